This is an optimization exercise on Yosys and OpenROAD, whose aim is small area, not a production implementation. The RTL was checked by simulation tests, not by an equivalence proof against the original design. Order is by start time. A run may have started before the one above it ended, and the first run may already hold edits. The series may have gaps, and a smaller design here may also do less where the tests do not look. In runs 6 to 8 the design's own scripts or RTL, not TritonCTS, make the clock network. No driver is modelled on the clock port, so clock power and skew are understated where the tree is cut down; a real chip needs a root buffer or a tree. Power and IR drop assume default switching activity.

<file path="flow/design.v">
`timescale 1ns / 1ps
module serial(
    output reg tx,
    output reg [7:0] dat_r,
    output ready,
    input clk,
    input rst,
    input rx,
    input [7:0] dat_t,
    input txe,
    input ready_rst
    );
parameter CLK_FREQ = 50_000_000;
parameter BAUD = 9600;
parameter CLK_MUL = CLK_FREQ / (BAUD * 16);
parameter CLK_MUL_WIDTH = 15;  
reg [(CLK_MUL_WIDTH-1):0] baudcounter;
wire baudtick16 = (baudcounter == (CLK_MUL-1));
always @(posedge clk)
    if(rst | baudtick16)
        baudcounter <= 0;
    else
        baudcounter <= baudcounter + 1;
reg [3:0] baudcounter2;
wire baudtick = baudtick16 & (baudcounter2 == 4'h0);
always @(posedge clk)
    if(rst)
        baudcounter2 <= 0;
    else if(baudtick16)
        baudcounter2 <= baudcounter2 + 1;
reg [7:0] dat_t_ff;
reg [3:0] tx_state;
always @(posedge clk)
    if(rst)
        tx_state <= 4'h0;
    else if(txe) begin
        tx_state <= 4'h1;
        dat_t_ff <= dat_t;
    end else if(baudtick)
        if(tx_state == 11)
            tx_state <= 4'h0;
        else if(tx_state != 0)
            tx_state <= tx_state + 1;
always @(tx_state[3:0] or dat_t_ff[7:0])
    casex(tx_state[3:0])
        0: tx <= 1'b1;  
        1: tx <= 1'b1;  
        2: tx <= 1'b0;  
        3: tx <= dat_t_ff[0];
        4: tx <= dat_t_ff[1];
        5: tx <= dat_t_ff[2];
        6: tx <= dat_t_ff[3];
        7: tx <= dat_t_ff[4];
        8: tx <= dat_t_ff[5];
        9: tx <= dat_t_ff[6];
        10: tx <= dat_t_ff[7];
        11: tx <= 1'b1;  
        default: tx <= 1'b1;
    endcase
reg rx_active;
reg [7:0] rx_counter;
reg ready_ff;
assign ready = ready_ff & ~ready_rst;
always @(posedge clk) begin
    if(ready_rst)
        ready_ff <= 0;
    if(rst) begin
        rx_active <= 0;
        rx_counter <= 8'h00;
        dat_r <= 8'h0;
        ready_ff <= 0;
    end else if(!rx_active) begin
        if(rx == 1'b0) begin
            rx_active <= 1;
            rx_counter <= 8'h00;
            ready_ff <= 0;
        end
    end else if(baudtick16) begin
        rx_counter <= rx_counter + 1;
        if(rx_counter[3:0] == 4'h8) begin
            case(rx_counter[7:4])
                0: begin
                    if(rx == 1'b1)
                        rx_active <= 0;
                end
                9: begin
                    rx_active <= 0;
                end
                default: begin
                    dat_r <= {rx, dat_r[7:1]};
                    if(rx_counter[7:4] == 8)
                        ready_ff <= 1;
                end 
            endcase
        end
    end
end
endmodule
`timescale 1ns / 1ps
module serial_wb_if(
    input clk,
    input rst,
    output serial_tx,
    input serial_rx,
    output [6:0] wb_adr_o,
    input [7:0] wb_dat_i,
    output [7:0] wb_dat_o,
    output wb_we_o,
    output wb_stb_o,
    input wb_ack_i,
    output wb_cyc_o
    );
reg [7:0] dat_t_ff;
reg txe_ff;
reg ready_rst_ff;
wire [7:0] dat_r;
wire ready;
serial serial(
    .tx(serial_tx),
    .dat_r(dat_r),
    .ready(ready),
    .clk(clk),
    .rst(rst),
    .rx(serial_rx),
    .dat_t(dat_t_ff),
    .txe(txe_ff),
    .ready_rst(ready_rst_ff)
);
reg [6:0] addr_ff;
assign wb_adr_o = addr_ff;
reg [7:0] data_ff;
assign wb_dat_o = data_ff;
reg wb_we_ff;
assign wb_we_o = wb_we_ff;
reg wb_stb_ff;
assign wb_stb_o = wb_stb_ff;
reg wb_cyc_ff;
assign wb_cyc_o = wb_cyc_ff;
parameter ST_IDLE = 2'h0;
parameter ST_READ_WAIT = 2'h1;
parameter ST_GET_DATA = 2'h2;
parameter ST_WRITE_WAIT = 2'h3;
wire write_cmd = dat_r[7];
reg [1:0] state;
always @(posedge clk) begin
    dat_t_ff <= 8'h00;
    txe_ff <= 0;
    ready_rst_ff <= 0; 
    wb_we_ff <= 0;
    wb_stb_ff <= 0;
    if(rst) begin
        state <= ST_IDLE;
        wb_cyc_ff <= 0;
    end else begin
        case(state)
            ST_IDLE: begin
                if(ready) begin
                    ready_rst_ff <= 1;
                    addr_ff <= dat_r[6:0];
                    if(write_cmd) begin
                        state <= ST_GET_DATA;
                    end else begin
                        state <= ST_READ_WAIT;
                        wb_stb_ff <= 1;
                        wb_cyc_ff <= 1;
                    end
                end
            end
            ST_READ_WAIT: begin
                if(wb_ack_i) begin
                    dat_t_ff <= wb_dat_i;
                    txe_ff <= 1;
                    wb_cyc_ff <= 0;
                    state <= ST_IDLE;
                end
            end
            ST_GET_DATA: begin
                if(ready) begin
                    ready_rst_ff <= 1;
                    data_ff <= dat_r;
                    wb_we_ff <= 1;
                    wb_stb_ff <= 1;
                    wb_cyc_ff <= 1;
                    state <= ST_WRITE_WAIT;
                end
            end
            ST_WRITE_WAIT: begin
                if(wb_ack_i) begin
                    dat_t_ff <= data_ff;
                    txe_ff <= 1;
                    wb_cyc_ff <= 0;
                    state <= ST_IDLE;
                end
            end
        endcase
    end
end
endmodule
module csr #(
    parameter NUM_CH = 4,
    parameter VOL_WIDTH = (8*2*NUM_CH),
    parameter ADDR_OFFSET_VOLS = 8'h00
)(
    input clk,
    input rst,
    output [(VOL_WIDTH-1):0] vol,
    input [6:0] wb_adr_i,
    input [7:0] wb_dat_i,
    output [7:0] wb_dat_o,
    input wb_we_i,
    input wb_stb_i,
    output wb_ack_o,
    input wb_cyc_i);
reg [(VOL_WIDTH-1):0] vol_ff;
assign vol = vol_ff;
reg wb_ack_ff;
assign wb_ack_o = wb_ack_ff;
reg [7:0] wb_dat_ff;
assign wb_dat_o = wb_dat_ff;
integer i;
always @(posedge clk) begin
    wb_ack_ff <= 0;
    wb_dat_ff <= 8'h00;
    if(rst) begin
        vol_ff <= {(VOL_WIDTH){1'b0}};
    end else if(wb_stb_i & wb_cyc_i) begin
        wb_ack_ff <= 1;
        for(i = 0; i < (VOL_WIDTH/8); i = i + 1) begin
            if(wb_we_i) begin
                if(wb_adr_i == ADDR_OFFSET_VOLS + i)
                    vol_ff[i*8 +:8] <= wb_dat_i;
            end else begin
                if(wb_adr_i == ADDR_OFFSET_VOLS + i)
                    wb_dat_ff <= vol_ff[i*8 +:8];
            end
        end
    end
end
endmodule
`timescale 1ns / 1ps
module top(
    input clk,
    input rst,
    output tx,
    input rx,
    output led,
    output led2
    );
assign led = ~tx;
assign led2 = ~rx;
wire [6:0] wb_adr;
wire [7:0] wb_dat_ms;
wire [7:0] wb_dat_sm;
wire wb_we;
wire wb_stb;
wire wb_ack;
wire wb_cyc;
serial_wb_if uut(
    .clk(clk), 
    .rst(rst),
    .serial_rx(rx),
    .serial_tx(tx),
    .wb_adr_o(wb_adr),
    .wb_dat_i(wb_dat_sm),
    .wb_dat_o(wb_dat_ms),
    .wb_we_o(wb_we),
    .wb_stb_o(wb_stb),
    .wb_ack_i(wb_ack),
    .wb_cyc_o(wb_cyc));
csr csr(
    .clk(clk),
    .rst(rst),
    .wb_adr_i(wb_adr),
    .wb_dat_i(wb_dat_ms),
    .wb_dat_o(wb_dat_sm),
    .wb_we_i(wb_we),
    .wb_stb_i(wb_stb),
    .wb_ack_o(wb_ack),
    .wb_cyc_i(wb_cyc));
endmodule
</file>
<file path="flow/constraint.sdc">
create_clock -name core_clock -period 20.0 [get_ports {clk}]
set_input_delay 4.0000 -clock core_clock [delete_from_list [all_inputs] [get_ports {clk}]]
set_output_delay 4.0000 -clock core_clock [all_outputs]
set_load 0.01 [all_outputs]
</file>
<file path="flow/config.mk">
export PLATFORM = sky130hd
export DESIGN_NAME = top
export DESIGN_NICKNAME = top
export VERILOG_FILES = /design/flow/design.v
export SDC_FILE = /design/flow/constraint.sdc
export NUM_CORES = 4
export LEC_CHECK = 0
export CAP_MARGIN = 20
export CORE_MARGIN = 2
export CORE_UTILIZATION = 40
export SLEW_MARGIN = 20
</file>
<file path="flow/run.sh">
#!/bin/bash
# synth_recipe.tcl (not shown) runs the flow's synth.tcl, then flattens the netlist and writes it again
# the make line also repeats each setting of config.mk as NAME=value (left out here)
make -C /OpenROAD-flow-scripts/flow DESIGN_CONFIG=/design/flow/config.mk WORK_HOME=/design/flow/orfs CLKGATE_MAP_FILE= SYNTH_SCRIPT=/design/flow/synth_recipe.tcl finish
</file>
==> run notes, run 1 <==
FP Rows=47; CTS tree=yes; clock sink count=152; Worst Skew=0.0102 ns; Final ANT Viol Nets=0; final WL=14400 um; reg-to-reg endpoint=csr.vol_ff[24]; cell area after synthesis=6860 sq um; die area=18200 sq um; RSZ-0062 raised after global routing=no; DRT iter0 DRCs=313; Post-Synthesis Cells=699; fraction of registers with async set/reset=0%; hold crit path type=reg2reg; post-synthesis average cell area=9.81 sq um; Register Area=3270 sq um; Worst Path Arrival=5.12 ns; CTS Root Cell=clkbuf_16; Post-Syn Nets=712; WL per Instance=15.8 um; leakage=3.04 nW; Die X=135 um; endpoints failing hold=0; antenna cells=0; # H-tree levels=4; VDD IR max=0.0553 mV; largest net degree at the start of global routing=74; post-synthesis cell type count=70; final setup fails=0; crit-path max FO=5; Hold EP=uut.serial.dat_t_ff[2]; nets=694; clock latency on the worst-skew pair=0.42 ns; CP cell instances=clkdlybuf4s50_1, inv_1, clkdlybuf4s50_1; HPWL Detailed=9610 um; WP data required=16.00 ns; fill count=1576; DR vias/cell=5.41; DRC errors left=0; via count=4945; WS Path Type=in2out; setup ws final=10.88 ns; Hold Buf Count CTS=0; GRT Total Usage=16.9%; Setup crit start kind=input port; Post-synth EDFFs=23; Critical Path End Type=primary output; pwr/cell area=84.0 nW/um^2; vias in the first global route=4809; CTS buffer count=17; layout cells sized above 1=10.2%; Final Slew Violations=0; detailed-router iteration count before antenna repair=5; Initial Util=41.1%; Hold Path Depth=0; Tcrit/Tclk final=45.6%; initial antenna violation count=0; CTS resizes=0; Final Critical Period=9.12 ns; Routability Congestion=0.841; Final TNS setup=0 ns; CTS Buffer Depth=2; relative slew slack=51.4%; post-CTS setup buffers=0; IO Port Bufs=5; sequential share of the synthesized area=47.7%; crit-path most repeated cell=clkdlybuf4s50_1; Highest Clock Rate=110 MHz; remaining global-route overflow=0; Synth warnings=3; ys flop type=dfxtp_1; status=complete, no violations; Crit-path slowest cell=clkdlybuf4s50_1; reg2reg setup slack=17.79 ns; core area=16700 sq um; worst slack at placement=10.88 ns; Clock Pin Slew Worst Setup and Hold Paths=0.06 ns; area occupied by multi-input gates=3280 sq um; global-route wire length before repair=24300 um; worst r2r path cells=4; io pins=6; Worst path max stage delay=0.53 ns; worst reg2reg startpoint=uut.addr_ff[5]; synthesized flop and latch total=152; min-delay src=uut.dat_t_ff[2]; max-capacitance violation count=0; worst slew pin tran=0.729 ns; Die H=135 um; Area growth, synth to finish=10.7%
-- how the worst max path moves through the flow --
stage / start / endpoint / slack [ns] / cells past startpoint
detailed placement: rx / led2 / 10.88 / 3
global route: rx / led2 / 10.83 / 3
global placement: rx / led2 / 10.90 / 3
floorplan: rx / led2 / 11.91 / 1
CTS: rx / led2 / 10.88 / 3
finish: rx / led2 / 10.88 / 3
-- final cells by class --
type	count	area share, %
inverter	25	1.24
timing repair buffer	10	1.14
sequential	152	43.1
clock buffer	23	6.29
multi-input combinational	475	43.2
clock inverter	9	1.47
tap	220	3.62
-- synth_stat cells, drive strengths merged, types with 3 or more instances --
cell,n,area [sq um]
nor3,6,35.0
xnor2,7,61.3
inv,24,90.1
ha,10,125
buf,17,98.8
a221oi,3,26.3
mux2i,78,781
mux2,15,169
and3,5,31.3
a31oi,18,113
a21oi,28,140
nand2,32,120
o211ai,3,22.5
o21ai,27,135
nand3,17,85.1
dfxtp,129,2580
and2,6,37.5
edfxtp,23,691
nor2b,7,43.8
a22o,6,52.6
nand4,18,156
or4,5,41.3
or3,4,25.0
clkbuf,30,116
nand4b,6,52.6
nand2b,5,31.3
nand4bb,6,67.6
nor4,4,40.0
xor2,5,43.8
and4,5,43.8
nor2,110,413
-- per-stage QoR --
step           utilization, %  total power, mW  cells  instance area (sq um)  hold slack, ns
2_1_floorplan               -            0.326    699                   6860           0.386
3_3_place_gp             41.9            0.327    881                   7000           0.392
3_5_place_dp             41.9            0.328    881                   7000           0.389
4_1_cts                  45.4            0.644    913                   7580           0.402
5_1_grt                  45.5            0.659    914                   7600           0.406
6_report                 45.5            0.638    914                   7600           0.402
-- sequential cells by signal, indices dropped and copies added, names as in the netlist --
name and flops:
csr.vol_ff 64, uut.serial.baudcounter 15, csr.wb_dat_ff 8, uut.dat_t_ff 8
uut.data_ff 8, uut.serial.dat_r 8, uut.serial.dat_t_ff 8, uut.serial.rx_counter 8
uut.addr_ff 7, uut.serial.baudcounter2 4, uut.serial.tx_state 4, uut.state 2
csr.wb_ack_ff 1, uut.ready_rst_ff 1, uut.serial.ready_ff 1, uut.serial.rx_active 1
uut.txe_ff 1, uut.wb_cyc_ff 1, uut.wb_stb_ff 1, uut.wb_we_ff 1
-- layer usage --
| layer | up-vias | wire length (um) | global-route usage (%) |
|---|---|---|---|
| met4 | 0 | 257 | 6.66 |
| met3 | 21 | 406 | 3.19 |
| li1 | 2461 | - | - |
| met2 | 63 | 6860 | 27.2 |
| met1 | 2400 | 6900 | 22.5 |
| met5 | - | 0 | 0 |
-- cell families (layout without fill, tap and decap cells) --
kind of cell	Yosys count	in the layout	synth area share [%]
fa+ha+maj	10	10	1.82
simple gates	251	251	20.0
buf+inv	72	67	4.50
compound gates	107	107	9.98
xor+xnor	12	12	1.53
flops	152	152	47.7
mux	95	95	14.5
-- power by group --
part	leakage [nW]	switching (mW)	total, mW	internal (mW)
Sequential	1.27	0.00182	0.312	0.310
Combinational	1.48	0.00591	0.00919	0.00328
Clock	0.289	0.123	0.317	0.195
-- worst max-delay path, delay by kind of cell --
family	cells	cell delay, ns
buffers and inverters	3	1.12
-- cell usage in the layout, fill, tap and decap left out, types with 5 or more instances in the layout --
cell type,instances
nand4_2,7
and4_1,5
xor2_1,5
nand4_1,11
nand4bb_1,6
ha_1,10
nor2_1,110
nand4b_1,6
mux2_2,15
dfxtp_1,129
and2_1,6
nand2_1,32
nor2b_1,7
xnor2_1,7
and3_1,5
inv_1,24
mux2i_1,78
a31oi_1,18
a21oi_1,28
clkbuf_16,17
nand3_1,17
a22o_1,6
nor3_1,5
nand2b_1,5
edfxtp_1,23
o21ai_0,25
==> inputs of run 2 (changes only) <==
==> flow/design.v (replaced) <==
`timescale 1ns / 1ps
module top(
    input clk,
    input rst,
    output tx,
    input rx,
    output led,
    output led2
    );
reg [3:0] c16;   
reg [2:0] c5a;   
reg [2:0] c5b;   
reg [3:0] c13;   
wire c5a_w = c5a[2];            
always @(posedge clk) begin
    if (rst) begin
        c16 <= 4'd0;
        c5a <= 3'd0;
        c5b <= 3'd0;
        c13 <= 4'd0;
    end else begin
        c16 <= c16 + 4'd1;
        c5a <= c5a_w ? 3'd0 : c5a + 3'd1;
        if (c5a_w)
            c5b <= c5b[2] ? 3'd0 : c5b + 3'd1;
        c13 <= (c13[3] & c13[2]) ? 4'd0 : c13 + 4'd1;
    end
end
wire t16  = c5a[2] & c5b[2] & c13[3] & c13[2];
wire tick = t16 & (c16 == 4'd4);
wire t16_3 = (c5a == 3'd3) & (c5b == 3'd0) & (c13 == 4'd3);
reg act;
reg [7:0] cnt;
reg [7:0] dat;
always @(posedge clk) begin
    if (rst) begin
        act <= 1'b0;
    end else if (!act) begin
        if (!rx) begin
            act <= 1'b1;
            cnt <= 8'h00;
        end
    end else if (t16) begin
        cnt <= cnt + 8'h01;
        if (cnt[3:0] == 4'h8) begin
            dat <= {rx, dat[7:1]};
            if (cnt[7:4] == 4'h0) begin
                if (rx) act <= 1'b0;
            end else if (cnt[7:4] == 4'h9) begin
                act <= 1'b0;
            end
        end
    end
end
reg gd;              
reg [3:0] rsel;      
wire proc  = act & (cnt == 8'h89) & t16_3;
wire fend  = act & t16 & (cnt == 8'h98);   
wire hi    = |dat[6:3];
wire reply = proc & (gd | ~dat[7]);
always @(posedge clk) begin
    if (rst)
        gd <= 1'b0;
    else if (fend)
        gd <= ~gd & dat[7];
    if (proc & ~gd)
        rsel <= hi ? {~dat[7], 3'b100} : {dat[2], 1'b0, dat[1:0]};
end
reg [79:0] ring;
reg clr;
wire tap   = ring[0];
wire rmat  = (rsel[3] == c16[3]) & (rsel[2:0] == c5a);
wire wr    = gd & ~(cnt[7] & cnt[4]) & rmat & (cnt[6:4] == c16[2:0]);
wire rin   = wr ? dat[7] : (clr ? 1'b0 : tap);
always @(posedge clk) begin
    ring <= {rin, ring[79:1]};
    clr <= rst | (clr & ~t16);
end
reg [3:0] ts;        
reg nxt;
reg txo;
always @(posedge clk) begin
    if (rmat & (ts[2:0] == c16[2:0]))
        nxt <= tap;
    if (rst) begin
        ts <= 4'hf;
        txo <= 1'b1;
    end else if (reply) begin
        ts <= 4'h0;
        txo <= 1'b1;
    end else if (tick) begin
        if (ts == 4'ha)
            ts <= 4'hf;
        else if (ts != 4'hf)
            ts <= ts + 4'h1;
        if (ts == 4'h0)
            txo <= 1'b0;
        else if (ts <= 4'h8)
            txo <= nxt;
        else
            txo <= 1'b1;
    end
end
assign tx = txo;
assign led = ~txo;
assign led2 = ~rx;
endmodule
==> run notes, run 2 <==
status=complete, no violations; GRT Total Usage=12.2% (-4.7 points); io pins=6 (unchanged); VDD IR max=0.0531 mV (-3.9%); count leader, synth=dfxtp_1; Critical Path End Type=primary output; clock latency on the worst-skew pair=0.51 ns (+0.09 ns); FP Rows=35 (-26%); endpoints failing hold=0 (unchanged); most used routing layer in global routing=met1; Synth warnings=1 (-2); min-delay src=ring[33]; vias in the first global route=1882 (-61%); remaining global-route overflow=0 (unchanged); detailed-router iteration count before antenna repair=4 (-1); worst reg2reg startpoint=c5a[0]; CTS Root Cell=clkbuf_8; fraction of registers with async set/reset=0% (unchanged); Die X=100 um (-26%); IO Port Bufs=5 (unchanged); commonest non-fill, non-tap cell in the layout=dfxtp_1; Highest Clock Rate=110 MHz (about the same); crit-path most repeated cell=clkdlybuf4s50_1; post-synthesis average cell area=13.5 sq um (+38%); most frequent cells in the layout=dfxtp_1, edfxtp_1, clkbuf_16; CP cell instances=clkdlybuf4s50_1, inv_1, clkdlybuf4s50_1; HPWL Detailed=3170 um (-67%); max-capacitance violation count=0 (unchanged); pwr/cell area=127 nW/um^2 (+51%); via count=1900 (-62%); die area=10000 sq um (-45%); Clock Pin Slew Worst Setup and Hold Paths=0.06 ns (about the same); final WL=5210 um (-64%); Setup crit start kind=input port; largest net degree at the start of global routing=19 (-74%); Die H=100 um (-26%); crit-path max FO=3 (-2); Area growth, synth to finish=20.4%; relative slew slack=49.1% (-2.3 points); Hold Path Depth=0 (unchanged); Post-synth top cells=dfxtp_1, edfxtp_1, inv_1; post-CTS setup buffers=0 (unchanged); final setup fails=0 (unchanged); worst r2r path cells=5 (+1); WS Path Type=in2out; antenna cells=0 (unchanged); Top Registers=ring: 80 flops, cnt: 8 flops, dat: 8 flops; Post-Route Utilization=48.8% (+3.3 points); worst slew pin tran=0.761 ns (+0.0315 ns); global-route wire length before repair=9060 um (-63%); Final Slew Violations=0 (unchanged); Final TNS setup=0 ns (unchanged); met2 GRT Util=15.6% (-12 points); met3 usage=6.06% (+2.9 points); DRT iter0 DRCs=105 (-66%); Post-synth EDFFs=21 (-8.7%); Largest Register=ring; reg-to-reg endpoint=rsel[1]; cell area after synthesis=3690 sq um (-46%); nets=308 (-56%); CTS buffer count=17 (unchanged); Final Critical Period=9.11 ns (-0.00890 ns); synthesized flop and latch total=123 (-19%); Routability Congestion=0.757 (-10%); CP Launch Point=rx; RSZ-0062 raised after global routing=no; Worst path max stage delay=0.54 ns (about the same); clock sink count=123 (-19%); layout cells sized above 1=12.8% (+2.6 points); Worst Path Arrival=5.11 ns (about the same); sequential share of the synthesized area=72.4% (+25 points); CTS tree=yes; hold_ws=0.323 ns (-0.0784 ns); Initial Util=40.5% (-0.54 points); Synth top area share=55.3% (+18 points); post-synthesis cell type count=45 (-36%); max reg flops=80 (+25%); hold crit path type=reg2reg; leakage=1.79 nW (-41%); CTS resizes=0 (unchanged); Hold EP=ring[32]; Post-Synthesis Cells=273 (-61%); Area contributors post-synth=dfxtp_1, edfxtp_1, ha_1; met1 usage=16.6% (-5.8 points); WP data required=16.00 ns (about the same); DRC errors left=0 (unchanged); Post-Syn Nets=289 (-59%); core area=9110 sq um (-45%); DR vias/cell=4.57 (-16%); WL per Instance=12.5 um (-21%); CTS Buffer Depth=2 (unchanged); Yosys top cell by area=dfxtp_1; Tcrit/Tclk final=45.6% (about the same); ys flop type=dfxtp_1; Final ANT Viol Nets=0 (unchanged); Worst Skew=0.00895 ns (-0.00125 ns); # H-tree levels=4 (unchanged); Crit-path slowest cell=clkdlybuf4s50_1; initial antenna violation count=0 (unchanged); reg2reg setup slack=18.11 ns (+0.32 ns); Hold Buf Count CTS=0 (unchanged)
==> run 2: cell count changes after synthesis, sizes merged, moves of 8 or more <==
cell / before / now
a31oi: 18 / 1
clkbuf: 30 / 2
dfxtp: 129 / 102
a21oi: 28 / 8
nand4: 18 / 4
inv: 24 / 16
mux2: 15 / 0
nand2: 32 / 4
o21ai: 27 / 5
mux2i: 78 / 3
nor2: 110 / 15
buf: 17 / 3
==> run 2: kinds of logic after synthesis <==
family	after synthesis	synth area share (%)
and+or+nand+nor	72	11.6
AOI/OAI and AO/OA	23	4.07
xor gates and xnor gates	17	4.03
DFF	123	72.4
buffers and inverters	21	2.44
muxes	3	0.813
adders and majority gates	14	4.68
==> run 2: worst max-delay path, delay by kind of cell <==
kind,cells,cell delay (ns)
buffers and inverters,3,1.12
==> run 2: layout make-up <==
| cell class | instances | area, sq um |
|---|---|---|
| Clock buffer | 20 | 468 |
| Clock inverter | 12 | 123 |
| Fill cell | 800 | 4660 |
| Inverter | 16 | 60.1 |
| Multi-Input combinational cell | 129 | 935 |
| Sequential cell | 123 | 2670 |
| Tap cell | 111 | 139 |
| Timing Repair Buffer | 5 | 50.0 |
==> run 2: per-stage QoR <==
stage	setup WS, ns	instance area, sq um	cells	power, mW
2_1_floorplan	11.91	3690	273	0.270
3_3_place_gp	10.86	3850	384	0.273
3_5_place_dp	10.86	3850	384	0.274
4_1_cts	10.86	4440	416	0.571
5_1_grt	10.84	4450	416	0.586
6_report	10.89	4450	416	0.564
==> run 2: power by group <==
| group | internal [mW] | switching [mW] |
|---|---|---|
| combinational | 0.00540 | 0.00490 |
| sequential | 0.254 | 0.00366 |
| clock | 0.182 | 0.113 |
==> run 2: metal layers <==
metal / wire length [um] / vias to the layer above / part of all wire [%]
li1: - / 971 / -
met1: 2750 / 897 / 53
met2: 2160 / 25 / 41
met3: 233 / 7 / 4.5
met4: 66 / 0 / 1.3
met5: 0 / - / 0
==> run 2: worst max path at each step <==
stage / endpoint / slack [ns] / depth (start not counted)
2_1_floorplan: led2 / 11.91 / 1
3_3_place_gp: led2 / 10.86 / 3
4_1_cts: led2 / 10.86 / 3
3_5_place_dp: led2 / 10.86 / 3
5_1_grt: led2 / 10.84 / 3
6_report: led2 / 10.89 / 3
==> inputs of run 3 (changes only) <==
==> flow/flow/run.sh (new file) <==
#!/bin/bash
# Own layout flow: the standard flow (standard.sh), with two changes:
# - CTS runs without dummy-load insertion and with small clock buffers only;
# - the port buffers are buf_1 cells instead of clkdlybuf4s50_1.
# make's full output goes to flow.log in the work folder; ORFS keeps each
# step's own log under orfs/logs/.
set -euo pipefail
export CTS_ARGS="-sink_clustering_enable -repair_clock_nets -dont_use_dummy_load -buf_list sky130_fd_sc_hd__clkbuf_4"
export BUFFER_PORTS_ARGS="-buffer_cell sky130_fd_sc_hd__buf_1"
bash standard.sh > flow.log 2>&1
==> flow/standard.sh (new file) <==
#!/bin/bash
# synth_recipe.tcl (not shown) runs the flow's synth.tcl, then flattens the netlist and writes it again
# the make line also repeats each setting of config.mk as NAME=value (left out here)
make -C /OpenROAD-flow-scripts/flow DESIGN_CONFIG=/design/flow/config.mk WORK_HOME=/design/flow/orfs CLKGATE_MAP_FILE= SYNTH_SCRIPT=/design/flow/synth_recipe.tcl "${@:-finish}"
removed: flow/run.sh
==> run notes, run 3 <==
status=complete, no violations; Worst path max stage delay=0.15 ns (-0.39 ns); antenna cells=0 (unchanged); Routability Congestion=0.742 (-2.1%); Clock Pin Slew Worst Setup and Hold Paths=0.09 ns (+0.03 ns); Switching Power=0.0774 mW (-37%); Worst Path Arrival=4.37 ns (-0.74 ns); io pins=6 (unchanged); worst reg2reg startpoint=c5a[0]; DRT iter0 DRCs=30 (-71%); DR vias/cell=4.56 (about the same); Final ANT Viol Nets=0 (unchanged); clock network fraction of design power=28.6% (-24 points); Post-Synthesis Cells=273 (unchanged); Initial Util=40.5% (unchanged); Gate power share=2.7% (+0.9 points); HPWL Detailed=3120 um (-1.6%); fill count=839 (+4.9%); crit-path max FO=3 (unchanged); min-delay src=ring[32]; VDD IR max=0.0480 mV (-9.7%); Flop pwr share=68.7% (+23 points); Top delay family on crit path=buffers and inverters; Crit-path slowest cell=buf_1; sequential share of the synthesized area=72.4% (unchanged); nets=309 (+0.32%); IO Port Bufs=5 (unchanged); commonest non-fill, non-tap cell in the layout=dfxtp_1; fraction of registers with async set/reset=0% (unchanged); CTS tree=yes; hold_ws=0.297 ns (-0.0261 ns); remaining global-route overflow=0 (unchanged); WS Path Type=in2out; DRC errors left=0 (unchanged); worst slack at placement=11.62 ns (+0.759 ns); CP cell instances=buf_1, inv_1, buf_1; worst slew pin tran=0.671 ns (-0.0897 ns); worst r2r path cells=5 (unchanged); CTS resizes=0 (unchanged); Post-synth EDFFs=21 (unchanged); Final TNS setup=0 ns (unchanged); initial antenna violation count=0 (unchanged); via count=1835 (-3.4%); vias in the first global route=1834 (-2.6%); post-synthesis average cell area=13.5 sq um (unchanged); Crit path buffers/inverters=3 (unchanged); WP data required=16.00 ns (about the same); Pint=0.298 mW (-33%); clock sink count=123 (unchanged); max reg flops=80 (unchanged); Top Registers=ring: 80 flops, cnt: 8 flops, dat: 8 flops; detailed-router iteration count before antenna repair=4 (unchanged); Highest Clock Rate=120 MHz (+8.9%); Final Slew Violations=0 (unchanged); RSZ-0062 raised after global routing=no; reg-to-reg endpoint=rsel[3]; Die X=100 um (unchanged); Area contributors post-synth=dfxtp_1, edfxtp_1, ha_1; Synth warnings=1 (unchanged); synthesized flop and latch total=123 (unchanged); reg2reg setup slack=18.05 ns (-0.06 ns); placed inst area=3830 sq um (-0.62%); Worst Skew=0.0463 ns (+0.0374 ns); CTS Buffer Depth=2 (unchanged); max-capacitance violation count=0 (unchanged); layout cells sized above 1=8.93% (-3.9 points); final setup fails=0 (unchanged); post-CTS setup buffers=0 (unchanged); Area growth, synth to finish=7.25%; Switching Fraction=20.6% (-1.0 points); global-route wire length before repair=8780 um (-3.1%); final WL=4980 um (-4.3%); # H-tree levels=4 (unchanged); leakage=1.57 nW (-12%); Setup crit start kind=input port; Synth top area share=55.3% (unchanged); core area=9110 sq um (unchanged); GRT Total Usage=11.7% (-0.47 points); CTS buffer count=17 (unchanged); pwr/cell area=94.8 nW/um^2 (-25%); Hold Path Depth=0 (unchanged); post-synthesis cell type count=45 (unchanged); Tcrit/Tclk final=41.8% (-3.7 points); Yosys top cell by area=dfxtp_1; count leader, synth=dfxtp_1; Final Critical Period=8.37 ns (-0.745 ns); Hold Buf Count CTS=0 (unchanged); Die H=100 um (unchanged); Critical Path End Type=primary output; Post-synth top cells=dfxtp_1, edfxtp_1, inv_1; largest net degree at the start of global routing=19 (unchanged); CTS Root Cell=clkbuf_4; setup ws final=11.63 ns (+0.745 ns); clock latency on the worst-skew pair=0.48 ns (-0.03 ns); most frequent cells in the layout=dfxtp_1, edfxtp_1, clkbuf_4; Hold EP=ring[31]; Finished Cell Area=3960 sq um (-11%); hold crit path type=reg2reg; Largest Register=ring; crit-path most repeated cell=buf_1; ys flop type=dfxtp_1; Post-Syn Nets=289 (unchanged); FP Rows=35 (unchanged); relative slew slack=55.1% (+6.0 points); die area=10000 sq um (unchanged); cell area after synthesis=3690 sq um (unchanged); endpoints failing hold=0 (unchanged); WL per Instance=12.4 um (-0.97%)
run 3: cell counts after synthesis:
No cell type changed its count.
run 3: stage by stage:
step	cells	utilization [%]	total power, mW
final	402	43.5	0.375
after global routing	402	43.5	0.393
after CTS	402	43.4	0.381
after detailed placement	385	42.0	0.274
after global placement	385	42.0	0.273
after floorplan	273	-	0.270
run 3: power groups by stage:
stage / combinational, mW / sequential (mW) / clock [mW]
3_5_place_dp: 0.0102 / 0.264 / 0
3_3_place_gp: 0.00978 / 0.263 / 0
4_1_cts: 0.0104 / 0.258 / 0.113
6_report: 0.0102 / 0.258 / 0.107
5_1_grt: 0.0121 / 0.258 / 0.122
2_1_floorplan: 0.00835 / 0.262 / 0
run 3: worst max-delay path by stage:
stage | endpoint | depth (start not counted) | slack [ns] | from
floorplan | led2 | 1 | 11.91 | rx
global placement | led2 | 3 | 11.64 | rx
detailed placement | led2 | 3 | 11.62 | rx
CTS | led2 | 3 | 11.62 | rx
global route | led2 | 3 | 11.58 | rx
finish | led2 | 3 | 11.63 | rx
run 3: cell type report:
class | instances | area [sq um] | share of cell area, %
flip-flops and latches | 123 | 2670 | 67.5
well taps | 111 | 139 | 3.51
multi-input cells | 129 | 935 | 23.6
clock buffers | 17 | 128 | 3.22
inverters | 16 | 60.1 | 1.52
repair buffers | 6 | 26.3 | 0.664
run 3: metal layers:
layer  track usage, %  vias up  routed length (um)
li1                 -      957                   -
met5                0        -                   0
met2             15.5       22                2030
met1             16.2      850                2690
met3             6.41        6                 202
met4             4.11        0                  51
run 3: kinds of logic after synthesis:
group	Yosys count	synth area share, %
multiplexers	3	0.813
buffers and inverters	21	2.44
adder cells (fa/ha/maj)	14	4.68
AO/OA/AOI/OAI	23	4.07
AND/OR/NAND/NOR	72	11.6
flip-flops	123	72.4
XOR/XNOR	17	4.03
==> inputs of run 4 (changes only) <==
==> flow/design.v (replaced) <==
`timescale 1ns / 1ps
module top(
    input clk,
    input rst,
    output tx,
    input rx,
    output led,
    output led2
    );
reg [3:0] dA;
reg [2:0] dB;
reg [2:0] dC;
reg [3:0] dD;
wire bw = dB[2] & ~dB[1];       
always @(posedge clk) begin
    if (rst) begin
        dA <= 4'b0000;
        dB <= 3'b000;
        dC <= 3'b000;
        dD <= 4'b0011;
    end else begin
        dA <= {dA[2:0], dA[3] ^ ~(dA[0] & ~dA[1] & ~dA[2])};
        dB <= {dB[1:0], ~(dB[1] | dB[2])};
        if (bw)
            dC <= {dC[1:0], ~(dC[1] | dC[2])};
        dD <= {dD[2:0], dD[3] ^ ~(dD[0] & ~dD[1])};
    end
end
wire t16  = bw & dC[2] & ~dC[1] & dD[0] & ~dD[1] & dD[3];
wire tick = t16 & (dA == 4'b1011);
wire t16_3 = ~dB[0] & dB[1] & ~dC[0] & ~dC[2] & ~dD[0] & dD[1] & dD[2];
reg act;
reg [3:0] L;
reg [3:0] H;
reg [2:0] adr;       
reg hacc;            
reg lastbit;         
wire l8  = (L == 4'b0100);
wire l9  = (L == 4'b1001);
wire l15 = (L == 4'b1000);
wire smp = act & t16 & l8;
always @(posedge clk) begin
    if (rst)
        act <= 1'b0;
    else if (!act)
        act <= ~rx;
    else if (smp & (((H == 4'h0) & rx) | (H == 4'h9)))
        act <= 1'b0;
    if (!act) begin
        L <= 4'b0000;
        H <= 4'h0;
    end else if (t16) begin
        L <= {L[2:0], L[3] ^ ~(L[0] & ~L[1] & ~L[2])};
        if (l15)
            H <= H + 4'h1;
    end
    if (smp) begin
        lastbit <= rx;
        if (H <= 4'h3)
            adr <= {rx, adr[2:1]};
        if (H <= 4'h3)
            hacc <= 1'b0;
        else if (H <= 4'h7)
            hacc <= hacc | rx;
    end
end
reg gd;              
reg [3:0] rsel;      
wire proc  = act & (H == 4'h8) & l9 & t16_3;   
wire fend  = smp & (H == 4'h9);                
wire reply = proc & (gd | ~lastbit);
always @(posedge clk) begin
    if (rst)
        gd <= 1'b0;
    else if (fend)
        gd <= ~gd & lastbit;
    if (proc & ~gd)
        rsel <= hacc ? {~lastbit, 3'b100} : {adr[2], adr[1] & ~adr[0], adr[1], adr[0]};
end
reg [79:0] ring;
reg clr;
wire tap   = ring[0];
wire rmat  = (rsel[3] == dA[3]) & (rsel[2:0] == dB);
wire wr    = gd & ~(H == 4'h9) & rmat & (H[2:0] == dA[2:0]);
wire rin   = wr ? lastbit : (clr ? 1'b0 : tap);
always @(posedge clk) begin
    ring <= {rin, ring[79:1]};
    clr <= rst | (clr & ~t16);
end
reg [3:0] ts;        
reg nxt;
reg txo;
always @(posedge clk) begin
    if (rmat & (ts[2:0] == dA[2:0]))
        nxt <= tap;
    if (rst) begin
        ts <= 4'hf;
        txo <= 1'b1;
    end else if (reply) begin
        ts <= 4'h0;
        txo <= 1'b1;
    end else if (tick) begin
        if (ts == 4'ha)
            ts <= 4'hf;
        else if (ts != 4'hf)
            ts <= ts + 4'h1;
        if (ts == 4'h0)
            txo <= 1'b0;
        else if (ts <= 4'h8)
            txo <= nxt;
        else
            txo <= 1'b1;
    end
end
assign tx = txo;
assign led = ~txo;
assign led2 = ~rx;
endmodule
==> run notes, run 4 <==
status=complete, no violations; Hold Buf Count CTS=0 (unchanged); Yosys top cell by area=dfxtp_1; via count=1753 (-4.5%); max reg flops=80 (unchanged); layout cells sized above 1=9.29% (+0.35 points); most frequent cells in the layout=dfxtp_1, clkbuf_4, nor2_1; nets=291 (-5.8%); HPWL Detailed=3000 um (-3.9%); VDD IR max=0.0582 mV (+21%); Final ANT Viol Nets=0 (unchanged); Routability Congestion=0.764 (+3.1%); vias in the first global route=1614 (-12%); Worst Path Arrival=4.37 ns (about the same); commonest non-fill, non-tap cell in the layout=dfxtp_1; Crit-path slowest cell=buf_1; Post-synth EDFFs=10 (-52%); CP cell instances=buf_1, inv_1, buf_1; CTS buffer count=17 (unchanged); Post-Route Utilization=45.0% (+1.5 points); Post-Synthesis Cells=262 (-4.0%); leakage=1.49 nW (-5.5%); Crit path buffers/inverters=3 (unchanged); Highest Clock Rate=120 MHz (unchanged); post-CTS setup buffers=0 (unchanged); core area=8300 sq um (-8.9%); initial antenna violation count=0 (unchanged); die area=9440 sq um (-5.8%); count leader, synth=dfxtp_1; endpoints failing hold=0 (unchanged); Area growth, synth to finish=7.57%; Top delay family on crit path=buffers and inverters; reg2reg setup slack=17.86 ns (-0.19 ns); Final Slew Violations=0 (unchanged); antenna cells=0 (unchanged); Tcrit/Tclk final=41.8% (about the same); Area contributors post-synth=dfxtp_1, edfxtp_1, mux2i_1; post-synthesis cell type count=44 (-2.2%); Synth top area share=63.4% (+8.1 points); final WL=4710 um (-5.5%); Largest Register=ring; post-synthesis average cell area=13.2 sq um (-2.1%); RSZ-0062 raised after global routing=no; largest net degree at the start of global routing=24 (+5); Die H=97.2 um (-2.9%); DR vias/cell=4.55 (-0.25%); crit-path most repeated cell=buf_1; remaining global-route overflow=0 (unchanged); sequential share of the synthesized area=72.1% (-0.28 points); fraction of registers with async set/reset=0% (unchanged); final setup fails=0 (unchanged); Post-synth top cells=dfxtp_1, nor2_1, mux2i_1, nand2_1, inv_1; WL per Instance=12.2 um (-1.3%); worst slew pin tran=1.01 ns (+0.342 ns); DRC errors left=0 (unchanged); Initial Util=41.8% (+1.3 points); Synth warnings=1 (unchanged); Post-Syn Nets=271 (-6.2%); Worst Skew=0.0390 ns (-0.00733 ns); WP data required=16.00 ns (about the same); CTS Buffer Depth=2 (unchanged); relative slew slack=32.5% (-23 points); GRT Total Usage=11.1% (-0.60 points); CTS resizes=0 (unchanged); Final TNS setup=0 ns (unchanged); # H-tree levels=4 (unchanged); hold_ws=0.301 ns (+0.00347 ns); ys flop type=dfxtp_1; worst r2r path cells=4 (-1); dpl cells=368 (-4.4%); pwr/cell area=95.4 nW/um^2 (+0.65%); clock sink count=120 (-2.4%); detailed-router iteration count before antenna repair=4 (unchanged); FP Rows=33 (-5.7%); io pins=6 (unchanged); crit-path max FO=6 (+3); DRT iter0 DRCs=44 (+47%); Worst path max stage delay=0.18 ns (+0.03 ns); final cell count without fillers=385 (-4.2%); Critical Path End Type=primary output; WS Path Type=in2out; Clock Pin Slew Worst Setup and Hold Paths=0.09 ns (about the same); Hold Path Depth=0 (unchanged); hold crit path type=reg2reg; CTS tree=yes; Final Critical Period=8.37 ns (+0.000100 ns); IO Port Bufs=5 (unchanged); CTS Root Cell=clkbuf_4; Crit path depth=3 (unchanged); cell area after synthesis=3470 sq um (-6.0%); max-capacitance violation count=0 (unchanged); synthesized flop and latch total=120 (-2.4%); Setup crit start kind=input port; Die X=97.2 um (-2.9%); global-route wire length before repair=8050 um (-8.3%); clock latency on the worst-skew pair=0.49 ns (about the same)
[run 4: worst paths after layout]
check	end	startpoint
worst max-delay path	led2	rx
worst min-delay path	ring[15]	ring[16]
worst max register to register	adr[0]	act
worst min register to register	ring[15]	ring[16]
[run 4: power breakdown]
part | switching, mW | total [mW] | internal [mW]
registers | 0.00212 | 0.245 | 0.243
logic | 0.00267 | 0.00565 | 0.00299
clock network | 0.0663 | 0.105 | 0.0388
[run 4: cell families after synthesis]
logic type,count (synthesis),share of synthesized area [%]
AO/OA/AOI/OAI,21,4.43
XOR/XNOR,13,3.28
adder cells (fa/ha/maj),6,2.16
buffers and inverters,16,1.73
flip-flops,120,72.1
multiplexers,13,3.79
AND/OR/NAND/NOR,73,12.5
[run 4: final cells by class]
type | instances | area (sq um)
fill | 767 | 4570
timing repair buffer | 5 | 18.8
inverter | 12 | 45.0
clock buffer | 17 | 128
multi-input combinational | 126 | 908
sequential | 120 | 2500
tap | 105 | 131
[run 4: metrics by stage]
step	total power, mW	worst slack (ns)	area [sq um]
floorplan	0.255	11.93	3470
global placement	0.256	11.64	3610
detailed placement	0.257	11.63	3610
CTS	0.361	11.63	3730
global route	0.371	11.59	3730
finish	0.356	11.63	3730
[run 4: layer usage]
| layer | GRT usage, % | up-vias | wire length (um) | share of wire (%) |
|---|---|---|---|---|
| li1 | - | 915 | - | - |
| met1 | 16.2 | 810 | 2620 | 56 |
| met2 | 13.2 | 20 | 1830 | 39 |
| met3 | 5.25 | 8 | 176 | 3.7 |
| met4 | 6.18 | 0 | 75 | 1.6 |
| met5 | 0 | - | 0 | 0 |
==> inputs of run 5 (changes only) <==
==> flow/design.v (replaced) <==
`timescale 1ns / 1ps
module top(
    input clk,
    input rst,
    output tx,
    input rx,
    output led,
    output led2
    );
reg [3:0] dA;
reg [2:0] dB;
reg [2:0] dC;
reg [3:0] dD;
wire bw = dB[2] & ~dB[1];       
always @(posedge clk) begin
    if (rst) begin
        dA <= 4'b0000;
        dB <= 3'b000;
        dC <= 3'b000;
        dD <= 4'b0011;
    end else begin
        dA <= {dA[2:0], dA[3] ^ ~(dA[0] & ~dA[1] & ~dA[2])};
        dB <= {dB[1:0], ~(dB[1] | dB[2])};
        if (bw)
            dC <= {dC[1:0], ~(dC[1] | dC[2])};
        dD <= {dD[2:0], dD[3] ^ ~(dD[0] & ~dD[1])};
    end
end
wire t16  = bw & dC[2] & ~dC[1] & dD[0] & ~dD[1] & dD[3];
wire tick = t16 & (dA == 4'b1011);
wire t16_3 = ~dB[0] & dB[1] & ~dC[0] & ~dC[2] & ~dD[0] & dD[1] & dD[2];
function qf(input [3:0] q);
    qf = (q[2] ^ q[1]) & ~(q[3] & q[2]);
endfunction
localparam [3:0] Q0 = 4'b0100, Q8 = 4'b1000, Q9 = 4'b0000;
reg act;
reg [3:0] L;
reg [3:0] H;
reg [2:0] adr;       
reg hacc;            
reg lastbit;         
wire l8  = (L == 4'b0100);
wire l9  = (L == 4'b1001);
wire l15 = (L == 4'b1000);
wire smp = act & t16 & l8;
wire h03 = (H == Q0) | (H == 4'b1001) | (H == 4'b0010) | (H == 4'b0101);
wire h47 = (H == 4'b1011) | (H == 4'b0111) | (H == 4'b1110) | (H == 4'b1100);
always @(posedge clk) begin
    if (rst)
        act <= 1'b0;
    else if (!act)
        act <= ~rx;
    else if (smp & (((H == Q0) & rx) | (H == Q9)))
        act <= 1'b0;
    if (!act) begin
        L <= 4'b0000;
        H <= Q0;
    end else if (t16) begin
        L <= {L[2:0], L[3] ^ ~(L[0] & ~L[1] & ~L[2])};
        if (l15)
            H <= {H[2:0], qf(H)};
    end
    if (smp) begin
        lastbit <= rx;
        if (h03)
            adr <= {rx, adr[2:1]};
        if (h03)
            hacc <= 1'b0;
        else if (h47)
            hacc <= hacc | rx;
    end
end
reg gd;              
reg [3:0] rsel;      
wire proc  = act & (H == Q8) & l9 & t16_3;   
wire fend  = smp & (H == Q9);                
wire reply = proc & (gd | ~lastbit);
always @(posedge clk) begin
    if (rst)
        gd <= 1'b0;
    else if (fend)
        gd <= ~gd & lastbit;
    if (proc & ~gd)
        rsel <= hacc ? {~lastbit, 3'b100} : {adr[2], adr[1] & ~adr[0], adr[1], adr[0]};
end
reg [79:0] ring;
reg clr;
wire tap   = ring[0];
wire rmat  = (rsel[3] == dA[3]) & (rsel[2:0] == dB);
wire wr    = gd & rmat & (H[2:0] == dA[2:0]);
wire rin   = wr ? lastbit : (clr ? 1'b0 : tap);
always @(posedge clk) begin
    ring <= {rin, ring[79:1]};
    clr <= rst | (clr & ~t16);
end
reg [3:0] ts;
reg nxt;
reg txo;
always @(posedge clk) begin
    if (reply)
        nxt <= 1'b0;
    else if (ts == Q9)
        nxt <= 1'b1;
    else if ((ts != Q0) & rmat & (ts[2:0] == dA[2:0]))
        nxt <= tap;
    if (rst)
        ts <= Q9;
    else if (reply)
        ts <= Q0;
    else if (tick)
        ts <= {ts[2:0], qf(ts)};
    if (rst | reply)
        txo <= 1'b1;
    else if (tick)
        txo <= nxt;
end
assign tx = txo;
assign led = ~txo;
assign led2 = ~rx;
endmodule
==> run notes, run 5 <==
post-CTS setup buffers=0 (unchanged); synthesized flop and latch total=120 (unchanged); CP Launch Point=rx; Setup crit start kind=input port; ys flop type=dfxtp_1; Final ANT Viol Nets=0 (unchanged); via count=1698 (-3.1%); reg2reg setup slack=18.11 ns (+0.25 ns); max-capacitance violation count=0 (unchanged); sequential share of the synthesized area=72.5% (+0.44 points); commonest non-fill, non-tap cell in the layout=dfxtp_1; Die H=96.7 um (-0.48%); Die X=96.7 um (-0.48%); endpoints failing hold=0 (unchanged); layout cells sized above 1=9.33% (+0.043 points); Worst Skew=0.0481 ns (+0.00912 ns); detailed-router iteration count before antenna repair=4 (unchanged); worst reg2reg startpoint=dB[1]; Critical Path End Type=primary output; nets=273 (-6.2%); Yosys top cell by area=dfxtp_1; cell area after synthesis=3440 sq um (-1.0%); DRC errors left=0 (unchanged); WS Path Type=in2out; setup ws final=11.64 ns (+0.0110 ns); Tcrit/Tclk final=41.8% (-0.055 points); CTS resizes=0 (unchanged); count leader, synth=dfxtp_1; Largest Register=ring; Synth top area share=64.7% (+1.2 points); worst r2r path cells=4 (unchanged); worst slack at placement=11.65 ns (+0.0135 ns); initial antenna violation count=0 (unchanged); pwr/cell area=97.0 nW/um^2 (+1.7%); Clock Pin Slew Worst Setup and Hold Paths=0.12 ns (+0.03 ns); global-route wire length before repair=7870 um (-2.2%); die area=9350 sq um (-0.97%); Setup crit end=led2; clock sink count=120 (unchanged); clock latency on the worst-skew pair=0.50 ns (about the same); reg-to-reg endpoint=adr[1]; CTS Root Cell=clkbuf_4; remaining global-route overflow=0 (unchanged); core area=8260 sq um (-0.50%); max reg flops=80 (unchanged); crit-path max FO=4 (-2); CTS buffer count=17 (unchanged); WL per Instance=12.2 um (-0.44%); vias in the first global route=1627 (+0.81%); IO Port Bufs=5 (unchanged); HPWL Detailed=2920 um (-2.8%); Post-Synthesis Cells=254 (-3.1%); Highest Clock Rate=120 MHz (+0.13%); worst slew pin tran=0.859 ns (-0.154 ns); Final Slew Violations=0 (unchanged); Worst Path Arrival=4.36 ns (about the same); hold crit path type=reg2reg; RSZ-0062 raised after global routing=no; most frequent cells in the layout=dfxtp_1, clkbuf_4, nor2b_1, nor2_1, mux2i_1; Area growth, synth to finish=6.92%; post-synthesis cell type count=50 (+14%); WP data required=16.00 ns (about the same); final WL=4540 um (-3.5%); Final Critical Period=8.36 ns (-0.0110 ns); status=complete, no violations; leakage=1.36 nW (-8.3%); Routability Congestion=0.712 (-6.9%); Initial Util=41.6% (-0.22 points); FP Rows=33 (unchanged); CTS tree=yes; VDD IR max=0.0501 mV (-14%); Area contributors post-synth=dfxtp_1, edfxtp_1, mux2i_1; antenna cells=0 (unchanged); Final TNS setup=0 ns (unchanged); # H-tree levels=4 (unchanged); Hold Buf Count CTS=0 (unchanged); Post-synth top cells=dfxtp_1, nor2_1, nor2b_1; relative slew slack=42.7% (+10 points); io pins=6 (unchanged); DRT iter0 DRCs=48 (+9.1%); Post-Syn Nets=257 (-5.2%); GRT Total Usage=11.0% (-0.12 points); Synth warnings=1 (unchanged); post-synthesis average cell area=13.5 sq um (+2.1%); Post-synth EDFFs=9 (-1); fraction of registers with async set/reset=0% (unchanged); CTS Buffer Depth=2 (unchanged); DR vias/cell=4.55 (about the same); largest net degree at the start of global routing=20 (-17%); final setup fails=0 (unchanged)
==> run 5: changes by cell type after synthesis, sizes merged, moves of 3 or more <==
cell / change
o21a: +5
nand2: -6
ha: -6
a31o: -3
inv: -7
xor2: -3
nor2b: +5
==> run 5: area by class of cell <==
cell class / instances / area [sq um]
well taps: 105 / 131
fillers: 762 / 4580
inverters: 5 / 18.8
clock buffers: 17 / 128
flip-flops and latches: 120 / 2490
repair buffers: 5 / 18.8
multi-input cells: 121 / 885
==> run 5: cells by family (layout without fill, tap and decap cells) <==
logic type / after synthesis / after routing / share of synthesized area [%]
AOI/OAI and AO/OA: 26 / 26 / 5.68
xor gates and xnor gates: 11 / 11 / 2.80
buffers and inverters: 13 / 27 / 1.71
DFF: 120 / 120 / 72.5
muxes: 14 / 14 / 4.30
and+or+nand+nor: 70 / 70 / 13.0
==> run 5: through the flow <==
stage / instances / utilization (%) / cell area, sq um / power (mW) / hold slack (ns)
floorplan: 254 / - / 3440 / 0.255 / 0.310
detailed placement: 356 / 42.9 / 3550 / 0.256 / 0.312
CTS: 373 / 44.5 / 3670 / 0.362 / 0.286
global route: 373 / 44.5 / 3670 / 0.373 / 0.297
global placement: 356 / 42.9 / 3550 / 0.256 / 0.312
finish: 373 / 44.5 / 3670 / 0.356 / 0.280
==> run 5: where the power goes <==
| part | total, mW | switching (mW) | leakage [nW] | internal, mW |
|---|---|---|---|---|
| Clock | 0.106 | 0.0672 | 0.0782 | 0.0388 |
| Sequential | 0.245 | 0.00211 | 0.981 | 0.243 |
| Combinational | 0.00533 | 0.00236 | 0.305 | 0.00297 |
==> run 5: worst min path at each step <==
stage	cells past startpoint	end	start	slack, ns
after floorplan	0	ring[0]	ring[1]	0.31
after global placement	0	ring[39]	ring[40]	0.31
after detailed placement	0	ring[21]	ring[22]	0.31
after CTS	0	ring[17]	ring[18]	0.29
after global routing	0	ring[17]	ring[18]	0.30
final	0	ring[17]	ring[18]	0.28
==> run 5: per-layer routing <==
layer	part of all wire [%]	GRT usage, %	wire length (um)	vias up
met5	0	0	0	-
met4	1.3	5.53	57	0
met3	4.2	5.71	190	8
met2	39	13.5	1750	26
met1	56	15.5	2540	772
li1	-	-	-	892
==> run 5: critical path, stage by stage <==
cell and delay, ns:
buf_1 0.10, inv_1 0.09, buf_1 0.16
==> inputs of run 6 (changes only) <==
==> flow/flow/run.sh (replaced) <==
#!/bin/bash
# Own layout flow: the standard flow (standard.sh) with two changes:
# - the clock tree is built by flow/pre_cts.tcl (a PRE_CTS_TCL hook) instead of
#   TritonCTS: k-means groups of about 10 sinks, one clkbuf_4 per group and a
#   clkbuf_8 root that the clock port drives;
# - the port buffers are buf_1 cells instead of clkdlybuf4s50_1.
# make's full output goes to flow.log in the work folder; ORFS keeps each
# step's own log under orfs/logs/.
set -euo pipefail
export PRE_CTS_TCL="$PWD/flow/pre_cts.tcl"
export BUFFER_PORTS_ARGS="-buffer_cell sky130_fd_sc_hd__buf_1"
bash standard.sh > flow.log 2>&1
==> flow/flow/pre_cts.tcl (new file) <==
# Hand-built clock tree, used in place of TritonCTS (sourced as PRE_CTS_TCL).
# The clock sinks are split into groups of about SINKS_PER_LEAF by k-means on
# their positions; each group gets a clkbuf_4 at its centre, and one root
# buffer next to the clock port's fan-out centre drives all of them. The
# clock port itself then drives the root buffer only.
set leaf_master_name sky130_fd_sc_hd__clkbuf_4
set root_master_name sky130_fd_sc_hd__clkbuf_8
if {[info exists ::env(MCTS_LEAF)]} { set leaf_master_name $::env(MCTS_LEAF) }
if {[info exists ::env(MCTS_ROOT)]} { set root_master_name $::env(MCTS_ROOT) }
set per_leaf 10
if {[info exists ::env(MCTS_PER_LEAF)]} { set per_leaf $::env(MCTS_PER_LEAF) }

set db [ord::get_db]
set block [ord::get_db_block]
set clk_net [$block findNet clk]
set leaf_master [$db findMaster $leaf_master_name]
set root_master [$db findMaster $root_master_name]

# clock sinks with their positions (instance centres)
set sinks {}
foreach it [$clk_net getITerms] {
  set inst [$it getInst]
  set bb [$inst getBBox]
  set x [expr {([$bb xMin] + [$bb xMax]) / 2.0}]
  set y [expr {([$bb yMin] + [$bb yMax]) / 2.0}]
  lappend sinks [list $it $x $y]
}
set n [llength $sinks]
set k [expr {int(ceil(double($n) / $per_leaf))}]
if {$k < 1} { set k 1 }
puts "manual CTS: $n sinks, $k leaf buffers"

# k-means, initial centres spread along the sinks sorted by x then y
set sorted [lsort -real -index 1 $sinks]
set cx {}; set cy {}
for {set i 0} {$i < $k} {incr i} {
  set s [lindex $sorted [expr {int(($i + 0.5) * $n / $k)}]]
  lappend cx [lindex $s 1]; lappend cy [lindex $s 2]
}
for {set iter 0} {$iter < 50} {incr iter} {
  # balanced assignment: each centre takes at most per_leaf sinks, nearest first
  set pairs {}
  set si 0
  foreach s $sinks {
    for {set i 0} {$i < $k} {incr i} {
      set d [expr {abs([lindex $s 1] - [lindex $cx $i]) + abs([lindex $s 2] - [lindex $cy $i])}]
      lappend pairs [list $d $si $i]
    }
    incr si
  }
  set pairs [lsort -real -index 0 $pairs]
  set assign [lrepeat $n -1]
  set count [lrepeat $k 0]
  set cap [expr {int(ceil(double($n) / $k))}]
  foreach p $pairs {
    lassign $p d si i
    if {[lindex $assign $si] >= 0} continue
    if {[lindex $count $i] >= $cap} continue
    lset assign $si $i
    lset count $i [expr {[lindex $count $i] + 1}]
  }
  set sx [lrepeat $k 0.0]; set sy [lrepeat $k 0.0]
  for {set si 0} {$si < $n} {incr si} {
    set i [lindex $assign $si]
    set s [lindex $sinks $si]
    lset sx $i [expr {[lindex $sx $i] + [lindex $s 1]}]
    lset sy $i [expr {[lindex $sy $i] + [lindex $s 2]}]
  }
  set moved 0
  for {set i 0} {$i < $k} {incr i} {
    set c [lindex $count $i]
    if {$c == 0} continue
    set nx [expr {[lindex $sx $i] / $c}]; set ny [expr {[lindex $sy $i] / $c}]
    if {abs($nx - [lindex $cx $i]) + abs($ny - [lindex $cy $i]) > 1} { set moved 1 }
    lset cx $i $nx; lset cy $i $ny
  }
  if {!$moved} break
}

# root buffer at the centre of the leaf buffers
set rx 0.0; set ry 0.0
for {set i 0} {$i < $k} {incr i} {
  set rx [expr {$rx + [lindex $cx $i]}]; set ry [expr {$ry + [lindex $cy $i]}]
}
set rx [expr {int($rx / $k)}]; set ry [expr {int($ry / $k)}]
set root [odb::dbInst_create $block $root_master clkbuf_root]
$root setLocation $rx $ry
$root setPlacementStatus PLACED
set root_net [odb::dbNet_create $block clknet_root]
$root_net setSigType CLOCK
[$root findITerm A] connect $clk_net
[$root findITerm X] connect $root_net

for {set i 0} {$i < $k} {incr i} {
  set buf [odb::dbInst_create $block $leaf_master clkbuf_leaf_$i]
  $buf setLocation [expr {int([lindex $cx $i])}] [expr {int([lindex $cy $i])}]
  $buf setPlacementStatus PLACED
  set net [odb::dbNet_create $block clknet_leaf_$i]
  $net setSigType CLOCK
  [$buf findITerm A] connect $root_net
  [$buf findITerm X] connect $net
  set leaf_net($i) $net
}
for {set si 0} {$si < $n} {incr si} {
  set it [lindex [lindex $sinks $si] 0]
  $it disconnect
  $it connect $leaf_net([lindex $assign $si])
}
global_connect
set_propagated_clock [all_clocks]

# cts.tcl calls clock_tree_synthesis next: the tree is already built.
rename clock_tree_synthesis orig_clock_tree_synthesis
proc clock_tree_synthesis {args} { puts "clock_tree_synthesis skipped: tree built by hand" }
--- a/flow/config.mk
+++ b/flow/config.mk
@@ -5,6 +5,7 @@
 export SDC_FILE = /design/flow/constraint.sdc
 export NUM_CORES = 4
 export LEC_CHECK = 0
+export ABC_AREA = 1
 export CAP_MARGIN = 20
 export CORE_MARGIN = 2
 export CORE_UTILIZATION = 40
==> run notes, run 6 <==
Final ANT Viol Nets=0 (unchanged); worst slew pin tran=0.501 ns (-0.359 ns); fill count=778 (+2.1%); WL per Instance=10.5 um (-14%); detailed-router iteration count before antenna repair=4 (unchanged); WS Path Type=in2out; PnR Total Power=0.349 mW (-2.1%); Synth top area share=65.7% (+0.98 points); Worst Skew=0.0136 ns (-0.0345 ns); DRT iter0 DRCs=35 (-27%); layout cells sized above 1=7.08% (-2.3 points); final WL=4530 um (-0.35%); setup ws final=11.67 ns (+0.0276 ns); hold crit path type=reg2reg; HPWL Detailed=2890 um (-0.93%); global-route wire length before repair=7820 um (-0.70%); crit-path max FO=4 (unchanged); fraction of registers with async set/reset=0% (unchanged); Switching Power=0.0709 mW (-1.1%); max reg flops=80 (unchanged); Pint=0.278 mW (-2.4%); Area growth, synth to finish=6.95% (about the same); DRC errors left=0 (unchanged); Yosys top cell by area=dfxtp_1; Gate power share=1.7% (+0.2 points); Initial Util=41.2% (-0.42 points); Finished Cell Area=3620 sq um (-1.5%); status=complete, no violations; antenna cells=0 (unchanged); GRT Total Usage=10.3% (-0.71 points); Die X=96.0 um (-0.72%); Final Critical Period=8.33 ns (-0.0276 ns); Largest Register=ring; hold_ws=0.322 ns (+0.0418 ns); Tcrit/Tclk final=41.6% (-0.14 points); most frequent cells in the layout=dfxtp_1, nand2_1, inv_1; count leader, synth=dfxtp_1; Final TNS setup=0 ns (unchanged); die area=9210 sq um (-1.4%); clock network fraction of design power=28.1% (-1.6 points); RSZ-0062 raised after global routing=no; Clock Pin Slew Worst Setup and Hold Paths=0.10 ns (-0.02 ns); Hold EP=ring[26]; nets=330 (+21%); Synth warnings=1 (unchanged); post-synthesis average cell area=10.9 sq um (-19%); Flop pwr share=70.2% (+1.4 points); IO Port Bufs=5 (unchanged); Final Slew Violations=0 (unchanged); pwr/cell area=96.4 nW/um^2 (-0.67%); Critical Path End Type=primary output; remaining global-route overflow=0 (unchanged); Hold Buf Count CTS=0 (unchanged); DR vias/cell=4.41 (-3.2%); Worst Path Arrival=4.33 ns (-0.03 ns); min-delay src=ring[27]; endpoints failing hold=0 (unchanged); core area=8220 sq um (-0.50%); vias in the first global route=1771 (+8.9%); Post-Synthesis Cells=310 (+22%); sequential share of the synthesized area=73.6% (+1.1 points); max-capacitance violation count=0 (unchanged); Die H=96.0 um (-0.72%); Post-synth top cells=dfxtp_1, nand2_1, inv_1; placed inst area=3520 sq um (-0.85%); Highest Clock Rate=120 MHz (+0.33%); largest net degree at the start of global routing=17 (-15%); leakage=1.48 nW (+8.6%); commonest non-fill, non-tap cell in the layout=dfxtp_1; worst slack at placement=11.67 ns (+0.0233 ns); synthesized flop and latch total=120 (unchanged); WP data required=16.00 ns (about the same); clock latency on the worst-skew pair=0.38 ns (-0.12 ns); VDD IR max=0.0611 mV (+22%); initial antenna violation count=0 (unchanged); relative slew slack=66.6% (+24 points); Area contributors post-synth=dfxtp_1, edfxtp_1, nand2_1; CTS resizes=0 (unchanged); Post-Syn Nets=313 (+22%); final setup fails=0 (unchanged); io pins=6 (unchanged); ys flop type=dfxtp_1; Switching Fraction=20.3% (+0.22 points); post-synthesis cell type count=25 (-50%); worst reg2reg startpoint=dB[2]; Post-synth EDFFs=9 (unchanged); cell area after synthesis=3380 sq um (-1.5%); Setup crit start kind=input port; reg2reg setup slack=18.33 ns (+0.22 ns); reg-to-reg endpoint=adr[1]; worst r2r path cells=6 (+2); Routability Congestion=0.869 (+22%); Hold Path Depth=0 (unchanged); post-CTS setup buffers=0 (unchanged); via count=1895 (+12%); FP Rows=33 (unchanged)
[run 6: cell types whose count changed in the layout (fill, tap and decap cells not counted), moves of 5 or more]
cell / delta
a21oi_1: +13
clkbuf_4: -5
inv_1: +27
mux2i_1: -11
nand2_1: +42
nand2b_1: -6
nand3_1: +13
nor2_1: +13
nor2b_1: -15
o21a_1: -5
o21ai_0: +17
[run 6: layout make-up]
class / count / area (sq um) / share of cell area [%]
sequential: 120 / 2490 / 68.9
multi-input combinational: 152 / 742 / 20.5
inverter: 35 / 131 / 3.63
tap: 105 / 131 / 3.63
buffer: 13 / 104 / 2.87
timing repair buffer: 5 / 18.8 / 0.518
[run 6: critical path, cell delays in order]
cell and delay (ns):
buf_1 0.13, inv_1 0.07, buf_1 0.13
[run 6: cells by family after synthesis]
logic type / Yosys count / synth area share, %
AO/OA/AOI/OAI: 38 / 5.95
XOR/XNOR: 8 / 2.07
AND/OR/NAND/NOR: 106 / 13.9
buffers and inverters: 38 / 4.44
flip-flops: 120 / 73.6
[run 6: worst max-delay path by stage]
stage	startpoint	to	slack, ns
2_1_floorplan	rx	led2	11.91
3_3_place_gp	rx	led2	11.68
3_5_place_dp	rx	led2	11.67
4_1_cts	rx	led2	11.67
5_1_grt	rx	led2	11.62
6_report	rx	led2	11.67
[run 6: per-layer routing]
| metal | global-route usage [%] | routed length (um) |
|---|---|---|
| met3 | 1.96 | 186 |
| met2 | 15.8 | 1790 |
| met5 | 0 | 0 |
| met4 | 3.10 | 123 |
| met1 | 14.8 | 2420 |
[run 6: power by group through the flow]
| stage | Clock, mW | Combinational (mW) | Sequential, mW |
|---|---|---|---|
| global route | 0.112 | 0.00702 | 0.245 |
| finish | 0.0979 | 0.00594 | 0.245 |
| floorplan | 0 | 0.00481 | 0.250 |
| detailed placement | 0 | 0.00602 | 0.251 |
| global placement | 0 | 0.00585 | 0.251 |
| CTS | 0.104 | 0.00606 | 0.245 |
[run 6: stage by stage]
step | util, % | instances
final | 44.1 | 430
after global routing | 44.1 | 430
after CTS | 44.1 | 430
after detailed placement | 42.8 | 417
after global placement | 42.8 | 417
after floorplan | - | 310
==> inputs of run 7 (changes only) <==
==> flow/flow/run.sh (replaced) <==
#!/bin/bash
# Own layout flow: the standard flow (standard.sh) with three changes:
# - synthesis maps with an area-only ABC script (flow/abc_area.script: deep
#   AIG optimisation, then area mapping) instead of ORFS's abc_area.script,
#   which also buffers and upsizes for a clock ABC is told is 20 ps. Every
#   other ORFS script is used unchanged, from a copy of $FLOW_HOME/scripts;
# - the clock tree is built by flow/pre_cts.tcl (a PRE_CTS_TCL hook) instead of
#   TritonCTS: k-means groups of about 10 sinks, one clkbuf_4 per group and a
#   clkbuf_8 root that the clock port drives;
# - the port buffers are buf_1 cells instead of clkdlybuf4s50_1.
# make's full output goes to flow.log in the work folder; ORFS keeps each
# step's own log under orfs/logs/.
set -euo pipefail
rm -rf scripts_abc
cp -r "$FLOW_HOME/scripts" scripts_abc
cp flow/abc_area.script scripts_abc/abc_area.script
export SCRIPTS_DIR="$PWD/scripts_abc"
export PRE_CTS_TCL="$PWD/flow/pre_cts.tcl"
export BUFFER_PORTS_ARGS="-buffer_cell sky130_fd_sc_hd__buf_1"
bash standard.sh > flow.log 2>&1
==> flow/flow/abc_area.script (new file) <==
strash
&get -n
&deepsyn -T 20
&put
dch
amap
topo
dnsize -c
==> run notes, run 7 <==
Area growth, synth to finish=7.82%; final WL=4420 um (-2.3%); CTS resizes=0 (unchanged); initial antenna violation count=0 (unchanged); reg2reg setup slack=17.21 ns (-1.12 ns); fraction of registers with async set/reset=0% (unchanged); sequential share of the synthesized area=77.9% (+4.2 points); worst r2r path cells=12 (+6); core area=7730 sq um (-6.0%); DR vias/cell=4.67 (+5.9%); Post-Synthesis Cells=263 (-15%); HPWL Detailed=2920 um (+0.95%); relative slew slack=48.8% (-18 points); Worst Path Arrival=4.38 ns (+0.05 ns); Post-Syn Nets=266 (-15%); Synth top area share=69.4% (+3.8 points); detailed-router iteration count before antenna repair=5 (+1); endpoints failing hold=0 (unchanged); fill count=733 (-5.8%); VDD IR max=0.0535 mV (-13%); global-route wire length before repair=7590 um (-2.9%); placed inst area=3350 sq um (-4.8%); worst slew pin tran=0.768 ns (+0.267 ns); GRT Total Usage=10.5% (+0.16 points); final setup fails=0 (unchanged); Final TNS setup=0 ns (unchanged); WS Path Type=in2out; count leader, synth=dfxtp_1; post-CTS setup buffers=0 (unchanged); most frequent cells in the layout=dfxtp_1, clkinv_1, nor2_1; DRC errors left=0 (unchanged); Routability Congestion=0.779 (-10%); io pins=6 (unchanged); ys flop type=dfxtp_1; Finished Cell Area=3450 sq um (-4.7%); layout cells sized above 1=4.63% (-2.5 points); max-capacitance violation count=0 (unchanged); max reg flops=80 (unchanged); Die X=93.5 um (-2.6%); pwr/cell area=100 nW/um^2 (+4.3%); clock latency on the worst-skew pair=0.38 ns (about the same); Hold Buf Count CTS=0 (unchanged); Final Slew Violations=0 (unchanged); dpl cells=370 (-11%); antenna cells=0 (unchanged); WP data required=16.00 ns (about the same); Largest Register=ring; Post-synth top cells=dfxtp_1, clkinv_1, nor2_1; Register Area=2490 sq um (unchanged); Highest Clock Rate=119 MHz (-0.58%); Area contributors post-synth=dfxtp_1, edfxtp_1, clkinv_1; commonest non-fill, non-tap cell in the layout=dfxtp_1; Final Critical Period=8.38 ns (+0.0483 ns); area occupied by multi-input gates=592 sq um (-20%); cell area after synthesis=3200 sq um (-5.4%); largest net degree at the start of global routing=19 (+2); PnR Total Power=0.347 mW (-0.59%); synthesized flop and latch total=120 (unchanged); post-synthesis average cell area=12.2 sq um (+11%); status=complete, no violations; die area=8730 sq um (-5.2%); reg-to-reg endpoint=act; leakage=1.27 nW (-14%); Setup crit start kind=input port; Post-synth EDFFs=9 (unchanged); Initial Util=41.4% (+0.23 points); Synth warnings=1 (unchanged); Clock Pin Slew Worst Setup and Hold Paths=0.10 ns (about the same); via count=1787 (-5.7%); RSZ-0062 raised after global routing=no; Critical Path End Type=primary output; Yosys top cell by area=dfxtp_1; WL per Instance=11.5 um (+9.7%); vias in the first global route=1687 (-4.7%); Setup crit end=led2; FP Rows=32 (-3.0%); worst reg2reg startpoint=dB[1]; final cell count without fillers=383 (-11%); post-synthesis cell type count=27 (+8.0%); hold crit path type=reg2reg; crit-path max FO=4 (unchanged); CP Launch Point=rx; IO Port Bufs=5 (unchanged); nets=286 (-13%); Die H=93.5 um (-2.6%); Tcrit/Tclk final=41.9% (+0.24 points); remaining global-route overflow=0 (unchanged); Final ANT Viol Nets=0 (unchanged); DRT iter0 DRCs=108 (+210%); Worst Skew=0.0193 ns (+0.00571 ns)
-- run 7: changes by cell type in the layout (fill, tap and decap cells not counted), sizes merged, moves of 3 or more --
cell    delta
a21oi     -10
inv       -34
o22ai     +14
nor2       -3
nand2     -34
nand3     -14
o21ai      -7
clkinv    +30
or4        +4
xnor2      -7
nor2b      +4
-- run 7: where the power goes --
group          switching (mW)  internal [mW]
sequential            0.00150          0.243
clock                  0.0642         0.0326
combinational         0.00346        0.00195
-- run 7: through the flow --
step / hold WS [ns] / setup WS [ns] / utilization [%]
global placement: 0.312 / 11.65 / 43.3
finish: 0.327 / 11.62 / 44.7
floorplan: 0.310 / 11.91 / -
detailed placement: 0.312 / 11.61 / 43.3
global route: 0.341 / 11.55 / 44.7
CTS: 0.322 / 11.61 / 44.7
-- run 7: worst min-delay path by stage --
stage	start	to	slack, ns	cells past startpoint
after global routing	ring[12]	ring[11]	0.34	0
after CTS	ring[63]	ring[62]	0.32	0
after global placement	ring[35]	ring[34]	0.31	0
after floorplan	ring[1]	ring[0]	0.31	0
after detailed placement	ring[68]	ring[67]	0.31	0
final	ring[63]	ring[62]	0.33	0
-- run 7: layer usage --
layer	part of all wire [%]	track usage, %	routed length [um]	vias to the layer above
li1	-	-	-	926
met1	51	15.7	2240	804
met2	41	15.5	1820	45
met3	5.8	1.69	258	12
met4	2.2	3.31	99	0
met5	0	0	0	-
-- run 7: cell type report --
type,count,share of cell area (%)
multi-input cells,112,17.2
plain buffers,13,3.01
repair buffers,5,0.544
inverters,31,3.37
well taps,102,3.70
flip-flops and latches,120,72.2
-- run 7: cell families after synthesis --
| logic type | Yosys count | share of synthesized area [%] |
|---|---|---|
| flops | 120 | 77.9 |
| simple gates | 70 | 10.2 |
| compound gates | 42 | 8.33 |
| buf+inv | 31 | 3.64 |
-- run 7: worst max-delay path: stages --
cell and delay, ns:
buf_1 0.14, clkinv_1 0.10, buf_1 0.13
==> inputs of run 8 (changes only) <==
--- a/flow/design.v
+++ b/flow/design.v
@@ -7,32 +7,35 @@
     output led,
     output led2
     );
-reg [3:0] dA;
-reg [2:0] dB;
-reg [2:0] dC;
+reg [2:0] dA;
+reg a3;
+reg [4:0] dBC;
 reg [3:0] dD;
-wire bw = dB[2] & ~dB[1];       
+reg [3:0] dE;
 always @(posedge clk) begin
     if (rst) begin
-        dA <= 4'b0000;
-        dB <= 3'b000;
-        dC <= 3'b000;
+        dA <= 3'b000;
+        a3 <= 1'b0;
+        dBC <= 5'b10010;
         dD <= 4'b0011;
+        dE <= 4'b0000;
     end else begin
-        dA <= {dA[2:0], dA[3] ^ ~(dA[0] & ~dA[1] & ~dA[2])};
-        dB <= {dB[1:0], ~(dB[1] | dB[2])};
-        if (bw)
-            dC <= {dC[1:0], ~(dC[1] | dC[2])};
+        dA <= {dA[1:0], dA[2] ^ (dA[1] | ~dA[0])};
+        a3 <= a3 ^ (dA == 3'b100);
+        dBC <= {dBC[3:0], (~dBC[3] & ~dBC[4]) | (~dBC[1] & ~dBC[2] & dBC[3] & ~dBC[4]) |
+                          (~dBC[1] & dBC[2] & dBC[3] & dBC[4])};
         dD <= {dD[2:0], dD[3] ^ ~(dD[0] & ~dD[1])};
+        dE <= {dE[2:0], ~dE[1] & ~(dE[2] ^ dE[3])};
     end
 end
-wire t16  = bw & dC[2] & ~dC[1] & dD[0] & ~dD[1] & dD[3];
-wire tick = t16 & (dA == 4'b1011);
-wire t16_3 = ~dB[0] & dB[1] & ~dC[0] & ~dC[2] & ~dD[0] & dD[1] & dD[2];
+wire t16  = dBC[0] & dBC[3] & dBC[4] & dD[0] & ~dD[1] & dD[3];
+wire tick = t16 & ~a3 & (dA == 3'b011);
+wire t16_3 = dBC[0] & dBC[1] & dBC[4] & ~dD[0] & dD[1] & dD[2];
 function qf(input [3:0] q);
     qf = (q[2] ^ q[1]) & ~(q[3] & q[2]);
 endfunction
 localparam [3:0] Q0 = 4'b0100, Q8 = 4'b1000, Q9 = 4'b0000;
+localparam [3:0] X = 4'b1100;    
 reg act;
 reg [3:0] L;
 reg [3:0] H;
@@ -72,8 +75,8 @@
 end
 reg gd;              
 reg [3:0] rsel;      
-wire proc  = act & (H == Q8) & l9 & t16_3;   
-wire fend  = smp & (H == Q9);                
+wire proc  = act & (H == Q8) & l9 & t16_3;     
+wire fend  = smp & (H == Q9);            
 wire reply = proc & (gd | ~lastbit);
 always @(posedge clk) begin
     if (rst)
@@ -81,19 +84,22 @@
     else if (fend)
         gd <= ~gd & lastbit;
     if (proc & ~gd)
-        rsel <= hacc ? {~lastbit, 3'b100} : {adr[2], adr[1] & ~adr[0], adr[1], adr[0]};
+        rsel <= hacc   ? X :
+                adr[2] ? {adr[1], ~adr[1], ~adr[1] & adr[0], adr[1] & adr[0]} :
+                         {2'b00, adr[1:0]};
 end
-reg [79:0] ring;
+reg [71:0] ring;
 reg clr;
+reg [3:0] ts;        
 wire tap   = ring[0];
-wire rmat  = (rsel[3] == dA[3]) & (rsel[2:0] == dB);
-wire wr    = gd & rmat & (H[2:0] == dA[2:0]);
-wire rin   = wr ? lastbit : (clr ? 1'b0 : tap);
+wire rmat  = (rsel == dE);
+wire wr    = gd & rmat & (H[2:0] == dA);
+wire zc    = (ts == Q9) & ~gd & (dE == X);
+wire rin   = wr ? lastbit : ((clr | zc) ? 1'b0 : tap);
 always @(posedge clk) begin
-    ring <= {rin, ring[79:1]};
+    ring <= {rin, ring[71:1]};
     clr <= rst | (clr & ~t16);
 end
-reg [3:0] ts;
 reg nxt;
 reg txo;
 always @(posedge clk) begin
@@ -101,7 +107,7 @@
         nxt <= 1'b0;
     else if (ts == Q9)
         nxt <= 1'b1;
-    else if ((ts != Q0) & rmat & (ts[2:0] == dA[2:0]))
+    else if ((ts != Q0) & rmat & (ts[2:0] == dA))
         nxt <= tap;
     if (rst)
         ts <= Q9;
--- a/flow/flow/run.sh
+++ b/flow/flow/run.sh
@@ -5,7 +5,7 @@
 #   which also buffers and upsizes for a clock ABC is told is 20 ps. Every
 #   other ORFS script is used unchanged, from a copy of $FLOW_HOME/scripts;
 # - the clock tree is built by flow/pre_cts.tcl (a PRE_CTS_TCL hook) instead of
-#   TritonCTS: k-means groups of about 10 sinks, one clkbuf_4 per group and a
+#   TritonCTS: k-means groups of about 9 sinks, one clkbuf_4 per group and a
 #   clkbuf_8 root that the clock port drives;
 # - the port buffers are buf_1 cells instead of clkdlybuf4s50_1.
 # make's full output goes to flow.log in the work folder; ORFS keeps each
--- a/flow/flow/pre_cts.tcl
+++ b/flow/flow/pre_cts.tcl
@@ -1,5 +1,5 @@
 # Hand-built clock tree, used in place of TritonCTS (sourced as PRE_CTS_TCL).
-# The clock sinks are split into groups of about SINKS_PER_LEAF by k-means on
+# The clock sinks are split into groups of about 9 sinks (MCTS_PER_LEAF) by k-means on
 # their positions; each group gets a clkbuf_4 at its centre, and one root
 # buffer next to the clock port's fan-out centre drives all of them. The
 # clock port itself then drives the root buffer only.
@@ -7,7 +7,7 @@
 set root_master_name sky130_fd_sc_hd__clkbuf_8
 if {[info exists ::env(MCTS_LEAF)]} { set leaf_master_name $::env(MCTS_LEAF) }
 if {[info exists ::env(MCTS_ROOT)]} { set root_master_name $::env(MCTS_ROOT) }
-set per_leaf 10
+set per_leaf 9
 if {[info exists ::env(MCTS_PER_LEAF)]} { set per_leaf $::env(MCTS_PER_LEAF) }
 
 set db [ord::get_db]
==> run notes, run 8 <==
met1 usage=15.6% (-0.13 points); max-capacitance violation count=0 (unchanged); dpl cells=378 (+2.2%); FP Rows=32 (unchanged); HPWL Detailed=2970 um (+1.6%); vias in the first global route=1756 (+4.1%); DR vias/cell=4.55 (-2.6%); detailed-router iteration count before antenna repair=4 (-1); Worst Path Arrival=4.37 ns (about the same); cell area after synthesis=3150 sq um (-1.4%); Worst Skew=0.0176 ns (-0.00174 ns); area occupied by multi-input gates=627 sq um (+5.9%); largest net degree at the start of global routing=20 (+1); final WL=4450 um (+0.50%); Setup crit start kind=input port; Final Critical Period=8.37 ns (-0.00430 ns); Area contributors post-synth=dfxtp_1, edfxtp_1, clkinv_1; commonest non-fill, non-tap cell in the layout=dfxtp_1; Top Registers=ring: 72 flops, dBC: 5 flops; Synth top area share=67.3% (-2.2 points); remaining global-route overflow=0 (unchanged); Final ANT Viol Nets=0 (unchanged); clock network fraction of design power=28.8% (+0.9 points); RSZ-0062 raised after global routing=no; hold crit path type=reg2reg; relative slew slack=42.6% (-6.2 points); PnR Total Power=0.339 mW (-2.2%); final cell count without fillers=392 (+2.3%); via count=1782 (-0.28%); status=complete, no violations; Critical Path End Type=primary output; Post-Synthesis Cells=271 (+3.0%); final setup fails=0 (unchanged); worst slack at placement=11.63 ns (+0.0180 ns); Register Area=2390 sq um (-4.0%); met2 GRT Util=17.0% (+1.6 points); WS Path Type=in2out; endpoints failing hold=0 (unchanged); Yosys top cell by area=dfxtp_1; Post-synth EDFFs=9 (unchanged); crit-path max FO=4 (unchanged); DRT iter0 DRCs=56 (-48%); Flop pwr share=69.4% (-1.1 points); IO Port Bufs=5 (unchanged); CTS resizes=0 (unchanged); most frequent cells in the layout=dfxtp_1, clkinv_1, nor2_1; CP cell instances=buf_1, clkinv_1, buf_1; synthesized flop and latch total=115 (-4.2%); Die H=92.8 um (-0.70%); Tcrit/Tclk final=41.9% (about the same); Post-Syn Nets=275 (+3.4%); post-CTS setup buffers=0 (unchanged); GRT Total Usage=10.9% (+0.39 points); most used routing layer in global routing=met2; ys flop type=dfxtp_1; core area=7690 sq um (-0.52%); Highest Clock Rate=119 MHz (about the same); Final TNS setup=0 ns (unchanged); layout cells sized above 1=4.83% (+0.20 points); WL per Instance=11.3 um (-1.8%); Initial Util=41.0% (-0.39 points); initial antenna violation count=0 (unchanged); die area=8610 sq um (-1.4%); setup ws final=11.63 ns (+0.00430 ns); placed inst area=3300 sq um (-1.4%); Routability Congestion=0.818 (+5.0%); max reg flops=72 (-10%); Pint=0.271 mW (-2.5%); post-synthesis cell type count=29 (+7.4%); Worst path max stage delay=0.14 ns (about the same); pwr/cell area=99.4 nW/um^2 (-1.1%); post-synthesis average cell area=11.6 sq um (-4.4%); Area growth, synth to finish=8.17%; leakage=1.28 nW (+0.81%); Synth warnings=1 (unchanged); io pins=6 (unchanged); Largest Register=ring; Clock Pin Slew Worst Setup and Hold Paths=0.10 ns (about the same); Switching Power=0.0686 mW (-0.75%); fraction of registers with async set/reset=0% (unchanged); antenna cells=0 (unchanged); nets=296 (+3.5%); Final Slew Violations=0 (unchanged); global-route wire length before repair=7910 um (+4.3%); Crit-path slowest cell=buf_1; Finished Cell Area=3410 sq um (-1.1%); count leader, synth=dfxtp_1; VDD IR max=0.0635 mV (+19%); Gate power share=1.8% (+0.2 points); Hold Buf Count CTS=0 (unchanged); Post-synth top cells=dfxtp_1, clkinv_1, nor2_1; Die X=92.8 um (-0.70%); crit-path most repeated cell=buf_1; met3 usage=1.87% (+0.18 points); WP data required=16.00 ns (about the same); DRC errors left=0 (unchanged); sequential share of the synthesized area=75.8% (-2.0 points); clock latency on the worst-skew pair=0.38 ns (about the same); Switching Fraction=20.2% (+0.29 points); fill count=745 (+1.6%); worst slew pin tran=0.861 ns (+0.0926 ns)
==> run 8: changes by cell type after synthesis, sizes merged, moves of 3 or more <==
cell    delta
nand3      +3
clkinv     +5
nor2       +5
dfxtp      -5
a21oi      +3
==> run 8: worst paths after layout <==
kind / start / end / slack [ns] / depth (start not counted)
min reg2reg: ring[48] / ring[47] / 0.32 / 0
min: ring[48] / ring[47] / 0.32 / 0
max: rx / led2 / 11.63 / 3
max reg2reg: dD[0] / adr[2] / 17.69 / 9
==> run 8: per-stage QoR <==
step / utilization [%] / hold slack, ns
after floorplan: - / 0.310
after global placement: 42.9 / 0.312
after detailed placement: 42.9 / 0.312
after CTS: 44.4 / 0.320
after global routing: 44.4 / 0.327
final: 44.4 / 0.322
==> run 8: worst max-delay path, delay by kind of cell <==
kind / cells / cell delay [ns]
buf+inv: 3 / 0.37
==> run 8: cells by family (layout without fill, tap and decap cells) <==
logic type,after synthesis,after routing,synth area share [%]
xor+xnor,1,1,0.278
simple gates,74,74,10.5
fa+ha+maj,1,1,0.397
buf+inv,36,55,4.28
compound gates,44,44,8.69
flops,115,115,75.8
==> run 8: layout make-up <==
| cell class | count | area share [%] |
|---|---|---|
| Buffer | 14 | 3.26 |
| Tap cell | 102 | 3.74 |
| Sequential cell | 115 | 70.1 |
| Multi-Input combinational cell | 120 | 18.4 |
| Inverter | 36 | 3.96 |
| Timing Repair Buffer | 5 | 0.550 |
==> run 8: power by group through the flow <==
stage	logic, mW	registers [mW]	clock network (mW)
final	0.00604	0.235	0.0978
after floorplan	0.00432	0.240	0
after CTS	0.00611	0.235	0.104
after global routing	0.00698	0.236	0.112
after detailed placement	0.00608	0.241	0
after global placement	0.00581	0.241	0
==> run 8: layer usage <==
layer  share of wire [%]  routed length, um
met4                 2.9                127
met3                 5.1                225
met5                   0                  0
met2                  40               1780
met1                  52               2320

[separate check: timing with driven ports]
How much do the figures lean on ideal ports? The routed layouts below were timed once more, with nothing changed but the port constraints. Step 1: set_driving_cell puts a clkbuf_16 on clk and a buf_2 on each other input, an assumption about the parent block. Step 2 adds t to the input delays and takes it off the output delays; t is the mean of the earliest and latest rising clock arrival at the registers after step 1. Input paths then give back, and output paths get back, about the clock's delay inside the block. a / b / c = ideal ports / drivers / drivers and shift; a / b = the first two.
| run | shift t [ns] | setup WS [ns] | worst hold slack (ns) |
|---|---|---|---|
| run 1 | 0.459 | 10.879 / 10.857 / 10.857 | 0.402 / 0.402 / 0.402 |
| run 2 | 0.534 | 10.888 / 10.867 / 10.867 | 0.323 / 0.323 / 0.323 |
| run 3 | 0.489 | 11.633 / 11.602 / 11.602 | 0.297 / 0.297 / 0.297 |
| run 4 | 0.493 | 11.633 / 11.613 / 11.613 | 0.301 / 0.301 / 0.301 |
| run 5 | 0.497 | 11.644 / 11.624 / 11.624 | 0.280 / 0.280 / 0.280 |
| run 6 | 0.402 | 11.672 / 11.645 / 11.645 | 0.322 / 0.322 / 0.322 |
| run 7 | 0.399 | 11.623 / 11.598 / 11.598 | 0.327 / 0.327 / 0.327 |
| run 8 | 0.400 | 11.628 / 11.603 / 11.603 | 0.322 / 0.322 / 0.322 |
After both steps setup and hold are still met in every run listed. The setup slack of run 3, which loses most, moves by -0.031 ns with the drivers and by -0.031 ns with both steps.
